Context: an optimization exercise on an open-source flow, tuned for a short achievable clock period. The choices shown serve that exercise and are no tape-out recipe. At most, simulation tests tie the RTL to the original design; equivalence was not proved. Order is by start time. A run may have started before the one above it ended, and the first run may already hold edits. Not every run is shown, and edits may drop behaviour that the tests do not exercise. For runs 1 to 4, only the layout was checked, not whether the RTL still works. Power figures rest on the tool's default switching activity, not on a simulated workload.

### design/flow/config.mk
export PLATFORM = sky130hd
export DESIGN_NAME = spiking_neural_network
export DESIGN_NICKNAME = spiking_neural_network
export VERILOG_FILES = /design/flow/design.v
export SDC_FILE = /design/flow/constraint.sdc
export NUM_CORES = 4
export LEC_CHECK = 0
export CAP_MARGIN = 20
export CORE_MARGIN = 2
export CORE_UTILIZATION = 40
export PLACE_DENSITY = 0.6
export SLEW_MARGIN = 20
### design/flow/constraint.sdc
create_clock -name core_clock -period 10.0 [get_ports {clk}]
set_input_delay 2.0000 -clock core_clock [delete_from_list [all_inputs] [get_ports {clk}]]
set_output_delay 2.0000 -clock core_clock [all_outputs]
set_load 0.01 [all_outputs]
### design/flow/design.v
module lif_neuron #(
    parameter int WIDTH = 16   
) (
    input  logic clk,          
    input  logic rst,          
    input  logic signed [WIDTH-1:0] I_in,   
    input  logic load_params,   
    input  logic [WIDTH-1:0] new_V_threshold,  
    input  logic [WIDTH-1:0] new_leak_factor,  
    input  logic [WIDTH-1:0] new_refr_period,  
    input  logic signed [WIDTH-1:0] new_V_max,  
    input  logic signed [WIDTH-1:0] new_V_min,  
    output logic spike          
);
    logic signed [WIDTH-1:0] V_threshold;
    logic signed [WIDTH-1:0] leak_factor;
    logic signed [WIDTH-1:0] V_max, V_min;
    logic [$clog2(WIDTH):0] refr_period;  
    logic [$clog2(WIDTH):0] refr_count;   
    logic signed [WIDTH-1:0] V_mem;   
    logic signed [WIDTH:0] V_new;     
    localparam signed [WIDTH-1:0] MAX_LIMIT =  (2**(WIDTH-1)) - 1;
    localparam signed [WIDTH-1:0] MIN_LIMIT = -(2**(WIDTH-1));
    always_ff @(posedge clk or posedge rst) begin
        if (rst) begin
            V_mem <= 0;
            spike <= 0;
            refr_count <= 0;
            V_threshold <= 30000;
            leak_factor <= 100;
            refr_period <= 10;
            V_max <= MAX_LIMIT;
            V_min <= MIN_LIMIT;
        end else if (load_params) begin
            logic signed [WIDTH-1:0] temp_V_max, temp_V_min;
            temp_V_max = (new_V_max > MAX_LIMIT) ? MAX_LIMIT : new_V_max;
            temp_V_min = (new_V_min < MIN_LIMIT) ? MIN_LIMIT : new_V_min;
            if (temp_V_max < temp_V_min) begin
                V_max <= temp_V_min + 1;  
                V_min <= temp_V_min;
            end else begin
                V_max <= temp_V_max;
                V_min <= temp_V_min;
            end
            V_threshold <= new_V_threshold;
            leak_factor <= new_leak_factor;
            refr_period <= new_refr_period;
        end else begin
            if (refr_count > 0) begin
                refr_count <= refr_count - 1;
                spike <= 0;
            end else begin
                V_new = V_mem + I_in - leak_factor;
                if (V_new > V_max) begin
                    V_mem <= V_max;
                end else if (V_new < V_min) begin
                    V_mem <= V_min;
                end else begin
                    V_mem <= V_new[WIDTH-1:0];  
                end
                if (V_mem >= V_threshold) begin
                    spike <= 1;
                    V_mem <= 0;  
                    refr_count <= refr_period - 1;  
                end else begin
                    spike <= 0;
                end
            end
        end
    end
endmodule
module spiking_neural_network #(
    parameter int WIDTH = 16,       
    parameter int N_INPUT = 4,      
    parameter int N_OUTPUT = 3      
) (
    input  logic clk, rst,      
    input  logic [N_INPUT*WIDTH-1:0] I_in,  
    input  logic load_params,   
    input  logic [WIDTH-1:0] new_V_threshold, new_leak_factor, new_refr_period,
    input  logic signed [WIDTH-1:0] new_V_max, new_V_min,
    input  logic [N_INPUT*N_OUTPUT*WIDTH-1:0] synapses,  
    output logic [N_OUTPUT-1:0] spike_L2   
);
    logic [N_INPUT-1:0] spike_L1;   
    logic signed [WIDTH+4:0] I_syn [N_OUTPUT];  
    logic signed [WIDTH-1:0] synapse_matrix [N_INPUT][N_OUTPUT];
    always_ff @(posedge clk) begin
        if (load_params) begin
            for (int i = 0; i < N_INPUT; i++) begin
                for (int j = 0; j < N_OUTPUT; j++) begin
                    synapse_matrix[i][j] <= synapses[(i*N_OUTPUT+j)*WIDTH +: WIDTH];
                end
            end
        end
    end
    genvar i;
    generate
        for (i = 0; i < N_INPUT; i++) begin : L1_NEURONS
            lif_neuron #(.WIDTH(WIDTH)) neuron_L1 (
                .clk(clk),
                .rst(rst),
                .I_in(I_in[i*WIDTH +: WIDTH]),
                .load_params(load_params),
                .new_V_threshold(new_V_threshold),
                .new_leak_factor(new_leak_factor),
                .new_refr_period(new_refr_period),
                .new_V_max(new_V_max),
                .new_V_min(new_V_min),
                .spike(spike_L1[i])
            );
        end
    endgenerate
    integer j, k;
    always_ff @(posedge clk or posedge rst) begin
        if (rst) begin
            for (j = 0; j < N_OUTPUT; j = j + 1) begin
                I_syn[j] <= 0;
            end
        end else begin
            for (j = 0; j < N_OUTPUT; j = j + 1) begin
                I_syn[j] <= 0;  
                for (k = 0; k < N_INPUT; k = k + 1) begin
                    if (spike_L1[k]) begin
                        I_syn[j] <= I_syn[j] + signed'(synapse_matrix[k][j]);
                    end
                end
            end
        end
    end
    genvar o;
    generate
        for (o = 0; o < N_OUTPUT; o++) begin : L2_NEURONS
            lif_neuron #(.WIDTH(WIDTH)) neuron_L2 (
                .clk(clk),
                .rst(rst),
                .I_in(I_syn[o][WIDTH-1:0]),  
                .load_params(load_params),
                .new_V_threshold(new_V_threshold),
                .new_leak_factor(new_leak_factor),
                .new_refr_period(new_refr_period),
                .new_V_max(new_V_max),
                .new_V_min(new_V_min),
                .spike(spike_L2[o])
            );
        end
    endgenerate
endmodule
### design/flow/run.sh
#!/bin/bash
# synth_recipe.tcl (not shown) runs the flow's synth.tcl, then flattens the netlist and writes it again
# the make line also repeats each setting of config.mk as NAME=value (left out here)
make -C /OpenROAD-flow-scripts/flow DESIGN_CONFIG=/design/flow/config.mk WORK_HOME=/design/flow/orfs CLKGATE_MAP_FILE= SYNTH_SCRIPT=/design/flow/synth_recipe.tcl finish
==> results of run 1 <==
-- kinds of logic (layout without fill, tap and decap cells) --
logic type                 after synthesis  count (layout)  synth area share [%]
adders and majority gates              790             790                 24.77
AOI/OAI and AO/OA                     1356            1356                 20.65
DFF                                    463             463                 28.82
and+or+nand+nor                        964             964                 10.95
buffers and inverters                  724            1114                 6.302
xor gates and xnor gates               277             277                 5.557
muxes                                  119             119                 2.955
other                                    0               2                     0
-- flip-flops by register name, indices dropped and copies added (netlist names), 15 cells and up --
| name | count |
|---|---|
| L2_NEURONS.neuron_L2.refr_count | 15 |
| L2_NEURONS.neuron_L2.V_threshold | 16 |
| L1_NEURONS.neuron_L1.refr_count | 20 |
| L1_NEURONS.neuron_L1.V_min | 16 |
| L2_NEURONS.neuron_L2.leak_factor | 16 |
| L1_NEURONS.neuron_L1.V_max | 16 |
| I_syn | 48 |
| synapse_matrix | 192 |
| L1_NEURONS.neuron_L1.V_mem | 64 |
| L2_NEURONS.neuron_L2.V_mem | 48 |
-- worst min-delay path, stage by stage (launching register included) --
cell and delay [ps]:
dfrtp_1 340, nand2_1 50, nand2_1 50
-- cell usage in the layout, fill, tap and decap left out, types with 58 or more instances in the layout --
cell type and n:
nand2_1 228, clkbuf_16 60, ha_1 666, nor2_1 247, inv_1 600, dfrtp_1 240
clkdlybuf4s50_1 329, xor2_1 89, nand3_1 73, nand4_1 65, nor2b_1 80, xnor2_1 188
fa_1 124, o22ai_1 62, buf_4 68, o21ai_0 264, edfxtp_1 192, mux2_2 65
nand2b_1 58, a21o_1 166, nor3_1 65, a21oi_1 346
-- per-layer routing --
metal,global-route usage (%),share of wire [%]
met2,41.57,42
met1,37.70,44
met3,5.615,9.2
met4,10.54,4.3
met5,0,0.0065
-- final cells by class --
| type | count | area share [%] |
|---|---|---|
| Inverter | 604 | 4.455 |
| Multi-Input combinational cell | 3506 | 55.52 |
| Tap cell | 1414 | 3.465 |
| Timing Repair Buffer | 399 | 7.500 |
| Clock buffer | 73 | 3.153 |
| Clock inverter | 38 | 1.247 |
| Antenna cell | 2 | 0.009801 |
| Sequential cell | 463 | 24.65 |
-- per-stage QoR --
stage / area, µm² / hold WS (ps) / utilization, % / setup slack, ps / cells
after floorplan: 43660 / 443.1 / - / 579.3 / 4693
after global placement: 48790 / 464.7 / 44.95 / 2082 / 6385
after detailed placement: 48800 / 465.8 / 44.96 / 2089 / 6386
after CTS: 51050 / 480.4 / 47.03 / 2731 / 6497
after global routing: 51060 / 509.9 / 47.04 / 2361 / 6497
final: 51060 / 473.9 / 47.04 / 2555 / 6499
-- final timing paths --
kind | endpoint | slack (ps) | depth (start not counted)
min in group asynchronous | L1_NEURONS[1].neuron_L1.V_mem[1] | 1940 | 2
max | L1_NEURONS[3].neuron_L1.V_mem[13] | 2550 | 22
min | L2_NEURONS[0].neuron_L2.spike | 470 | 2
max reg2reg | L1_NEURONS[3].neuron_L1.V_mem[13] | 3410 | 20
max in group asynchronous | L2_NEURONS[1].neuron_L2.refr_count[0] | 6120 | 4
min reg2reg | L2_NEURONS[0].neuron_L2.spike | 470 | 2
==> metrics.yaml, run 1 <==
slowest_delay_ps: 920
grt_max_degree: 121
via_per_inst: 5.797
synthTopCellsByArea: "ha_1, dfrtp_1, edfxtp_1, fa_1, inv_1"
grt_pass1_vias: 36720
wl_per_cell_um: 23.79
numCtsBuffers: 59
timing.final.crit_share_pct: 74.45
cts_hold_buf: 0
crit_start: "I_in[49]"
cp.required_ps: 10590
fp.dieH_um: 334.4
crit_path_start_kind: "input port"
clock_path_buffers: 3
critPathCaptureType: "flop"
status: "no timing/DRC/antenna violations"
io_buffer_count: 330
ff_latch_area_um2: 12590
track_usage_pct: 27.22
drv_slew: 0
fill_cells: 10170
synth_top_cell_area_share_pct: 19.09
dpl.hpwl_um: 115500
crit_fanout: 14
layout-drive-gt1-share_pct: 6.453
fin_worst_skew_ps: 35.05
setup_viol: 0
setup_tns_ps: 0
die_x_um: 334.4
place.gp.congestion: 0.9330
clock-sinks: 463
cts_tree: "built"
rsz0062_at_grt: "no"
ioPinCount: 342
ys_ff_latch: 463
post-route-min-period_ps: 7445
post_cts_resize_count: 0
finalHoldViolations: 0
clockRootBuffer: "clkbuf_16"
cpMostUsedCell: "a21oi_1"
dieArea_um2: 111800
rows: 121
netlist_area_um2: 43660
gr-total-overflow: 0
synthMostInstantiatedCell: "ha_1"
syn_inst: 4693
synth_cell_types: 95
synthTopCellsByCount: "ha_1, inv_1, a21oi_1"
path_class: "input port to flop"
ys_warn_count: 6
maxCapViolations: 0
post_cts_buffers: 0
ys_seq_area_share_pct: 28.82
max_slew_margin_pct: 20.77
drt_iter0_drc: 3564
nets: 6162
first_pass_iters: 8
grt_pass1_wl_um: 227600
r2r_start: "L2_NEURONS[1].neuron_L2.leak_factor[1]"
via_count: 37670
path_clk_slew_ps: 50
avgSynthCellArea_um2: 9.303
slowest_stage: "nor2_1"
arrival_ps: 8030
ant_nets: 0
drc: 0
routed_wl_um: 154600
synth_ff_type: "dfrtp_1"
clk_latency_ps: 680
worst-path-buf-inv: 3
tightest_slew_ps: 1184
htree_num_levels: 2
fmax_mhz: 134.3
initial_utilization_pct: 40.22
critPathTopFamily: "compound AO/OA/AOI/OAI gates"
multi_input_area_um2: 28350
hold_path_class: "flop to flop"
area_growth_pct: 16.96
crit_chain: "clkdlybuf4s50_1 -> inv_1 -> fa_1 -> inv_1 -> ha_1 -> a21o_1 -> a21oi_1 -> nor2b_1 -> o31a_1 -> o22a_1 -> a211o_1 -> a21oi_1 -> xnor2_1 -> ha_1 -> nand3_1 -> or4_1 -> o21ai_0 -> a21oi_1 -> o22ai_1 -> nand2_1 -> nor2_1 -> a221o_1"
async_flop_share_pct: 58.53
synth_edf_count: 192
coreArea_um2: 108600
antenna_found_initial: 3
yosysTopAreaCell: "ha_1"
min-delay-start: "L2_NEURONS[0].neuron_L2.spike"
Power of run 1 is not shown: the default activity estimate is doubtful for this run.
==> run 2: changes to the inputs <==
==> design/flow/design.v (replaced) <==
module lif_neuron (
    input  logic clk,
    input  logic rst,
    input  logic signed [15:0] I_in,
    input  logic hold,                  
    input  logic signed [15:0] V_threshold,
    input  logic signed [15:0] leak_factor,
    input  logic signed [15:0] V_max,
    input  logic signed [15:0] V_min,
    input  logic [4:0] refr_reload,     
    output logic spike
);
    logic signed [15:0] V_mem;
    logic [4:0] refr_count;
    logic signed [16:0] A;        
    logic signed [17:0] K_max;    
    logic signed [17:0] K_min;    
    logic signed [17:0] K_wpos;   
    logic signed [17:0] K_wneg;   
    assign A      = 17'(V_mem) - 17'(leak_factor);
    assign K_max  = 18'(V_max) - 18'(A);
    assign K_min  = 18'(V_min) - 18'(A);
    assign K_wpos = 18'sd65536 - 18'(A);
    assign K_wneg = -18'sd65536 - 18'(A);
    logic signed [17:0] I_x;
    assign I_x = 18'(I_in);
    logic w_pos, w_neg, gt0, lt0, gt, lt;
    assign w_pos = I_x >= K_wpos;    
    assign w_neg = I_x <  K_wneg;    
    assign gt0   = I_x >  K_max;     
    assign lt0   = I_x <  K_min;     
    assign gt    = w_neg | (gt0 & ~w_pos);    
    assign lt    = w_pos | (lt0 & ~w_neg);    
    logic [15:0] S_lo;
    assign S_lo = A[15:0] + I_in;
    logic signed [15:0] V_sat;
    assign V_sat = gt ? V_max : (lt ? V_min : S_lo);
    always_ff @(posedge clk or posedge rst) begin
        if (rst) begin
            V_mem      <= '0;
            spike      <= 1'b0;
            refr_count <= '0;
        end else if (!hold) begin
            if (refr_count != 5'd0) begin
                refr_count <= refr_count - 5'd1;
                spike      <= 1'b0;
            end else if (V_mem >= V_threshold) begin
                spike      <= 1'b1;
                V_mem      <= '0;
                refr_count <= refr_reload;
            end else begin
                spike      <= 1'b0;
                V_mem      <= V_sat;
            end
        end
    end
endmodule
module spiking_neural_network #(
    parameter int WIDTH = 16,       
    parameter int N_INPUT = 4,      
    parameter int N_OUTPUT = 3      
) (
    input  logic clk, rst,
    input  logic [N_INPUT*WIDTH-1:0] I_in,  
    input  logic load_params,   
    input  logic [WIDTH-1:0] new_V_threshold, new_leak_factor, new_refr_period,
    input  logic signed [WIDTH-1:0] new_V_max, new_V_min,
    input  logic [N_INPUT*N_OUTPUT*WIDTH-1:0] synapses,  
    output logic [N_OUTPUT-1:0] spike_L2   
);
    logic signed [15:0] V_threshold, leak_factor, V_max, V_min;
    logic [4:0] refr_reload;    
    always_ff @(posedge clk or posedge rst) begin
        if (rst) begin
            V_threshold <= 16'sd30000;
            leak_factor <= 16'sd100;
            V_max       <= 16'sh7fff;
            V_min       <= 16'sh8000;
            refr_reload <= 5'd9;
        end else if (load_params) begin
            V_threshold <= new_V_threshold;
            leak_factor <= new_leak_factor;
            V_max       <= (new_V_max < new_V_min) ? new_V_min + 16'sd1 : new_V_max;
            V_min       <= new_V_min;
            refr_reload <= new_refr_period[4:0] - 5'd1;
        end
    end
    logic [N_INPUT*N_OUTPUT*WIDTH-1:0] weights;
    always_ff @(posedge clk) begin
        if (load_params) weights <= synapses;
    end
    logic [N_INPUT-1:0] spike_L1;
    logic [WIDTH-1:0] I_syn [N_OUTPUT];
    genvar i;
    generate
        for (i = 0; i < N_INPUT; i++) begin : L1_NEURONS
            lif_neuron neuron_L1 (
                .clk(clk), .rst(rst),
                .I_in(I_in[i*WIDTH +: WIDTH]),
                .hold(load_params),
                .V_threshold(V_threshold), .leak_factor(leak_factor),
                .V_max(V_max), .V_min(V_min), .refr_reload(refr_reload),
                .spike(spike_L1[i])
            );
        end
    endgenerate
    genvar o;
    generate
        for (o = 0; o < N_OUTPUT; o++) begin : SYN
            logic [WIDTH-1:0] w_sel;
            always_comb begin
                if (spike_L1[3])      w_sel = weights[(3*N_OUTPUT+o)*WIDTH +: WIDTH];
                else if (spike_L1[2]) w_sel = weights[(2*N_OUTPUT+o)*WIDTH +: WIDTH];
                else if (spike_L1[1]) w_sel = weights[(1*N_OUTPUT+o)*WIDTH +: WIDTH];
                else                  w_sel = weights[(0*N_OUTPUT+o)*WIDTH +: WIDTH];
            end
            always_ff @(posedge clk or posedge rst) begin
                if (rst)              I_syn[o] <= '0;
                else if (|spike_L1)   I_syn[o] <= I_syn[o] + w_sel;
                else                  I_syn[o] <= '0;
            end
        end
    endgenerate
    generate
        for (o = 0; o < N_OUTPUT; o++) begin : L2_NEURONS
            lif_neuron neuron_L2 (
                .clk(clk), .rst(rst),
                .I_in(I_syn[o]),
                .hold(load_params),
                .V_threshold(V_threshold), .leak_factor(leak_factor),
                .V_max(V_max), .V_min(V_min), .refr_reload(refr_reload),
                .spike(spike_L2[o])
            );
        end
    endgenerate
endmodule
==> run 2 against run 1 <==
Global-route usage is 0.90 points lower. Register-to-register slack lost 1500 ps. Clock-buffer cell count fell by 9. Cell area up 21%. Routed wire length grew 21%. First-iteration DRC count grew 6.8%. Critical path type is now flop to flop. Synthesized area grew 24%. Via count is 29% higher. Still clean. Cell count is 29% higher. Non-clock buffer count grew 23. Fmax fell by 7.6%. Setup slack lost 610 ps.
==> metrics.yaml, run 2 <==
slowest_stage: "o31ai_4"
setup_tns_ps: 0  # unchanged
cpMostUsedCell: "a21o_1"
die_x_um: 371.8  # +11%
clock-sinks: 463  # unchanged
layout-drive-gt1-share_pct: 5.317  # -1.1 points
path_clk_slew_ps: 60  # about the same
holdWs_ps: 480.0  # +6.156 ps
largestRegisters: "weights (192), L1_NEURONS.neuron_L1.V_mem (64)"
avgSynthCellArea_um2: 8.703  # -6.4%
antenna_found_initial: 8  # +5
synthTopCellsByCount: "ha_1, nor2_1, a21oi_1"
synth_cell_types: 103  # +8.4%
synth_edf_count: 192  # unchanged
ioPinCount: 342  # unchanged
max_slew_margin_pct: 22.18  # +1.4 points
arrival_ps: 8600  # +570 ps
cts_tree: "built"
wl_per_cell_um: 22.26  # -6.5%
synth_top_cell_area_share_pct: 22.63  # +3.5 points
numCtsBuffers: 52  # -12%
final_cells: 8374  # +29%
cts_hold_buf: 0  # unchanged
path_class: "flop to flop"
netlist_area_um2: 54120  # +24%
ys_warn_count: 4  # -2
dieArea_um2: 138300  # +24%
grt_pass1_wl_um: 276700  # +22%
synthMostInstantiatedCell: "ha_1"
slowest_delay_ps: 900  # -20 ps
post_cts_resize_count: 0  # unchanged
r2r_setup_slack_ps: 1940  # -1470 ps
dpl.cell_count: 8270  # +30%
rows: 134  # +11%
maxCapViolations: 0  # unchanged
crit_fanout: 18  # +4
largest_reg_flops: 192  # unchanged
via_count: 48600  # +29%
status: "no timing/DRC/antenna violations"
critPathTopFamily: "compound AO/OA/AOI/OAI gates"
hold_path_class: "flop to flop"
grt_max_degree: 114  # -5.8%
first_pass_iters: 5  # -3
nets: 7906  # +28%
worst-path-buf-inv: 3  # unchanged
synthTopCellsByArea: "ha_1, dfrtp_1, edfxtp_1, xnor2_1, a21oi_1"
fmax_mhz: 124.1  # -7.6%
critPathCaptureType: "flop"
timing.final.crit_share_pct: 80.57  # +6.1 points
ant_nets: 0  # unchanged
drv_slew: 0  # unchanged
drt_iter0_drc: 3806  # +6.8%
via_per_inst: 5.804  # +0.12%
place.gp.congestion: 0.9519  # +2.0%
clk_latency_ps: 670  # about the same
area_growth_pct: 14.29
yosysTopAreaCell: "ha_1"
drc: 0  # unchanged
htree_num_levels: 2  # unchanged
syn_inst: 6219  # +33%
gr-total-overflow: 0  # unchanged
top_register: "weights"
async_flop_share_pct: 58.53  # unchanged
grt_pass1_vias: 46270  # +26%
rsz0062_at_grt: "no"
coreArea_um2: 134000  # +23%
tightest_slew_ps: 1160  # -23.94 ps
routed_wl_um: 186400  # +21%
synth_ff_type: "dfrtp_1"
initial_utilization_pct: 40.40  # +0.18 points
clockRootBuffer: "clkbuf_16"
track_usage_pct: 26.32  # -0.90 points
clock_path_buffers: 3  # unchanged
post_cts_buffers: 0  # unchanged
finalHoldViolations: 0  # unchanged
setup_viol: 0  # unchanged
ys_seq_area_share_pct: 23.25  # -5.6 points
utilization_pct: 46.18  # -0.87 points
io_buffer_count: 330  # unchanged
fp.dieH_um: 371.8  # +11%
final_common_cell: "ha_1"
fin_worst_skew_ps: 58.32  # +23.27 ps
layout_common_cells: "ha_1, nor2_1, a21oi_1"
post-route-min-period_ps: 8057  # +611.7 ps
crit_path_start_kind: "flop"
cp.required_ps: 10540  # -50 ps
ys_ff_latch: 463  # unchanged
dpl.hpwl_um: 142400  # +23%
==> run 2: stage by stage <==
step / instance area, µm² / setup slack [ps]
global placement: 59870 / 2146
detailed placement: 59900 / 2061
CTS: 61820 / 2033
floorplan: 54120 / 579.3
finish: 61860 / 1943
global route: 61850 / 1369
==> run 2: cell type report <==
| class | instances | area, µm² |
|---|---|---|
| well taps | 1768 | 2212 |
| clock buffers | 64 | 1416 |
| diodes | 5 | 12.51 |
| repair buffers | 422 | 4006 |
| inverters | 368 | 1391 |
| flip-flops and latches | 463 | 12590 |
| multi-input cells | 5250 | 39730 |
| clock inverters | 34 | 504.2 |
| fillers | 12870 | 72100 |
==> run 2: cell families after synthesis <==
kind of cell | Yosys count | synth area share [%]
multiplexers | 236 | 4.469
flip-flops | 463 | 23.25
adder cells (fa/ha/maj) | 1052 | 24.56
AND/OR/NAND/NOR | 1672 | 14.74
AO/OA/AOI/OAI | 1754 | 20.64
buffers and inverters | 506 | 3.567
XOR/XNOR | 536 | 8.775
==> run 2: final timing paths <==
check,to,depth (start not counted),from
max reg2reg,L1_NEURONS[2].neuron_L1.V_mem[2],28,leak_factor[1]
max in group asynchronous,leak_factor[11],3,rst
max,L1_NEURONS[2].neuron_L1.V_mem[2],28,leak_factor[1]
min in group asynchronous,L2_NEURONS[0].neuron_L2.V_mem[3],2,rst
min,L1_NEURONS[3].neuron_L1.V_mem[0],2,L1_NEURONS[3].neuron_L1.V_mem[0]
min reg2reg,L1_NEURONS[3].neuron_L1.V_mem[0],2,L1_NEURONS[3].neuron_L1.V_mem[0]
==> run 2: worst register-to-register path: cells and delay by family (launching register included) <==
kind	cells	cell delay, ps
buffers and inverters	3	1050
DFF	1	320
AOI/OAI and AO/OA	15	3710
xor gates and xnor gates	2	400
and+or+nand+nor	1	380
muxes	3	730
adders and majority gates	4	1370
==> run 2: per-layer routing <==
| metal | track usage (%) | vias up | routed length [µm] |
|---|---|---|---|
| li1 | - | 23570 | - |
| met1 | 36.13 | 22940 | 82420 |
| met2 | 40.06 | 1755 | 78060 |
| met3 | 4.858 | 334 | 16660 |
| met4 | 11.83 | 8 | 9204 |
| met5 | 0 | - | 47 |
Power of run 2 is not shown: the default activity estimate is doubtful for this run.
==> run 3: changes to the inputs <==
--- a/design/flow/config.mk
+++ b/design/flow/config.mk
@@ -11,2 +11,3 @@
 export PLACE_DENSITY = 0.6
+export SETUP_SLACK_MARGIN = 5
 export SLEW_MARGIN = 20
==> run 3 against run 2 <==
Still clean. Flip-flop and latch count unchanged. Setup slack better by 1500 ps. Critical path depth up 4. Clock skew down 10 ps. Synthesized area unchanged. Sequential share of layout area down 2.1 points. Fmax up 23%. Clock-buffer cell count up 11. Via count up 4.7%. Critical endpoint is now L1_NEURONS[0].neuron_L1.V_mem[14].
==> metrics.yaml, run 3 <==
status: "no timing/DRC/antenna violations"
rows: 134  # unchanged
holdWs_ps: 477.9  # -2.185 ps
arrival_ps: 7100  # -1500 ps
hold_path_class: "flop to flop"
ys_warn_count: 4  # unchanged
place.gp.congestion: 0.9458  # -0.64%
yosysTopAreaCell: "ha_1"
clk_latency_ps: 670  # about the same
cts_tree: "built"
clock-sinks: 463  # unchanged
timing.final.crit_share_pct: 65.68  # -15 points
routed_wl_um: 198300  # +6.4%
track_usage_pct: 27.43  # +1.1 points
drv_slew: 0  # unchanged
synthMostInstantiatedCell: "ha_1"
max_slew_margin_pct: 23.83  # +1.7 points
post-route-min-period_ps: 6568  # -1488 ps
largestRegisters: "weights (192), L1_NEURONS.neuron_L1.V_mem (64)"
synthTopCellsByCount: "ha_1, nor2_1, a21oi_1"
synth_edf_count: 192  # unchanged
slowest_delay_ps: 480  # -420 ps
drc: 0  # unchanged
wl_met1_um: 85460  # +3.7%
clock_path_buffers: 3  # unchanged
hold_depth: 1  # -1
setup_viol: 0  # unchanged
path_clk_slew_ps: 60  # about the same
crit_path_start_kind: "flop"
area_growth_pct: 27.25
layout_common_cells: "ha_1, nand2_1, nor2_1"
largest_reg_flops: 192  # unchanged
r2r_cells: 32  # +14%
coreArea_um2: 134000  # unchanged
min-delay-start: "L2_NEURONS[2].neuron_L2.spike"
nets: 8204  # +3.8%
dieArea_um2: 138300  # unchanged
synth_ff_type: "dfrtp_1"
io_buffer_count: 330  # unchanged
grt_max_degree: 149  # +31%
rsz0062_at_grt: "yes"
die_x_um: 371.8  # unchanged
via_per_inst: 5.866  # +1.1%
grt_pass1_vias: 48330  # +4.5%
tightest_slew_ps: 1143  # -17.65 ps
slowest_stage: "dfrtp_4"
routed.top_layer: "met5"
avgSynthCellArea_um2: 8.703  # unchanged
clockRootBuffer: "clkbuf_16"
first_pass_iters: 6  # +1
fp.dieH_um: 371.8  # unchanged
antenna_found_initial: 7  # -1
ioPinCount: 342  # unchanged
final_common_cell: "ha_1"
numCtsBuffers: 55  # +5.8%
whs_endpoint: "L2_NEURONS[2].neuron_L2.spike"
setup_tns_ps: 0  # unchanged
path_class: "flop to flop"
synth_top_cell_area_share_pct: 22.63  # unchanged
wl_per_cell_um: 22.86  # +2.7%
layout-drive-gt1-share_pct: 18.36  # +13 points
syn_inst: 6219  # unchanged
via_count: 50870  # +4.7%
finalHoldViolations: 0  # unchanged
drt_iter0_drc: 3853  # +1.2%
top_register: "weights"
critPathCaptureType: "flop"
r2r_setup_slack_ps: 3430  # +1490 ps
htree_num_levels: 2  # unchanged
maxCapViolations: 0  # unchanged
grt_pass1_wl_um: 288800  # +4.3%
r2r_start: "leak_factor[0]"
netlist_area_um2: 54120  # unchanged
ys_ff_latch: 463  # unchanged
cpMostUsedCell: "buf_12"
wl_met3_um: 17690  # +6.2%
cp.required_ps: 10530  # about the same
fmax_mhz: 152.2  # +23%
synth_cell_types: 103  # unchanged
crit_fanout: 6  # -12
async_flop_share_pct: 58.53  # unchanged
ys_seq_area_share_pct: 23.25  # unchanged
rr_endpoint: "L1_NEURONS[0].neuron_L1.V_mem[14]"
ant_nets: 0  # unchanged
fin_worst_skew_ps: 47.84  # -10.48 ps
gr-total-overflow: 0  # unchanged
initial_utilization_pct: 40.40  # unchanged
synthTopCellsByArea: "ha_1, dfrtp_1, edfxtp_1, xnor2_1, a21oi_1"
dpl.hpwl_um: 140400  # -1.4%
wl_met2_um: 84010  # +7.6%
## run 3: cell counts after synthesis
Identical to the previous run, type by type.
## run 3: metrics by stage
stage | instances | instance area, µm² | setup WS [ps] | util [%]
final | 8673 | 68870 | 3432 | 51.41
after detailed placement | 8257 | 60430 | 2383 | 45.11
after global placement | 8256 | 60420 | 2352 | 45.10
after CTS | 8584 | 66630 | 3591 | 49.74
after floorplan | 6219 | 54920 | 3969 | -
after global routing | 8670 | 68870 | 3284 | 51.41
## run 3: layout make-up
type / count / area, µm²
Inverter: 368 / 1415
Fill cell: 12180 / 65090
Sequential cell: 463 / 12590
Tap cell: 1768 / 2212
Multi-Input combinational cell: 5260 / 43970
Timing Repair Buffer: 707 / 6930
Clock buffer: 75 / 1533
Antenna cell: 3 / 7.507
Clock inverter: 29 / 211.5
## run 3: critical path, delay by kind of cell (launching register included)
kind	cells	cell delay (ps)
AND/OR/NAND/NOR	7	1200
XOR/XNOR	1	150
multiplexers	1	280
buffers and inverters	8	1050
AO/OA/AOI/OAI	12	2410
flip-flops	1	480
adder cells (fa/ha/maj)	3	840
## run 3: cell families after synthesis
logic type	share of synthesized area, %
AO/OA/AOI/OAI	20.64
flip-flops	23.25
multiplexers	4.469
AND/OR/NAND/NOR	14.74
adder cells (fa/ha/maj)	24.56
XOR/XNOR	8.775
buffers and inverters	3.567
## run 3: how the worst max path moves through the flow
stage	end	slack [ps]	startpoint	cells after the start
after floorplan	L1_NEURONS[2].neuron_L1.V_mem[12]	3970	leak_factor[1]	28
after global placement	L2_NEURONS[2].neuron_L2.V_mem[2]	2350	leak_factor[1]	28
after detailed placement	L2_NEURONS[0].neuron_L2.V_mem[14]	2380	leak_factor[1]	25
after CTS	L1_NEURONS[0].neuron_L1.V_mem[13]	3590	leak_factor[0]	29
after global routing	L2_NEURONS[2].neuron_L2.V_mem[2]	3280	leak_factor[0]	32
final	L1_NEURONS[0].neuron_L1.V_mem[14]	3430	leak_factor[0]	32
## run 3: what timing repair did
action	CTS	global route
pin swaps	228	289
resized for setup	494	336
setup endpoints to repair	112	113
gates cloned	22	3
buffers inserted	201	83
hold buffers	0	0
## run 3: per-layer routing
| layer | vias up | GRT usage, % |
|---|---|---|
| met4 | 8 | 13.10 |
| met2 | 1977 | 41.99 |
| li1 | 24180 | - |
| met5 | - | 0 |
| met3 | 455 | 5.334 |
| met1 | 24250 | 36.98 |
Power of run 3 is not shown: the default activity estimate is doubtful for this run.
==> run 4: changes to the inputs <==
==> design/flow/design.v (replaced) <==
module pfx_gp (
    input  logic g_hi, p_hi, g_lo, p_lo,
    output logic g, p
);
    assign g = g_hi | (p_hi & g_lo);
    assign p = p_hi & p_lo;
endmodule
module pfx_g (
    input  logic g_hi, p_hi, g_lo,
    output logic g
);
    assign g = g_hi | (p_hi & g_lo);
endmodule
module ks_add #(
    parameter int W = 16
) (
    input  logic [W-1:0] a,
    input  logic [W-1:0] b,
    input  logic         cin,
    output logic [W-1:0] s
);
    localparam int L = $clog2(W);
    logic [W-1:0] p0, g0;
    logic [W-1:0] g [0:L];
    logic [W-1:0] p [0:L];
    assign p0 = a ^ b;
    assign g0 = a & b;
    pfx_g u_cin (.g_hi(g0[0]), .p_hi(p0[0]), .g_lo(cin), .g(g[0][0]));
    assign p[0][0] = p0[0];
    assign g[0][W-1:1] = g0[W-1:1];
    assign p[0][W-1:1] = p0[W-1:1];
    genvar l, i;
    generate
        for (l = 1; l <= L; l++) begin : lvl
            for (i = 0; i < W; i++) begin : bit_
                if (i >= (1 << (l - 1))) begin : node
                    pfx_gp u (.g_hi(g[l-1][i]), .p_hi(p[l-1][i]),
                              .g_lo(g[l-1][i - (1 << (l - 1))]), .p_lo(p[l-1][i - (1 << (l - 1))]),
                              .g(g[l][i]), .p(p[l][i]));
                end else begin : pass
                    assign g[l][i] = g[l-1][i];
                    assign p[l][i] = p[l-1][i];
                end
            end
        end
    endgenerate
    assign s = p0 ^ {g[L][W-2:0], cin};
endmodule
module csa #(
    parameter int W = 16
) (
    input  logic [W-1:0] a,
    input  logic [W-1:0] b,
    input  logic [W-1:0] c,
    output logic [W-1:0] s,
    output logic [W-1:0] c_out
);
    assign s     = a ^ b ^ c;
    assign c_out = (a & b) | (a & c) | (b & c);
endmodule
module lif_neuron (
    input  logic clk,
    input  logic rst,
    input  logic [15:0] I_in,
    input  logic hold,
    input  logic [15:0] V_threshold,
    input  logic [17:0] n_leak,
    input  logic [17:0] c_x,
    input  logic [17:0] c_y,
    input  logic [15:0] V_max,
    input  logic [15:0] V_min,
    input  logic [4:0]  refr_reload,    
    output logic spike,
    output logic spike_next
);
    logic [15:0] V_mem;
    logic [4:0] refr_count;
    logic [17:0] v_x, i_x;
    assign v_x = {{2{V_mem[15]}}, V_mem};
    assign i_x = {{2{I_in[15]}}, I_in};
    logic [17:0] S, X, Y;
    logic [17:0] ss, sc, xs, xc, ys, yc;
    csa    #(18) u_cs (.a(v_x), .b(i_x), .c(n_leak), .s(ss), .c_out(sc));
    ks_add #(18) u_s  (.a(ss), .b({sc[16:0], 1'b0}), .cin(1'b1), .s(S));
    csa    #(18) u_cx (.a(v_x), .b(i_x), .c(c_x), .s(xs), .c_out(xc));
    ks_add #(18) u_x  (.a(xs), .b({xc[16:0], 1'b0}), .cin(1'b0), .s(X));
    csa    #(18) u_cy (.a(v_x), .b(i_x), .c(c_y), .s(ys), .c_out(yc));
    ks_add #(18) u_y  (.a(ys), .b({yc[16:0], 1'b0}), .cin(1'b0), .s(Y));
    logic wrapped, gt, lt;
    assign wrapped = S[17] ^ S[16];
    assign gt = ~(X[17] ^ wrapped);    
    assign lt = Y[17] ^ wrapped;       
    logic [15:0] V_sat;
    assign V_sat = gt ? V_max : (lt ? V_min : S[15:0]);
    logic [16:0] d_thr;
    ks_add #(17) u_thr (.a({V_mem[15], V_mem}), .b(~{V_threshold[15], V_threshold}),
                        .cin(1'b1), .s(d_thr));
    logic refr_zero, fire;
    assign refr_zero = (refr_count == 5'd0);
    assign fire = refr_zero & ~d_thr[16];
    assign spike_next = hold ? spike : fire;
    always_ff @(posedge clk or posedge rst) begin
        if (rst) begin
            V_mem      <= '0;
            spike      <= 1'b0;
            refr_count <= '0;
        end else begin
            spike <= spike_next;
            if (!hold) begin
                if (!refr_zero) begin
                    refr_count <= refr_count - 5'd1;
                end else if (fire) begin
                    V_mem      <= '0;
                    refr_count <= refr_reload;
                end else begin
                    V_mem      <= V_sat;
                end
            end
        end
    end
endmodule
module spiking_neural_network #(
    parameter int WIDTH = 16,       
    parameter int N_INPUT = 4,      
    parameter int N_OUTPUT = 3      
) (
    input  logic clk, rst,
    input  logic [N_INPUT*WIDTH-1:0] I_in,  
    input  logic load_params,   
    input  logic [WIDTH-1:0] new_V_threshold, new_leak_factor, new_refr_period,
    input  logic signed [WIDTH-1:0] new_V_max, new_V_min,
    input  logic [N_INPUT*N_OUTPUT*WIDTH-1:0] synapses,  
    output logic [N_OUTPUT-1:0] spike_L2   
);
    logic [15:0] V_threshold, V_max, V_min;
    logic [17:0] n_leak, c_x, c_y;
    logic [4:0]  refr_reload;    
    logic [17:0] nl_x, nmax_x, nmin_x;
    assign nl_x   = ~{{2{new_leak_factor[15]}}, new_leak_factor};
    assign nmax_x = ~{{2{new_V_max[15]}}, new_V_max};
    assign nmin_x = ~{{2{new_V_min[15]}}, new_V_min};
    logic [16:0] d_lim;
    ks_add #(17) u_lim (.a({new_V_max[15], new_V_max}), .b(~{new_V_min[15], new_V_min}),
                        .cin(1'b1), .s(d_lim));
    logic adj;
    assign adj = d_lim[16];
    logic [15:0] min_p1;
    ks_add #(16) u_inc (.a(new_V_min), .b(16'd0), .cin(1'b1), .s(min_p1));
    logic [17:0] cx_a, cx_b, cx_w, cy_n, cys, cyc;
    ks_add #(18) u_cxa (.a(nl_x), .b(nmax_x), .cin(1'b1), .s(cx_a));
    ks_add #(18) u_cxb (.a(nl_x), .b(nmin_x), .cin(1'b0), .s(cx_b));
    assign cx_w = {nl_x[17:15] + 3'd1, nl_x[14:0]};
    logic min_top;
    assign min_top = (new_V_min == 16'h7fff);
    csa    #(18) u_cyc (.a(nl_x), .b(nmin_x), .c(18'd2), .s(cys), .c_out(cyc));
    ks_add #(18) u_cy  (.a(cys), .b({cyc[16:0], 1'b0}), .cin(1'b0), .s(cy_n));
    localparam logic [17:0] CX_RST = -18'sd100 - 18'sd32767 - 18'sd1;
    localparam logic [17:0] CY_RST = -18'sd100 + 18'sd32768;
    always_ff @(posedge clk or posedge rst) begin
        if (rst) begin
            V_threshold <= 16'd30000;
            n_leak      <= ~18'd100;
            V_max       <= 16'h7fff;
            V_min       <= 16'h8000;
            c_x         <= CX_RST;
            c_y         <= CY_RST;
            refr_reload <= 5'd9;
        end else if (load_params) begin
            V_threshold <= new_V_threshold;
            n_leak      <= nl_x;
            V_max       <= adj ? min_p1 : new_V_max;
            V_min       <= new_V_min;
            c_x         <= adj ? (min_top ? cx_w : cx_b) : cx_a;
            c_y         <= cy_n;
            refr_reload <= new_refr_period[4:0] - 5'd1;
        end
    end
    logic [15:0] d_V_threshold, d_V_max, d_V_min;
    logic [17:0] d_n_leak, d_c_x, d_c_y;
    logic [4:0]  d_refr_reload;
    always_ff @(posedge clk or posedge rst) begin
        if (rst) begin
            d_V_threshold <= 16'd30000;
            d_n_leak      <= ~18'd100;
            d_V_max       <= 16'h7fff;
            d_V_min       <= 16'h8000;
            d_c_x         <= CX_RST;
            d_c_y         <= CY_RST;
            d_refr_reload <= 5'd9;
        end else begin
            d_V_threshold <= V_threshold;
            d_n_leak      <= n_leak;
            d_V_max       <= V_max;
            d_V_min       <= V_min;
            d_c_x         <= c_x;
            d_c_y         <= c_y;
            d_refr_reload <= refr_reload;
        end
    end
    logic [N_INPUT*WIDTH-1:0] I_in_d;
    always_ff @(posedge clk) I_in_d <= I_in;
    logic load_d;
    always_ff @(posedge clk or posedge rst) begin
        if (rst) load_d <= 1'b1;
        else     load_d <= load_params;
    end
    logic [N_INPUT*N_OUTPUT*WIDTH-1:0] weights;
    always_ff @(posedge clk) begin
        if (load_params) weights <= synapses;
    end
    logic [N_INPUT-1:0] spike_L1;    
    logic [N_INPUT-1:0] spike_L1_late;
    logic [WIDTH-1:0] I_syn [N_OUTPUT];
    genvar i;
    generate
        for (i = 0; i < N_INPUT; i++) begin : L1_NEURONS
            lif_neuron neuron_L1 (
                .clk(clk), .rst(rst),
                .I_in(I_in_d[i*WIDTH +: WIDTH]),
                .hold(load_d),
                .V_threshold(d_V_threshold), .n_leak(d_n_leak), .c_x(d_c_x), .c_y(d_c_y),
                .V_max(d_V_max), .V_min(d_V_min), .refr_reload(d_refr_reload),
                .spike(spike_L1_late[i]),
                .spike_next(spike_L1[i])
            );
        end
    endgenerate
    genvar o, k;
    generate
        for (o = 0; o < N_OUTPUT; o++) begin : SYN
            logic [WIDTH-1:0] sum [N_INPUT];
            for (k = 0; k < N_INPUT; k++) begin : ADD
                ks_add #(WIDTH) u_syn (.a(I_syn[o]), .b(weights[(k*N_OUTPUT+o)*WIDTH +: WIDTH]),
                                       .cin(1'b0), .s(sum[k]));
            end
            always_ff @(posedge clk or posedge rst) begin
                if (rst)              I_syn[o] <= '0;
                else if (spike_L1[3]) I_syn[o] <= sum[3];
                else if (spike_L1[2]) I_syn[o] <= sum[2];
                else if (spike_L1[1]) I_syn[o] <= sum[1];
                else if (spike_L1[0]) I_syn[o] <= sum[0];
                else                  I_syn[o] <= '0;
            end
        end
    endgenerate
    logic [N_OUTPUT-1:0] spike_L2_next;
    generate
        for (o = 0; o < N_OUTPUT; o++) begin : L2_NEURONS
            lif_neuron neuron_L2 (
                .clk(clk), .rst(rst),
                .I_in(I_syn[o]),
                .hold(load_params),
                .V_threshold(V_threshold), .n_leak(n_leak), .c_x(c_x), .c_y(c_y),
                .V_max(V_max), .V_min(V_min), .refr_reload(refr_reload),
                .spike(spike_L2[o]),
                .spike_next(spike_L2_next[o])
            );
        end
    endgenerate
endmodule
--- a/design/flow/config.mk
+++ b/design/flow/config.mk
@@ -13 +13,2 @@
 export SLEW_MARGIN = 20
+export SYNTH_HIERARCHICAL = 1
==> run 4 against run 3 <==
First-iteration DRC count rose by 16%. Critical endpoint is now I_syn[2][1]. Still clean. Worst hold slack got worse by 9.6 ps. Critical path type unchanged. Largest cell class unchanged. Fmax up 38%. Routed wire length rose by 30%. Synthesized cell count rose by 11%. Register-to-register slack improved by 1800 ps.
==> metrics.yaml, run 4 <==
post-route-min-period_ps: 4769  # -1800 ps
largest_reg_flops: 192  # unchanged
ioPinCount: 342  # unchanged
routed_wl_um: 257000  # +30%
critPathCaptureType: "flop"
clock-sinks: 669  # +44%
ant_nets: 0  # unchanged
gr-total-overflow: 0  # unchanged
drc: 0  # unchanged
rows: 153  # +14%
fill_cells: 16390  # +35%
initial_utilization_pct: 40.32  # -0.084 points
dieArea_um2: 178800  # +29%
netlist_area_um2: 70160  # +30%
via_count: 55670  # +9.4%
htree_num_levels: 3  # +1
track_usage_pct: 28.21  # +0.79 points
timing.final.crit_share_pct: 47.69  # -18 points
cts_hold_buf: 0  # unchanged
antenna_found_initial: 12  # +5
clockRootBuffer: "clkbuf_16"
whs_endpoint: "d_V_threshold[12]"
ff_latch_area_um2: 17540  # +39%
setup_viol: 0  # unchanged
setup_tns_ps: 0  # unchanged
nets: 8815  # +7.4%
grt_pass1_vias: 56010  # +16%
grt_pass1_wl_um: 370600  # +28%
place.gp.congestion: 0.9505  # +0.50%
hold_depth: 0  # -1
layout-drive-gt1-share_pct: 6.663  # -12 points
hold_path_class: "flop to flop"
drt_iter0_drc: 4466  # +16%
clk_latency_ps: 750  # +80 ps
cts_tree: "built"
clock_path_buffers: 3  # unchanged
area_growth_pct: 13.28
status: "no timing/DRC/antenna violations"
r2r_cells: 15  # -53%
maxCapViolations: 0  # unchanged
multi_input_area_um2: 51430  # +17%
min-delay-start: "V_threshold[12]"
final_common_cell: "a21o_1"
tightest_slew_ps: 1127  # -15.44 ps
cp.required_ps: 10580  # +50 ps
fp.dieH_um: 422.8  # +14%
path_class: "flop to flop"
fin_worst_skew_ps: 52.38  # +4.538 ps
syn_inst: 6933  # +11%
via_per_inst: 5.709  # -2.7%
rsz0062_at_grt: "no"
drv_slew: 0  # unchanged
io_buffer_count: 330  # unchanged
finalHoldViolations: 0  # unchanged
dpl.hpwl_um: 201500  # +44%
top_register: "weights"
largestRegisters: "weights (192), I_in_d (64), L1_NEURONS.neuron_L1.V_mem (64)"
crit_fanout: 51  # +45
r2r_setup_slack_ps: 5230  # +1800 ps
rr_endpoint: "I_syn[2][1]"
die_x_um: 422.8  # +14%
r2r_start: "L1_NEURONS[1].neuron_L1.V_mem[0]"
numCtsBuffers: 86  # +56%
grt_max_degree: 108  # -28%
coreArea_um2: 174000  # +30%
first_pass_iters: 8  # +2
wl_per_cell_um: 26.36  # +15%
ys_warn_count: 28  # +24
layout_common_cells: "a21o_1, and2_1, ha_1"
max_slew_margin_pct: 24.86  # +1.0 points
arrival_ps: 5340  # -1760 ps
path_clk_slew_ps: 60  # about the same
avgSynthCellArea_um2: 10.12  # +16%
crit_path_start_kind: "flop"
fmax_mhz: 209.7  # +38%
run 4: layout make-up:
| type | instances | share of cell area, % |
|---|---|---|
| multi-input combinational | 5962 | 64.72 |
| sequential | 669 | 22.07 |
| timing repair buffer | 393 | 4.788 |
| tap | 2325 | 3.660 |
| clock buffer | 115 | 2.985 |
| inverter | 229 | 1.086 |
| clock inverter | 46 | 0.6549 |
| antenna | 13 | 0.04093 |
run 4: layer usage:
layer	up-vias	global-route usage, %	routed length (µm)
met5	-	0	47
li1	25730	-	-
met2	1874	44.83	116700
met3	499	4.271	15590
met1	27560	36.30	107200
met4	6	16.89	17480
run 4: worst max path at each step:
stage	from	endpoint	slack (ps)
floorplan	rst	I_syn[0][0]	4690
global placement	new_V_min[0]	c_x[15]	4310
CTS	L1_NEURONS[1].neuron_L1.V_mem[0]	I_syn[0][8]	5010
global route	I_syn[1][15]	L2_NEURONS[1].neuron_L2.V_mem[1]	5040
finish	L1_NEURONS[1].neuron_L1.V_mem[0]	I_syn[2][1]	5230
detailed placement	new_V_min[0]	c_x[15]	4250
run 4: what timing repair did:
item	4_1_cts	5_1_grt
cloned	0	1
pin swaps	0	1
endpoints found under the setup margin	40	49
gates resized for setup	3	3
setup buffers	0	2
run 4: through the flow:
stage | util (%) | instance area [µm²] | hold slack [ps] | setup slack, ps | instances
after global routing | 45.65 | 79440 | 464.6 | 5041 | 9739
after floorplan | - | 70570 | 369.0 | 4688 | 7041
final | 45.67 | 79470 | 468.2 | 5231 | 9752
after global placement | 43.97 | 76510 | 464.4 | 4312 | 9575
after CTS | 45.63 | 79410 | 470.5 | 5010 | 9736
after detailed placement | 43.97 | 76510 | 464.0 | 4253 | 9575
run 4: critical path: stages (launching register included):
cell and delay (ps):
dfrtp_1 640, ha_1 320, a21o_1 180, a21o_1 170
a21o_1 190, a21o_1 280, a21o_1 230, xor3_2 430
inv_1 300, nand2_1 170, o21ai_4 160, buf_6 400
nor2b_4 70, buf_4 230, a221oi_1 590, o31ai_1 120
Power of run 4 is left out: the tool's default activity adds up to more than one toggle a clock period on the data nets, which glitch-free logic cannot reach.
==> run 5: changes to the inputs <==
--- a/design/flow/design.v
+++ b/design/flow/design.v
@@ -1,13 +1,55 @@
-module pfx_gp (
+module pfx_n (
     input  logic g_hi, p_hi, g_lo, p_lo,
+    output logic ng, np
+);
+    assign ng = ~(g_hi | (p_hi & g_lo));
+    assign np = ~(p_hi & p_lo);
+endmodule
+module pfx_p (
+    input  logic ng_hi, np_hi, ng_lo, np_lo,
     output logic g, p
 );
-    assign g = g_hi | (p_hi & g_lo);
-    assign p = p_hi & p_lo;
-endmodule
-module pfx_g (
-    input  logic g_hi, p_hi, g_lo,
-    output logic g
-);
-    assign g = g_hi | (p_hi & g_lo);
+    assign g = ~(ng_hi & (np_hi | ng_lo));
+    assign p = ~(np_hi | np_lo);
+endmodule
+module ks_carry #(
+    parameter int W = 16
+) (
+    input  logic [W-1:0] a,
+    input  logic [W-1:0] b,
+    input  logic         cin,
+    output logic [W-1:0] p0,
+    output logic [W:0]   c
+);
+    localparam int L = $clog2(W);
+    logic [W-1:0] g [0:L];
+    logic [W-1:0] p [0:L];
+    assign p0 = a ^ b;
+    always_comb begin
+        g[0] = a & b;
+        g[0][0] = (a[0] & b[0]) | (p0[0] & cin);
+    end
+    assign p[0] = p0;
+    genvar l, i;
+    generate
+        for (l = 1; l <= L; l++) begin : lvl
+            for (i = 0; i < W; i++) begin : bit_
+                if (i >= (1 << (l - 1))) begin : node
+                    if (l % 2 == 1) begin : n
+                        pfx_n u (.g_hi(g[l-1][i]), .p_hi(p[l-1][i]),
+                                 .g_lo(g[l-1][i - (1 << (l - 1))]), .p_lo(p[l-1][i - (1 << (l - 1))]),
+                                 .ng(g[l][i]), .np(p[l][i]));
+                    end else begin : p_
+                        pfx_p u (.ng_hi(g[l-1][i]), .np_hi(p[l-1][i]),
+                                 .ng_lo(g[l-1][i - (1 << (l - 1))]), .np_lo(p[l-1][i - (1 << (l - 1))]),
+                                 .g(g[l][i]), .p(p[l][i]));
+                    end
+                end else begin : pass
+                    assign g[l][i] = ~g[l-1][i];
+                    assign p[l][i] = ~p[l-1][i];
+                end
+            end
+        end
+    endgenerate
+    assign c = (L % 2 == 1) ? {~g[L], cin} : {g[L], cin};
 endmodule
@@ -21,28 +63,29 @@
 );
-    localparam int L = $clog2(W);
-    logic [W-1:0] p0, g0;
-    logic [W-1:0] g [0:L];
-    logic [W-1:0] p [0:L];
-    assign p0 = a ^ b;
-    assign g0 = a & b;
-    pfx_g u_cin (.g_hi(g0[0]), .p_hi(p0[0]), .g_lo(cin), .g(g[0][0]));
-    assign p[0][0] = p0[0];
-    assign g[0][W-1:1] = g0[W-1:1];
-    assign p[0][W-1:1] = p0[W-1:1];
-    genvar l, i;
-    generate
-        for (l = 1; l <= L; l++) begin : lvl
-            for (i = 0; i < W; i++) begin : bit_
-                if (i >= (1 << (l - 1))) begin : node
-                    pfx_gp u (.g_hi(g[l-1][i]), .p_hi(p[l-1][i]),
-                              .g_lo(g[l-1][i - (1 << (l - 1))]), .p_lo(p[l-1][i - (1 << (l - 1))]),
-                              .g(g[l][i]), .p(p[l][i]));
-                end else begin : pass
-                    assign g[l][i] = g[l-1][i];
-                    assign p[l][i] = p[l-1][i];
-                end
-            end
-        end
-    endgenerate
-    assign s = p0 ^ {g[L][W-2:0], cin};
+    logic [W-1:0] p0;
+    logic [W:0] c;
+    ks_carry #(W) u_c (.a(a), .b(b), .cin(cin), .p0(p0), .c(c));
+    assign s = p0 ^ c[W-1:0];
+endmodule
+module mux_bit (
+    input  logic sel,
+    input  logic d1,
+    input  logic d0,
+    output logic y
+);
+    assign y = sel ? d1 : d0;
+endmodule
+module muxi_bit (
+    input  logic sel,
+    input  logic d1,
+    input  logic d0,
+    output logic y_n
+);
+    assign y_n = ~(sel ? d1 : d0);
+endmodule
+module xor_bit (
+    input  logic late,
+    input  logic early,
+    output logic y
+);
+    assign y = late ^ early;
 endmodule
@@ -60,3 +103,5 @@
 endmodule
-module lif_neuron (
+module lif_neuron #(
+    parameter bit NEXT_OUT = 1    
+) (
     input  logic clk,
@@ -80,16 +125,25 @@
     assign i_x = {{2{I_in[15]}}, I_in};
-    logic [17:0] S, X, Y;
     logic [17:0] ss, sc, xs, xc, ys, yc;
-    csa    #(18) u_cs (.a(v_x), .b(i_x), .c(n_leak), .s(ss), .c_out(sc));
-    ks_add #(18) u_s  (.a(ss), .b({sc[16:0], 1'b0}), .cin(1'b1), .s(S));
-    csa    #(18) u_cx (.a(v_x), .b(i_x), .c(c_x), .s(xs), .c_out(xc));
-    ks_add #(18) u_x  (.a(xs), .b({xc[16:0], 1'b0}), .cin(1'b0), .s(X));
-    csa    #(18) u_cy (.a(v_x), .b(i_x), .c(c_y), .s(ys), .c_out(yc));
-    ks_add #(18) u_y  (.a(ys), .b({yc[16:0], 1'b0}), .cin(1'b0), .s(Y));
-    logic wrapped, gt, lt;
-    assign wrapped = S[17] ^ S[16];
-    assign gt = ~(X[17] ^ wrapped);    
-    assign lt = Y[17] ^ wrapped;       
-    logic [15:0] V_sat;
-    assign V_sat = gt ? V_max : (lt ? V_min : S[15:0]);
+    logic [17:0] s_b, x_b, y_b;
+    csa #(18) u_cs (.a(v_x), .b(i_x), .c(n_leak), .s(ss), .c_out(sc));
+    csa #(18) u_cx (.a(v_x), .b(i_x), .c(c_x), .s(xs), .c_out(xc));
+    csa #(18) u_cy (.a(v_x), .b(i_x), .c(c_y), .s(ys), .c_out(yc));
+    assign s_b = {sc[16:0], 1'b0};
+    assign x_b = {xc[16:0], 1'b0};
+    assign y_b = {yc[16:0], 1'b0};
+    logic [17:0] ps, px, py;
+    logic [18:0] cs, cx, cy;
+    ks_carry #(18) u_s (.a(ss), .b(s_b), .cin(1'b1), .p0(ps), .c(cs));
+    ks_carry #(18) u_x (.a(xs), .b(x_b), .cin(1'b0), .p0(px), .c(cx));
+    ks_carry #(18) u_y (.a(ys), .b(y_b), .cin(1'b0), .p0(py), .c(cy));
+    logic gen16, kill16, w0, w1;
+    assign gen16  = ss[16] & s_b[16];
+    assign kill16 = ~(ss[16] | s_b[16]);
+    assign w0 = ps[16] ^ ps[17] ^ gen16;     
+    assign w1 = ps[16] ^ ps[17] ^ kill16;    
+    logic gt_w, lt_w, gt, lt;
+    mux_bit u_gtw (.sel(cs[16]), .d1(~(px[17] ^ w1)), .d0(~(px[17] ^ w0)), .y(gt_w));
+    mux_bit u_ltw (.sel(cs[16]), .d1(py[17] ^ w1), .d0(py[17] ^ w0), .y(lt_w));
+    xor_bit u_gt (.late(cx[17]), .early(gt_w), .y(gt));
+    xor_bit u_lt (.late(cy[17]), .early(lt_w), .y(lt));
     logic [16:0] d_thr;
@@ -100,19 +154,38 @@
     assign fire = refr_zero & ~d_thr[16];
-    assign spike_next = hold ? spike : fire;
+    logic [15:0] a0, b0, c0, a_n, b_v, c_v, r_n, v_next, s_lo;
+    assign s_lo = ps[15:0] ^ cs[15:0];
+    assign a0 = ~refr_zero ? V_mem : (fire ? 16'd0 : V_max);
+    assign b0 = ~refr_zero ? V_mem : (fire ? 16'd0 : V_min);
+    assign c0 = ~refr_zero ? V_mem : (fire ? 16'd0 : s_lo);
+    genvar i;
+    generate
+        for (i = 0; i < 16; i++) begin : SEL
+            muxi_bit u_ha (.sel(hold), .d1(V_mem[i]), .d0(a0[i]), .y_n(a_n[i]));
+            mux_bit  u_hb (.sel(hold), .d1(V_mem[i]), .d0(b0[i]), .y(b_v[i]));
+            mux_bit  u_hc (.sel(hold), .d1(V_mem[i]), .d0(c0[i]), .y(c_v[i]));
+            muxi_bit u_lt (.sel(lt), .d1(b_v[i]), .d0(c_v[i]), .y_n(r_n[i]));
+            muxi_bit u_gt (.sel(gt), .d1(a_n[i]), .d0(r_n[i]), .y_n(v_next[i]));
+        end
+    endgenerate
+    generate
+        if (NEXT_OUT) begin : g_next
+            assign spike_next = hold ? spike : fire;
+        end else begin : g_no_next
+            assign spike_next = 1'b0;
+        end
+    endgenerate
+    always_ff @(posedge clk or posedge rst) begin
+        if (rst) V_mem <= '0;
+        else     V_mem <= v_next;
+    end
     always_ff @(posedge clk or posedge rst) begin
         if (rst) begin
-            V_mem      <= '0;
             spike      <= 1'b0;
             refr_count <= '0;
-        end else begin
-            spike <= spike_next;
-            if (!hold) begin
-                if (!refr_zero) begin
-                    refr_count <= refr_count - 5'd1;
-                end else if (fire) begin
-                    V_mem      <= '0;
-                    refr_count <= refr_reload;
-                end else begin
-                    V_mem      <= V_sat;
-                end
+        end else if (!hold) begin
+            spike <= fire;
+            if (!refr_zero) begin
+                refr_count <= refr_count - 5'd1;
+            end else if (fire) begin
+                refr_count <= refr_reload;
             end
@@ -216,3 +289,3 @@
         for (i = 0; i < N_INPUT; i++) begin : L1_NEURONS
-            lif_neuron neuron_L1 (
+            lif_neuron #(.NEXT_OUT(1)) neuron_L1 (
                 .clk(clk), .rst(rst),
@@ -248,3 +321,3 @@
         for (o = 0; o < N_OUTPUT; o++) begin : L2_NEURONS
-            lif_neuron neuron_L2 (
+            lif_neuron #(.NEXT_OUT(0)) neuron_L2 (
                 .clk(clk), .rst(rst),
==> design/flow/flow/run.sh (new file) <==
#!/bin/bash
# The standard layout, with the timing repair aiming below the clock
# period (setup margin) so that it keeps improving paths that already meet
# the period. The clock, constraints and every other step are unchanged.
set -euo pipefail
bash standard.sh SETUP_SLACK_MARGIN=7.5 finish > standard_flow.log 2>&1
==> design/flow/standard.sh (new file) <==
#!/bin/bash
# synth_recipe.tcl (not shown) runs the flow's synth.tcl, then flattens the netlist and writes it again
# the make line also repeats each setting of config.mk as NAME=value (left out here)
make -C /OpenROAD-flow-scripts/flow DESIGN_CONFIG=/design/flow/config.mk WORK_HOME=/design/flow/orfs CLKGATE_MAP_FILE= SYNTH_SCRIPT=/design/flow/synth_recipe.tcl "${@:-finish}"
--- a/design/flow/config.mk
+++ b/design/flow/config.mk
@@ -11,3 +11,2 @@
 export PLACE_DENSITY = 0.6
-export SETUP_SLACK_MARGIN = 5
 export SLEW_MARGIN = 20
removed: design/flow/run.sh
==> run 5 against run 4 <==
Cell count up 7.4%. First-iteration DRC count down 10%. Fmax up 34%. Cell area up 20%. Synthesized area up 6.3%. Routed wire length up 8.2%. Via count up 5.0%. Die area up 6.3%. Clock-buffer cell count down 6. Register-to-register slack better by 1200 ps. Critical path depth down 3. Non-clock buffer count up 477. Still clean.
==> metrics.yaml, run 5 <==
status: "no timing/DRC/antenna violations"
finalHoldViolations: 0  # unchanged
rsz0062_at_grt: "yes"
grt_pass1_vias: 59390  # +6.0%
place.gp.congestion: 0.9555  # +0.53%
post-route-min-period_ps: 3556  # -1213 ps
layout-drive-gt1-share_pct: 43.20  # +37 points
holdWs_ps: 463.5  # -4.712 ps
dpl.hpwl_um: 194000  # -3.7%
crit_chain: "buf_8 -> clkinvlp_4 -> fa_1 -> ha_4 -> a21oi_2 -> o21ai_2 -> a21oi_2 -> o21ai_2 -> a21oi_2 -> inv_1 -> xor2_1 -> mux2_4"
arrival_ps: 4180  # -1160 ps
fin_worst_skew_ps: 94.13  # +41.76 ps
layout_common_cells: "a21oi_2, nand2_1, ha_1"
drt_iter0_drc: 4012  # -10%
fmax_mhz: 281.2  # +34%
netlist_area_um2: 74600  # +6.3%
largestRegisters: "weights (192), I_in_d (64), L1_NEURONS.neuron_L1.V_mem (64)"
drc: 0  # unchanged
clock_path_buffers: 3  # unchanged
ioPinCount: 342  # unchanged
slowest_delay_ps: 630  # about the same
timing.final.crit_share_pct: 35.56  # -12 points
routed_wl_um: 278000  # +8.2%
nets: 9435  # +7.0%
gr-total-overflow: 0  # unchanged
ant_nets: 0  # unchanged
drv_slew: 0  # unchanged
antenna_found_initial: 20  # +8
grt_max_degree: 106  # -1.9%
wl_per_cell_um: 26.54  # +0.70%
slowest_stage: "fa_1"
multi_input_area_um2: 59820  # +16%
tightest_slew_ps: 1293  # +166.2 ps
fill_cells: 16400  # +0.079%
syn_inst: 7174  # +3.5%
via_count: 58430  # +5.0%
largest_reg_flops: 192  # unchanged
critPathTopFamily: "adder cells"
met3_usage_pct: 4.137  # -0.13 points
maxCapViolations: 0  # unchanged
ys_warn_count: 345  # +1100%
cts_tree: "built"
cpMostUsedCell: "a21oi_2"
fp.dieH_um: 435.9  # +3.1%
setup_viol: 0  # unchanged
initial_utilization_pct: 40.23  # -0.087 points
post-route-worst-setup-slack_ps: 6444  # +1213 ps
coreArea_um2: 185400  # +6.6%
setup_tns_ps: 0  # unchanged
io_buffer_count: 330  # unchanged
crit_fanout: 4  # -92%
top_usage_layer: "met2"
rows: 158  # +3.3%
dieArea_um2: 190000  # +6.3%
worst-path-buf-inv: 3  # unchanged
first_pass_iters: 5  # -3
met2_usage_pct: 46.38  # +1.5 points
cp.required_ps: 10620  # +40 ps
numCtsBuffers: 87  # +1.2%
grt_pass1_wl_um: 396700  # +7.0%
max_slew_margin_pct: 13.56  # -11 points
ff_latch_area_um2: 17880  # +1.9%
critPathCaptureType: "flop"
avgSynthCellArea_um2: 10.40  # +2.8%
via_per_inst: 5.579  # -2.3%
clock-sinks: 669  # unchanged
top_register: "weights"
crit_path_start_kind: "input port"
htree_num_levels: 3  # unchanged
pre_cts_ws_ps: 4567  # +313.2 ps
final_common_cell: "a21oi_2"
path_clk_slew_ps: 60  # about the same
clockRootBuffer: "clkbuf_16"
track_usage_pct: 28.43  # +0.22 points
path_class: "input port to flop"
use_met1_pct: 36.37  # +0.070 points
area_growth_pct: 27.77
clk_latency_ps: 790  # +40 ps
die_x_um: 435.9  # +3.1%
hold_path_class: "flop to flop"
-- run 5: layer usage --
metal  vias up  part of all wire (%)
li1      26840                     -
met5         -                 0.041
met1     29210                    41
met4        16                   6.3
met2      1789                    47
met3       575                   5.6
-- run 5: worst paths after layout --
kind | startpoint | to | slack (ps) | depth (start not counted)
min reg2reg | refr_reload[3] | d_refr_reload[3] | 460 | 0
max in group asynchronous | rst | c_y[13] | 7660 | 4
min in group asynchronous | rst | L1_NEURONS[2].neuron_L1.spike | 1310 | 2
min | refr_reload[3] | d_refr_reload[3] | 460 | 0
max | new_leak_factor[15] | c_y[17] | 6440 | 12
max reg2reg | n_leak[0] | L2_NEURONS[0].neuron_L2.V_mem[12] | 6480 | 14
-- run 5: area by class of cell --
type,instances,share of cell area (%)
multi-input combinational,5895,62.76
sequential,669,18.76
timing repair buffer,870,10.31
tap,2480,3.255
clock buffer,109,2.466
inverter,393,1.785
clock inverter,54,0.6603
antenna,4,0.01050
-- run 5: worst reg2reg max path, stage by stage (launching register included) --
cell and delay (ps):
dfstp_4 700, buf_6 130, buf_12 100, fa_1 420
ha_4 240, a21o_1 200, a21oi_4 200, o21ai_4 80
a21oi_2 190, o21ai_2 110, mux2_4 340, xor2_4 270
clkbuf_16 210, mux2i_1 190, mux2i_1 80
-- run 5: metrics by stage --
step,util [%],area [µm²],std cells
after floorplan,-,77990,7305
after global placement,44.04,81660,9769
after detailed placement,44.04,81660,9769
after CTS,50.09,92880,10340
after global routing,51.40,95310,10470
final,51.40,95320,10470
-- run 5: what timing repair did --
item	4_1_cts	5_1_grt
gates resized for setup	1004	283
pin swaps	290	207
cloned	61	10
hold buffers	0	0
setup buffers	351	116
endpoints found under the setup margin	682	438
Power of run 5 is not shown: the default activity estimate is doubtful for this run.
==> run 6: changes to the inputs <==
--- a/design/flow/design.v
+++ b/design/flow/design.v
@@ -84,2 +84,9 @@
 endmodule
+module xnor_bit (
+    input  logic late,
+    input  logic early,
+    output logic y
+);
+    assign y = ~(late ^ early);
+endmodule
 module xor_bit (
@@ -143,7 +150,13 @@
     assign w1 = ps[16] ^ ps[17] ^ kill16;    
-    logic gt_w, lt_w, gt, lt;
-    mux_bit u_gtw (.sel(cs[16]), .d1(~(px[17] ^ w1)), .d0(~(px[17] ^ w0)), .y(gt_w));
-    mux_bit u_ltw (.sel(cs[16]), .d1(py[17] ^ w1), .d0(py[17] ^ w0), .y(lt_w));
-    xor_bit u_gt (.late(cx[17]), .early(gt_w), .y(gt));
-    xor_bit u_lt (.late(cy[17]), .early(lt_w), .y(lt));
+    logic gt_wn, lt_wn;
+    logic [1:0] gt, lt;
+    muxi_bit u_gtw (.sel(cs[16]), .d1(px[17] ^ w1), .d0(px[17] ^ w0), .y_n(gt_wn));
+    muxi_bit u_ltw (.sel(cs[16]), .d1(py[17] ^ w1), .d0(py[17] ^ w0), .y_n(lt_wn));
+    genvar h;
+    generate
+        for (h = 0; h < 2; h++) begin : GL
+            xor_bit  u_gt (.late(cx[17]), .early(gt_wn), .y(gt[h]));
+            xnor_bit u_lt (.late(cy[17]), .early(lt_wn), .y(lt[h]));
+        end
+    endgenerate
     logic [16:0] d_thr;
@@ -165,4 +178,4 @@
             mux_bit  u_hc (.sel(hold), .d1(V_mem[i]), .d0(c0[i]), .y(c_v[i]));
-            muxi_bit u_lt (.sel(lt), .d1(b_v[i]), .d0(c_v[i]), .y_n(r_n[i]));
-            muxi_bit u_gt (.sel(gt), .d1(a_n[i]), .d0(r_n[i]), .y_n(v_next[i]));
+            muxi_bit u_lt (.sel(lt[i / 8]), .d1(b_v[i]), .d0(c_v[i]), .y_n(r_n[i]));
+            muxi_bit u_gt (.sel(gt[i / 8]), .d1(a_n[i]), .d0(r_n[i]), .y_n(v_next[i]));
         end
@@ -227,3 +240,4 @@
     assign min_top = (new_V_min == 16'h7fff);
-    csa    #(18) u_cyc (.a(nl_x), .b(nmin_x), .c(18'd2), .s(cys), .c_out(cyc));
+    assign cys = nl_x ^ nmin_x ^ 18'd2;
+    assign cyc = (nl_x & nmin_x) | ((nl_x | nmin_x) & 18'd2);
     ks_add #(18) u_cy  (.a(cys), .b({cyc[16:0], 1'b0}), .cin(1'b0), .s(cy_n));
==> run 6 against run 5 <==
Clock skew is 53 ps lower. Cell count is 0.56% lower. Register-to-register slack better by 130 ps. Fmax is 3.1% higher. Flip-flop and latch count stayed put. Largest cell class unchanged.
==> metrics.yaml, run 6 <==
min-delay-start: "refr_reload[3]"
final_common_cell: "a21oi_2"
arrival_ps: 4060  # -120 ps
dpl.hpwl_um: 195900  # +0.98%
timing.final.crit_share_pct: 34.51  # -1.1 points
fmax_mhz: 289.8  # +3.1%
routed_wl_um: 269500  # -3.1%
grt_max_degree: 83  # -22%
largestRegisters: "weights (192), I_in_d (64), L1_NEURONS.neuron_L1.V_mem (64)"
ys_warn_count: 345  # unchanged
max_slew_margin_pct: 34.18  # +21 points
grt_pass1_vias: 59220  # -0.30%
drv_slew: 0  # unchanged
nets: 9374  # -0.65%
gr-total-overflow: 0  # unchanged
grt_pass1_wl_um: 386600  # -2.5%
first_pass_iters: 5  # unchanged
slowest_delay_ps: 340  # -290 ps
largest_reg_flops: 192  # unchanged
htree_num_levels: 3  # unchanged
clk_latency_ps: 760  # -30 ps
cts_hold_buf: 0  # unchanged
worst-path-buf-inv: 5  # +2
path_clk_slew_ps: 60  # about the same
clock-sinks: 669  # unchanged
slowest_stage: "ha_4"
hold_path_class: "flop to flop"
setup_viol: 0  # unchanged
status: "no timing/DRC/antenna violations"
crit_path_start_kind: "input port"
cts_tree: "built"
path_class: "input port to flop"
layout_common_cells: "a21oi_2, nand2_1, ha_1"
antenna_found_initial: 14  # -30%
rsz0062_at_grt: "yes"
crit_fanout: 4  # unchanged
ioPinCount: 342  # unchanged
numCtsBuffers: 86  # -1.1%
wl_per_cell_um: 25.87  # -2.5%
via_count: 58020  # -0.71%
ant_nets: 0  # unchanged
utilization_pct: 51.54  # +0.13 points
tightest_slew_ps: 973.6  # -319.7 ps
cp.required_ps: 10610  # about the same
crit_start: "new_V_min[4]"
rows: 158  # unchanged
drt_iter0_drc: 3756  # -6.4%
setup_tns_ps: 0  # unchanged
area_growth_pct: 28.22
io_buffer_count: 330  # unchanged
maxCapViolations: 0  # unchanged
r2r_start: "n_leak[0]"
dieArea_um2: 189400  # -0.31%
clock_path_buffers: 3  # unchanged
place.gp.congestion: 0.9168  # -4.1%
fin_worst_skew_ps: 40.99  # -53.14 ps
critPathCaptureType: "flop"
finalHoldViolations: 0  # unchanged
crit_chain: "buf_12 -> clkinvlp_4 -> ha_4 -> ha_4 -> a21oi_4 -> buf_4 -> buf_6 -> buf_6 -> o21ai_4 -> a21oi_4 -> o21ai_2 -> xor2_1 -> mux2_4"
coreArea_um2: 185000  # -0.21%
r2r_setup_slack_ps: 6610  # +130 ps
die_x_um: 435.2  # -0.15%
critPathTopFamily: "buffers and inverters"
top_register: "weights"
drc: 0  # unchanged
clockRootBuffer: "clkbuf_16"
avgSynthCellArea_um2: 10.37  # -0.24%
netlist_area_um2: 74370  # -0.31%
fp.dieH_um: 435.2  # -0.15%
post-route-min-period_ps: 3451  # -105.4 ps
syn_inst: 7169  # -0.070%
track_usage_pct: 27.53  # -0.90 points
initial_utilization_pct: 40.19  # about the same
via_per_inst: 5.571  # -0.15%
layout-drive-gt1-share_pct: 43.16  # -0.044 points
run 6: worst paths after layout:
path                                                          to  cells after the start
worst min-delay path                            d_refr_reload[3]                      0
worst max register to register  L2_NEURONS[2].neuron_L2.V_mem[1]                     13
worst max-delay path                                     c_y[15]                     13
max in group asynchronous                                 c_y[2]                      4
worst min register to register                  d_refr_reload[3]                      0
min in group asynchronous          L1_NEURONS[3].neuron_L1.spike                      2
run 6: metrics by stage:
step / instances / setup WS [ps] / instance area [µm²] / hold WS (ps)
2_1_floorplan: 7282 / 4688 / 77570 / 373.1
3_3_place_gp: 9769 / 4579 / 81510 / 419.9
3_5_place_dp: 9772 / 4569 / 81580 / 420.9
4_1_cts: 10290 / 6629 / 92930 / 429.2
5_1_grt: 10410 / 6532 / 95350 / 427.5
6_report: 10420 / 6549 / 95360 / 428.7
run 6: area by class of cell:
| class | instances | area, µm² |
|---|---|---|
| Tap cell | 2480 | 3103 |
| Inverter | 374 | 1539 |
| Sequential cell | 669 | 17870 |
| Multi-Input combinational cell | 5883 | 59940 |
| Clock buffer | 103 | 2266 |
| Timing Repair Buffer | 843 | 9769 |
| Fill cell | 16420 | 89680 |
| Antenna cell | 4 | 10.01 |
| Clock inverter | 59 | 869.6 |
run 6: repair_timing:
action / CTS / global route
setup endpoints to repair: 745 / 404
gates cloned: 35 / 16
pin swaps: 289 / 180
gates resized for setup: 967 / 278
buffers inserted: 324 / 102
run 6: routing by layer:
metal	vias up	wire length, µm	track usage [%]
li1	26700	-	-
met1	29110	112000	35.01
met2	1658	126500	45.54
met3	535	14480	3.827
met4	12	16370	14.12
met5	-	87	0
Power of run 6 is not shown: the default activity estimate is doubtful for this run.
==> run 7: changes to the inputs <==
--- a/design/flow/design.v
+++ b/design/flow/design.v
@@ -26,6 +26,13 @@
     logic [W-1:0] p [0:L];
-    assign p0 = a ^ b;
+    logic [W-1:0] g0;
+    genvar j;
+    generate
+        for (j = 0; j < W; j++) begin : PG
+            xor_bit u_p (.late(a[j]), .early(b[j]), .y(p0[j]));
+            and_bit u_g (.a(a[j]), .b(b[j]), .y(g0[j]));
+        end
+    endgenerate
     always_comb begin
-        g[0] = a & b;
-        g[0][0] = (a[0] & b[0]) | (p0[0] & cin);
+        g[0] = g0;
+        g[0][0] = g0[0] | (p0[0] & cin);
     end
@@ -107,7 +114,30 @@
 );
-    assign s     = a ^ b ^ c;
-    assign c_out = (a & b) | (a & c) | (b & c);
+    logic [W-1:0] ab;
+    genvar j;
+    generate
+        for (j = 0; j < W; j++) begin : B
+            xor_bit u_ab (.late(a[j]), .early(b[j]), .y(ab[j]));
+            xor_bit u_s  (.late(ab[j]), .early(c[j]), .y(s[j]));
+            maj_bit u_c  (.a(a[j]), .b(b[j]), .c(c[j]), .y(c_out[j]));
+        end
+    endgenerate
+endmodule
+module maj_bit (
+    input  logic a,
+    input  logic b,
+    input  logic c,
+    output logic y
+);
+    assign y = (a & b) | (c & (a | b));
+endmodule
+module and_bit (
+    input  logic a,
+    input  logic b,
+    output logic y
+);
+    assign y = a & b;
 endmodule
 module lif_neuron #(
-    parameter bit NEXT_OUT = 1    
+    parameter bit NEXT_OUT = 1,
+    parameter bit TRUE_OUT = 0
 ) (
@@ -124,4 +154,9 @@
     input  logic [4:0]  refr_reload,    
+    input  logic        load_now,
+    input  logic [15:0] thr_now,
+    input  logic [17:0] c_t,
+    input  logic        max_at_thr,     
+    input  logic        min_at_thr,     
     output logic spike,
-    output logic spike_next
+    output logic [2:0] spike_next      
 );
@@ -161,8 +196,10 @@
     endgenerate
-    logic [16:0] d_thr;
-    ks_add #(17) u_thr (.a({V_mem[15], V_mem}), .b(~{V_threshold[15], V_threshold}),
-                        .cin(1'b1), .s(d_thr));
-    logic refr_zero, fire;
+    logic [15:0] p_thr;
+    logic [16:0] c_thr;
+    ks_carry #(16) u_thr (.a({~V_mem[15], V_mem[14:0]}), .b({V_threshold[15], ~V_threshold[14:0]}),
+                          .cin(1'b1), .p0(p_thr), .c(c_thr));
+    logic refr_zero, fire, keep;
     assign refr_zero = (refr_count == 5'd0);
-    assign fire = refr_zero & ~d_thr[16];
+    assign fire = refr_zero & c_thr[16];
+    assign keep = hold | ~refr_zero;
     logic [15:0] a0, b0, c0, a_n, b_v, c_v, r_n, v_next, s_lo;
@@ -182,26 +219,60 @@
     endgenerate
+    logic [4:0] refr_next;
+    assign refr_next = hold ? refr_count
+                     : (~refr_zero ? refr_count - 5'd1 : (fire ? refr_reload : 5'd0));
+    always_ff @(posedge clk or posedge rst) begin
+        if (rst) begin
+            V_mem      <= '0;
+            refr_count <= '0;
+        end else begin
+            V_mem      <= v_next;
+            refr_count <= refr_next;
+        end
+    end
+    genvar n;
     generate
         if (NEXT_OUT) begin : g_next
-            assign spike_next = hold ? spike : fire;
+            logic spike_late;
+            always_ff @(posedge clk or posedge rst) begin
+                if (rst)        spike_late <= 1'b0;
+                else if (!hold) spike_late <= fire;
+            end
+            for (n = 0; n < 3; n++) begin : CP
+                mux_bit u_next (.sel(hold), .d1(spike_late), .d0(fire), .y(spike_next[n]));
+            end
         end else begin : g_no_next
-            assign spike_next = 1'b0;
+            assign spike_next = '0;
         end
-    endgenerate
-    always_ff @(posedge clk or posedge rst) begin
-        if (rst) V_mem <= '0;
-        else     V_mem <= v_next;
-    end
-    always_ff @(posedge clk or posedge rst) begin
-        if (rst) begin
-            spike      <= 1'b0;
-            refr_count <= '0;
-        end else if (!hold) begin
-            spike <= fire;
-            if (!refr_zero) begin
-                refr_count <= refr_count - 5'd1;
-            end else if (fire) begin
-                refr_count <= refr_reload;
+        if (TRUE_OUT) begin : g_true
+            logic [17:0] ts, tc, pt;
+            logic [18:0] ct;
+            csa      #(18) u_ct (.a(v_x), .b(i_x), .c(c_t), .s(ts), .c_out(tc));
+            ks_carry #(18) u_t  (.a(ts), .b({tc[16:0], 1'b0}), .cin(1'b0), .p0(pt), .c(ct));
+            logic [15:0] p_u;
+            logic [16:0] c_u;
+            ks_carry #(16) u_u (.a({~V_mem[15], V_mem[14:0]}), .b({thr_now[15], ~thr_now[14:0]}),
+                                .cin(1'b1), .p0(p_u), .c(c_u));
+            logic zero_at_thr;
+            assign zero_at_thr = thr_now[15] | (thr_now == 16'd0);
+            logic rz_next, e_kf, kf, sel_s, e_c;
+            assign rz_next = (refr_next == 5'd0);
+            assign kf      = keep | fire;
+            assign e_kf    = rz_next & (keep ? c_u[16] : zero_at_thr);
+            assign sel_s   = ~load_now & ~kf;
+            assign e_c     = load_now ? spike : e_kf;
+            logic a_t, b_t, c_t1, a_tn, r_tn, d_t;
+            assign a_t = load_now ? spike : (kf ? e_kf : max_at_thr);
+            assign b_t = load_now ? spike : (kf ? e_kf : min_at_thr);
+            mux_bit  u_tc (.sel(sel_s), .d1(~(pt[17] ^ ct[17])), .d0(e_c), .y(c_t1));
+            assign a_tn = ~a_t;
+            muxi_bit u_tl (.sel(lt[1]), .d1(b_t), .d0(c_t1), .y_n(r_tn));
+            muxi_bit u_tg (.sel(gt[1]), .d1(a_tn), .d0(r_tn), .y_n(d_t));
+            always_ff @(posedge clk or posedge rst) begin
+                if (rst) spike <= 1'b0;
+                else     spike <= d_t;
             end
+        end else begin : g_no_true
+            assign spike = 1'b0;
         end
-    end
+    endgenerate
 endmodule
@@ -220,68 +291,117 @@
 );
-    logic [15:0] V_threshold, V_max, V_min;
-    logic [17:0] n_leak, c_x, c_y;
-    logic [4:0]  refr_reload;    
-    logic [17:0] nl_x, nmax_x, nmin_x;
-    assign nl_x   = ~{{2{new_leak_factor[15]}}, new_leak_factor};
-    assign nmax_x = ~{{2{new_V_max[15]}}, new_V_max};
-    assign nmin_x = ~{{2{new_V_min[15]}}, new_V_min};
-    logic [16:0] d_lim;
-    ks_add #(17) u_lim (.a({new_V_max[15], new_V_max}), .b(~{new_V_min[15], new_V_min}),
-                        .cin(1'b1), .s(d_lim));
+    localparam logic [15:0] THR_R  = 16'd30000;
+    localparam logic [15:0] LEAK_R = 16'd100;
+    localparam logic [15:0] VMAX_R = 16'h7fff;
+    localparam logic [15:0] VMIN_R = 16'h8000;
+    localparam logic [4:0]  RP_R   = 5'd10;
+    logic [15:0] thr_e, leak_e, vmax_e, vmin_e;
+    logic [4:0]  rp_e;
+    always_ff @(posedge clk or posedge rst) begin
+        if (rst) begin
+            thr_e  <= '0;
+            leak_e <= '0;
+            vmax_e <= '0;
+            vmin_e <= '0;
+            rp_e   <= '0;
+        end else if (load_params) begin
+            thr_e  <= new_V_threshold ^ THR_R;
+            leak_e <= new_leak_factor ^ LEAK_R;
+            vmax_e <= new_V_max ^ VMAX_R;
+            vmin_e <= new_V_min ^ VMIN_R;
+            rp_e   <= new_refr_period[4:0] ^ RP_R;
+        end
+    end
+    logic [15:0] thr, leak, vmax_in, vmin;
+    logic [4:0]  rp;
+    assign thr     = thr_e ^ THR_R;
+    assign leak    = leak_e ^ LEAK_R;
+    assign vmax_in = vmax_e ^ VMAX_R;
+    assign vmin    = vmin_e ^ VMIN_R;
+    assign rp      = rp_e ^ RP_R;
+    logic [17:0] nl_x, nmax_x, nmin_x, nthr_x;
+    assign nl_x   = ~{{2{leak[15]}}, leak};
+    assign nmax_x = ~{{2{vmax_in[15]}}, vmax_in};
+    assign nmin_x = ~{{2{vmin[15]}}, vmin};
+    assign nthr_x = ~{{2{thr[15]}}, thr};
+    logic [15:0] p_lim;
+    logic [16:0] c_lim;
+    ks_carry #(16) u_lim (.a({~vmax_in[15], vmax_in[14:0]}), .b({vmin[15], ~vmin[14:0]}),
+                          .cin(1'b1), .p0(p_lim), .c(c_lim));
     logic adj;
-    assign adj = d_lim[16];
-    logic [15:0] min_p1;
-    ks_add #(16) u_inc (.a(new_V_min), .b(16'd0), .cin(1'b1), .s(min_p1));
-    logic [17:0] cx_a, cx_b, cx_w, cy_n, cys, cyc;
+    assign adj = ~c_lim[16];
+    logic [15:0] min_p1, vmax;
+    ks_add #(16) u_inc (.a(vmin), .b(16'd0), .cin(1'b1), .s(min_p1));
+    assign vmax = adj ? min_p1 : vmax_in;
+    logic [17:0] cx_a, cx_b, cx_bw, cx;
     ks_add #(18) u_cxa (.a(nl_x), .b(nmax_x), .cin(1'b1), .s(cx_a));
     ks_add #(18) u_cxb (.a(nl_x), .b(nmin_x), .cin(1'b0), .s(cx_b));
-    assign cx_w = {nl_x[17:15] + 3'd1, nl_x[14:0]};
     logic min_top;
-    assign min_top = (new_V_min == 16'h7fff);
+    assign min_top = (vmin == 16'h7fff);
+    assign cx_bw = {cx_b[17:16] + {1'b0, min_top}, cx_b[15:0]};
+    assign cx    = adj ? cx_bw : cx_a;
+    logic [17:0] cy, cys, cyc, ct, cts, ctc;
     assign cys = nl_x ^ nmin_x ^ 18'd2;
     assign cyc = (nl_x & nmin_x) | ((nl_x | nmin_x) & 18'd2);
-    ks_add #(18) u_cy  (.a(cys), .b({cyc[16:0], 1'b0}), .cin(1'b0), .s(cy_n));
-    localparam logic [17:0] CX_RST = -18'sd100 - 18'sd32767 - 18'sd1;
-    localparam logic [17:0] CY_RST = -18'sd100 + 18'sd32768;
-    always_ff @(posedge clk or posedge rst) begin
-        if (rst) begin
-            V_threshold <= 16'd30000;
-            n_leak      <= ~18'd100;
-            V_max       <= 16'h7fff;
-            V_min       <= 16'h8000;
-            c_x         <= CX_RST;
-            c_y         <= CY_RST;
-            refr_reload <= 5'd9;
-        end else if (load_params) begin
-            V_threshold <= new_V_threshold;
-            n_leak      <= nl_x;
-            V_max       <= adj ? min_p1 : new_V_max;
-            V_min       <= new_V_min;
-            c_x         <= adj ? (min_top ? cx_w : cx_b) : cx_a;
-            c_y         <= cy_n;
-            refr_reload <= new_refr_period[4:0] - 5'd1;
-        end
-    end
-    logic [15:0] d_V_threshold, d_V_max, d_V_min;
-    logic [17:0] d_n_leak, d_c_x, d_c_y;
-    logic [4:0]  d_refr_reload;
+    ks_add #(18) u_cy (.a(cys), .b({cyc[16:0], 1'b0}), .cin(1'b0), .s(cy));
+    assign cts = nl_x ^ nthr_x ^ 18'd2;
+    assign ctc = (nl_x & nthr_x) | ((nl_x | nthr_x) & 18'd2);
+    ks_add #(18) u_ct (.a(cts), .b({ctc[16:0], 1'b0}), .cin(1'b0), .s(ct));
+    logic [15:0] p_mx, p_mn;
+    logic [16:0] c_mx, c_mn;
+    ks_carry #(16) u_mx (.a({~vmax[15], vmax[14:0]}), .b({thr[15], ~thr[14:0]}),
+                         .cin(1'b1), .p0(p_mx), .c(c_mx));
+    ks_carry #(16) u_mn (.a({~vmin[15], vmin[14:0]}), .b({thr[15], ~thr[14:0]}),
+                         .cin(1'b1), .p0(p_mn), .c(c_mn));
+    logic [4:0] rr;
+    assign rr = rp - 5'd1;
+    localparam logic [15:0] D_THR_R  = 16'd30000;
+    localparam logic [17:0] D_NL_R   = ~18'd100;
+    localparam logic [17:0] D_CX_R   = -18'sd100 - 18'sd32767 - 18'sd1;
+    localparam logic [17:0] D_CY_R   = -18'sd100 + 18'sd32768;
+    localparam logic [17:0] D_CT_R   = -18'sd100 - 18'sd30000;
+    localparam logic [15:0] D_VMAX_R = 16'h7fff;
+    localparam logic [15:0] D_VMIN_R = 16'h8000;
+    localparam logic [4:0]  D_RR_R   = 5'd9;
+    logic [15:0] d_thr_e, d_vmax_e, d_vmin_e;
+    logic [17:0] d_nl_e, d_cx_e, d_cy_e, d_ct_e;
+    logic [4:0]  d_rr_e;
+    logic        d_mx_e, d_mn;
     always_ff @(posedge clk or posedge rst) begin
         if (rst) begin
-            d_V_threshold <= 16'd30000;
-            d_n_leak      <= ~18'd100;
-            d_V_max       <= 16'h7fff;
-            d_V_min       <= 16'h8000;
-            d_c_x         <= CX_RST;
-            d_c_y         <= CY_RST;
-            d_refr_reload <= 5'd9;
+            d_thr_e  <= '0;
+            d_nl_e   <= '0;
+            d_cx_e   <= '0;
+            d_cy_e   <= '0;
+            d_ct_e   <= '0;
+            d_vmax_e <= '0;
+            d_vmin_e <= '0;
+            d_rr_e   <= '0;
+            d_mx_e   <= 1'b0;
+            d_mn     <= 1'b0;
         end else begin
-            d_V_threshold <= V_threshold;
-            d_n_leak      <= n_leak;
-            d_V_max       <= V_max;
-            d_V_min       <= V_min;
-            d_c_x         <= c_x;
-            d_c_y         <= c_y;
-            d_refr_reload <= refr_reload;
+            d_thr_e  <= thr ^ D_THR_R;
+            d_nl_e   <= nl_x ^ D_NL_R;
+            d_cx_e   <= cx ^ D_CX_R;
+            d_cy_e   <= cy ^ D_CY_R;
+            d_ct_e   <= ct ^ D_CT_R;
+            d_vmax_e <= vmax ^ D_VMAX_R;
+            d_vmin_e <= vmin ^ D_VMIN_R;
+            d_rr_e   <= rr ^ D_RR_R;
+            d_mx_e   <= ~c_mx[16];       
+            d_mn     <= c_mn[16];        
         end
     end
+    logic [15:0] d_thr, d_vmax, d_vmin;
+    logic [17:0] d_nl, d_cx, d_cy, d_ct;
+    logic [4:0]  d_rr;
+    logic        d_mx;
+    assign d_thr  = d_thr_e ^ D_THR_R;
+    assign d_nl   = d_nl_e ^ D_NL_R;
+    assign d_cx   = d_cx_e ^ D_CX_R;
+    assign d_cy   = d_cy_e ^ D_CY_R;
+    assign d_ct   = d_ct_e ^ D_CT_R;
+    assign d_vmax = d_vmax_e ^ D_VMAX_R;
+    assign d_vmin = d_vmin_e ^ D_VMIN_R;
+    assign d_rr   = d_rr_e ^ D_RR_R;
+    assign d_mx   = ~d_mx_e;
     logic [N_INPUT*WIDTH-1:0] I_in_d;
@@ -297,5 +417,5 @@
     end
-    logic [N_INPUT-1:0] spike_L1;    
-    logic [N_INPUT-1:0] spike_L1_late;
+    logic [N_INPUT-1:0] spike_L1 [N_OUTPUT];
     logic [WIDTH-1:0] I_syn [N_OUTPUT];
+    logic [WIDTH-1:0] I_syn_d [N_OUTPUT];
     genvar i;
@@ -303,3 +423,5 @@
         for (i = 0; i < N_INPUT; i++) begin : L1_NEURONS
-            lif_neuron #(.NEXT_OUT(1)) neuron_L1 (
+            logic [2:0] nxt;
+            logic unused;
+            lif_neuron #(.NEXT_OUT(1), .TRUE_OUT(0)) neuron_L1 (
                 .clk(clk), .rst(rst),
@@ -307,7 +429,12 @@
                 .hold(load_d),
-                .V_threshold(d_V_threshold), .n_leak(d_n_leak), .c_x(d_c_x), .c_y(d_c_y),
-                .V_max(d_V_max), .V_min(d_V_min), .refr_reload(d_refr_reload),
-                .spike(spike_L1_late[i]),
-                .spike_next(spike_L1[i])
+                .V_threshold(d_thr), .n_leak(d_nl), .c_x(d_cx), .c_y(d_cy),
+                .V_max(d_vmax), .V_min(d_vmin), .refr_reload(d_rr),
+                .load_now(1'b0), .thr_now(16'd0), .c_t(18'd0),
+                .max_at_thr(1'b0), .min_at_thr(1'b0),
+                .spike(unused),
+                .spike_next(nxt)
             );
+            assign spike_L1[0][i] = nxt[0];
+            assign spike_L1[1][i] = nxt[1];
+            assign spike_L1[2][i] = nxt[2];
         end
@@ -322,23 +449,29 @@
             end
+            logic [N_INPUT-1:0] sp, pick;
+            assign sp = spike_L1[o];
+            assign pick[3] = sp[3];
+            assign pick[2] = ~sp[3] & sp[2];
+            assign pick[1] = ~sp[3] & ~sp[2] & sp[1];
+            assign pick[0] = ~sp[3] & ~sp[2] & ~sp[1] & sp[0];
             always_ff @(posedge clk or posedge rst) begin
-                if (rst)              I_syn[o] <= '0;
-                else if (spike_L1[3]) I_syn[o] <= sum[3];
-                else if (spike_L1[2]) I_syn[o] <= sum[2];
-                else if (spike_L1[1]) I_syn[o] <= sum[1];
-                else if (spike_L1[0]) I_syn[o] <= sum[0];
-                else                  I_syn[o] <= '0;
+                if (rst) I_syn[o] <= '0;
+                else     I_syn[o] <= ({WIDTH{pick[3]}} & sum[3]) | ({WIDTH{pick[2]}} & sum[2])
+                                   | ({WIDTH{pick[1]}} & sum[1]) | ({WIDTH{pick[0]}} & sum[0]);
             end
+            always_ff @(posedge clk) I_syn_d[o] <= I_syn[o];
         end
     endgenerate
-    logic [N_OUTPUT-1:0] spike_L2_next;
     generate
         for (o = 0; o < N_OUTPUT; o++) begin : L2_NEURONS
-            lif_neuron #(.NEXT_OUT(0)) neuron_L2 (
+            logic [2:0] unused;
+            lif_neuron #(.NEXT_OUT(0), .TRUE_OUT(1)) neuron_L2 (
                 .clk(clk), .rst(rst),
-                .I_in(I_syn[o]),
-                .hold(load_params),
-                .V_threshold(V_threshold), .n_leak(n_leak), .c_x(c_x), .c_y(c_y),
-                .V_max(V_max), .V_min(V_min), .refr_reload(refr_reload),
+                .I_in(I_syn_d[o]),
+                .hold(load_d),
+                .V_threshold(d_thr), .n_leak(d_nl), .c_x(d_cx), .c_y(d_cy),
+                .V_max(d_vmax), .V_min(d_vmin), .refr_reload(d_rr),
+                .load_now(load_params), .thr_now(thr), .c_t(d_ct),
+                .max_at_thr(d_mx), .min_at_thr(d_mn),
                 .spike(spike_L2[o]),
-                .spike_next(spike_L2_next[o])
+                .spike_next(unused)
             );
==> run 7 against run 6 <==
Cell area is 12% higher. Global-route usage rose by 1.5 points. Clock skew increased by 20 ps. Still clean on timing, DRC and antenna. Die area up 15%. Via count up 26%. Cell count up 29%. Non-clock buffer count up 139. Synthesized area grew 16%.
==> metrics.yaml, run 7 <==
status: "no timing/DRC/antenna violations"
dpl.hpwl_um: 225400  # +15%
grt_pass1_vias: 70630  # +19%
syn_inst: 9593  # +34%
cp.required_ps: 8000  # -2610 ps
rsz0062_at_grt: "yes"
clk_latency_ps: 810  # +50 ps
ioPinCount: 342  # unchanged
r2r_setup_slack_ps: 6680  # +70 ps
via_count: 73390  # +26%
coreArea_um2: 214000  # +16%
crit_fanout: 2  # -2
hold_depth: 0  # unchanged
fmax_mhz: 289.4  # -0.15%
rows: 170  # +7.6%
gr-total-overflow: 0  # unchanged
hold_path_class: "flop to flop"
rr_endpoint: "L2_NEURONS[2].neuron_L2.V_mem[12]"
ys_warn_count: 228  # -34%
layout_common_cells: "xor2_1, a21oi_2, and2_1"
stdcell_area_um2: 107100  # +12%
crit_chain: "buf_6"
path_clk_slew_ps: 60  # about the same
critPathTopFamily: "flip-flops"
area_growth_pct: 24.62
grt_max_degree: 109  # +31%
whs_endpoint: "d_rr_e[0]"
io_buffer_count: 330  # unchanged
avgSynthCellArea_um2: 8.958  # -14%
r2r_start: "d_nl_e[16]"
critPathCaptureType: "primary output"
htree_num_levels: 3  # unchanged
arrival_ps: 1460  # -2600 ps
initial_utilization_pct: 40.16  # about the same
utilization_pct: 50.05  # -1.5 points
layout-drive-gt1-share_pct: 37.63  # -5.5 points
largest_reg_flops: 192  # unchanged
max_slew_margin_pct: 12.48  # -22 points
post-route-min-period_ps: 3456  # +5.060 ps
clockRootBuffer: "clkbuf_16"
drv_slew: 0  # unchanged
ant_nets: 0  # unchanged
wl_per_cell_um: 24.69  # -4.6%
final_common_cell: "xor2_1"
cts_tree: "built"
first_pass_iters: 6  # +1
die_x_um: 467.5  # +7.4%
timing.final.crit_share_pct: 34.56  # +0.051 points
netlist_area_um2: 85940  # +16%
top_register: "weights"
setup_viol: 0  # unchanged
grt_pass1_wl_um: 468800  # +21%
antenna_found_initial: 26  # +12
setup_tns_ps: 0  # unchanged
place.gp.congestion: 0.9487  # +3.5%
r2r_cells: 16  # +3
largestRegisters: "weights (192), I_in_d (64), L1_NEURONS.neuron_L1.V_mem (64)"
path_class: "flop to primary output"
drc: 0  # unchanged
numCtsBuffers: 94  # +9.3%
worst-path-buf-inv: 1  # -4
crit_path_start_kind: "flop"
cts_hold_buf: 0  # unchanged
fp.dieH_um: 467.5  # +7.4%
drt_iter0_drc: 5953  # +58%
via_per_inst: 5.466  # -1.9%
maxCapViolations: 0  # unchanged
track_usage_pct: 29.06  # +1.5 points
slowest_stage: "dfrtp_2"
clock_path_buffers: 3  # unchanged
routed_wl_um: 331500  # +23%
post-route-worst-setup-slack_ps: 6544  # -5.060 ps
fin_worst_skew_ps: 61.48  # +20.49 ps
min-delay-start: "rp_e[0]"
dpl-instance-area_um2: 91980  # +13%
tightest_slew_ps: 1311  # +337.8 ps
nets: 10880  # +16%
dieArea_um2: 218600  # +15%
pre_cts_ws_ps: 5361  # +792.8 ps
slowest_delay_ps: 490  # +150 ps
clock-sinks: 701  # +4.8%
finalHoldViolations: 0  # unchanged
[run 7: layout make-up]
cell class,count,area [µm²]
Tap cell,2838,3551
Fill cell,19890,106900
Clock inverter,60,777.0
Clock buffer,117,2645
Timing Repair Buffer,982,10100
Inverter,559,2576
Antenna cell,11,27.53
Multi-Input combinational cell,8154,68970
Sequential cell,701,18410
Timing Repair inverter,3,28.78
[run 7: through the flow]
step / hold slack, ps / cells
global route: 419.9 / 13420
global placement: 355.4 / 12660
CTS: 372.5 / 13210
floorplan: 353.7 / 9762
detailed placement: 359.0 / 12660
finish: 410.4 / 13430
[run 7: routing by layer]
layer	vias up	routed length [µm]	share of wire (%)	GRT usage, %
met2	2639	143000	43	44.39
met3	718	26470	8.0	6.265
met1	35970	139600	42	37.95
met5	-	107	0.032	0
li1	34040	-	-	-
met4	18	22230	6.7	16.15
[run 7: worst max path at each step]
stage / slack (ps) / start / cells past startpoint / to
final: 6540 / L2_NEURONS[0].neuron_L2.spike / 1 / spike_L2[0]
after global routing: 6520 / L2_NEURONS[0].neuron_L2.spike / 1 / spike_L2[0]
after CTS: 6500 / L2_NEURONS[0].neuron_L2.spike / 1 / spike_L2[0]
after detailed placement: 5360 / L1_NEURONS[0].neuron_L1.V_mem[15] / 12 / I_syn[2][6]
after global placement: 5420 / L1_NEURONS[0].neuron_L1.V_mem[15] / 12 / I_syn[2][8]
after floorplan: 4450 / load_d / 9 / L2_NEURONS[0].neuron_L2.spike
[run 7: what timing repair did]
action | CTS | global route
endpoints found under the setup margin | 806 | 438
resized for setup | 912 | 360
gates cloned | 25 | 7
pin swaps | 134 | 136
buffers inserted | 348 | 195
Power of run 7 is not shown: the default activity estimate is doubtful for this run.
==> run 8: changes to the inputs <==
--- a/design/flow/design.v
+++ b/design/flow/design.v
@@ -145,8 +145,7 @@
     input  logic rst,
-    input  logic [15:0] I_in,
+    input  logic [17:0] j_s,
+    input  logic [17:0] j_x,
+    input  logic [17:0] j_y,
     input  logic hold,
     input  logic [15:0] V_threshold,
-    input  logic [17:0] n_leak,
-    input  logic [17:0] c_x,
-    input  logic [17:0] c_y,
     input  logic [15:0] V_max,
@@ -154,5 +153,5 @@
     input  logic [4:0]  refr_reload,    
+    input  logic [17:0] j_t,
     input  logic        load_now,
     input  logic [15:0] thr_now,
-    input  logic [17:0] c_t,
     input  logic        max_at_thr,     
@@ -164,21 +163,12 @@
     logic [4:0] refr_count;
-    logic [17:0] v_x, i_x;
+    logic [17:0] v_x;
     assign v_x = {{2{V_mem[15]}}, V_mem};
-    assign i_x = {{2{I_in[15]}}, I_in};
-    logic [17:0] ss, sc, xs, xc, ys, yc;
-    logic [17:0] s_b, x_b, y_b;
-    csa #(18) u_cs (.a(v_x), .b(i_x), .c(n_leak), .s(ss), .c_out(sc));
-    csa #(18) u_cx (.a(v_x), .b(i_x), .c(c_x), .s(xs), .c_out(xc));
-    csa #(18) u_cy (.a(v_x), .b(i_x), .c(c_y), .s(ys), .c_out(yc));
-    assign s_b = {sc[16:0], 1'b0};
-    assign x_b = {xc[16:0], 1'b0};
-    assign y_b = {yc[16:0], 1'b0};
     logic [17:0] ps, px, py;
     logic [18:0] cs, cx, cy;
-    ks_carry #(18) u_s (.a(ss), .b(s_b), .cin(1'b1), .p0(ps), .c(cs));
-    ks_carry #(18) u_x (.a(xs), .b(x_b), .cin(1'b0), .p0(px), .c(cx));
-    ks_carry #(18) u_y (.a(ys), .b(y_b), .cin(1'b0), .p0(py), .c(cy));
+    ks_carry #(18) u_s (.a(v_x), .b(j_s), .cin(1'b0), .p0(ps), .c(cs));
+    ks_carry #(18) u_x (.a(v_x), .b(j_x), .cin(1'b0), .p0(px), .c(cx));
+    ks_carry #(18) u_y (.a(v_x), .b(j_y), .cin(1'b0), .p0(py), .c(cy));
     logic gen16, kill16, w0, w1;
-    assign gen16  = ss[16] & s_b[16];
-    assign kill16 = ~(ss[16] | s_b[16]);
+    assign gen16  = v_x[16] & j_s[16];
+    assign kill16 = ~(v_x[16] | j_s[16]);
     assign w0 = ps[16] ^ ps[17] ^ gen16;     
@@ -246,6 +236,5 @@
         if (TRUE_OUT) begin : g_true
-            logic [17:0] ts, tc, pt;
+            logic [17:0] pt;
             logic [18:0] ct;
-            csa      #(18) u_ct (.a(v_x), .b(i_x), .c(c_t), .s(ts), .c_out(tc));
-            ks_carry #(18) u_t  (.a(ts), .b({tc[16:0], 1'b0}), .cin(1'b0), .p0(pt), .c(ct));
+            ks_carry #(18) u_t (.a(v_x), .b(j_t), .cin(1'b0), .p0(pt), .c(ct));
             logic [15:0] p_u;
@@ -269,6 +258,3 @@
             muxi_bit u_tg (.sel(gt[1]), .d1(a_tn), .d0(r_tn), .y_n(d_t));
-            always_ff @(posedge clk or posedge rst) begin
-                if (rst) spike <= 1'b0;
-                else     spike <= d_t;
-            end
+            always_ff @(posedge clk) spike <= d_t;
         end else begin : g_no_true
@@ -296,2 +282,17 @@
     localparam logic [4:0]  RP_R   = 5'd10;
+    logic [1:0] adj;
+    genvar q;
+    generate
+        for (q = 0; q < 2; q++) begin : LIM
+            logic [15:0] p_lim;
+            logic [16:0] c_lim;
+            ks_carry #(16) u_lim (.a({~new_V_max[15], new_V_max[14:0]}),
+                                  .b({new_V_min[15], ~new_V_min[14:0]}),
+                                  .cin(1'b1), .p0(p_lim), .c(c_lim));
+            assign adj[q] = ~c_lim[16];
+        end
+    endgenerate
+    logic [15:0] min_p1, vmax_new;
+    ks_add #(16) u_inc (.a(new_V_min), .b(16'd0), .cin(1'b1), .s(min_p1));
+    assign vmax_new = {adj[1] ? min_p1[15:8] : new_V_max[15:8], adj[0] ? min_p1[7:0] : new_V_max[7:0]};
     logic [15:0] thr_e, leak_e, vmax_e, vmin_e;
@@ -308,3 +309,3 @@
             leak_e <= new_leak_factor ^ LEAK_R;
-            vmax_e <= new_V_max ^ VMAX_R;
+            vmax_e <= vmax_new ^ VMAX_R;
             vmin_e <= new_V_min ^ VMIN_R;
@@ -313,37 +314,18 @@
     end
-    logic [15:0] thr, leak, vmax_in, vmin;
+    logic [15:0] thr, leak, vmax, vmin;
     logic [4:0]  rp;
-    assign thr     = thr_e ^ THR_R;
-    assign leak    = leak_e ^ LEAK_R;
-    assign vmax_in = vmax_e ^ VMAX_R;
-    assign vmin    = vmin_e ^ VMIN_R;
-    assign rp      = rp_e ^ RP_R;
+    assign thr  = thr_e ^ THR_R;
+    assign leak = leak_e ^ LEAK_R;
+    assign vmax = vmax_e ^ VMAX_R;
+    assign vmin = vmin_e ^ VMIN_R;
+    assign rp   = rp_e ^ RP_R;
     logic [17:0] nl_x, nmax_x, nmin_x, nthr_x;
     assign nl_x   = ~{{2{leak[15]}}, leak};
-    assign nmax_x = ~{{2{vmax_in[15]}}, vmax_in};
+    assign nmax_x = ~{{2{vmax[15]}}, vmax};
     assign nmin_x = ~{{2{vmin[15]}}, vmin};
     assign nthr_x = ~{{2{thr[15]}}, thr};
-    logic [15:0] p_lim;
-    logic [16:0] c_lim;
-    ks_carry #(16) u_lim (.a({~vmax_in[15], vmax_in[14:0]}), .b({vmin[15], ~vmin[14:0]}),
-                          .cin(1'b1), .p0(p_lim), .c(c_lim));
-    logic adj;
-    assign adj = ~c_lim[16];
-    logic [15:0] min_p1, vmax;
-    ks_add #(16) u_inc (.a(vmin), .b(16'd0), .cin(1'b1), .s(min_p1));
-    assign vmax = adj ? min_p1 : vmax_in;
-    logic [17:0] cx_a, cx_b, cx_bw, cx;
-    ks_add #(18) u_cxa (.a(nl_x), .b(nmax_x), .cin(1'b1), .s(cx_a));
-    ks_add #(18) u_cxb (.a(nl_x), .b(nmin_x), .cin(1'b0), .s(cx_b));
-    logic min_top;
-    assign min_top = (vmin == 16'h7fff);
-    assign cx_bw = {cx_b[17:16] + {1'b0, min_top}, cx_b[15:0]};
-    assign cx    = adj ? cx_bw : cx_a;
-    logic [17:0] cy, cys, cyc, ct, cts, ctc;
-    assign cys = nl_x ^ nmin_x ^ 18'd2;
-    assign cyc = (nl_x & nmin_x) | ((nl_x | nmin_x) & 18'd2);
-    ks_add #(18) u_cy (.a(cys), .b({cyc[16:0], 1'b0}), .cin(1'b0), .s(cy));
-    assign cts = nl_x ^ nthr_x ^ 18'd2;
-    assign ctc = (nl_x & nthr_x) | ((nl_x | nthr_x) & 18'd2);
-    ks_add #(18) u_ct (.a(cts), .b({ctc[16:0], 1'b0}), .cin(1'b0), .s(ct));
+    localparam logic [15:0] D_THR_R  = 16'd30000;
+    localparam logic [15:0] D_VMAX_R = 16'h7fff;
+    localparam logic [15:0] D_VMIN_R = 16'h8000;
+    localparam logic [4:0]  D_RR_R   = 5'd9;
     logic [15:0] p_mx, p_mn;
@@ -354,14 +336,3 @@
                          .cin(1'b1), .p0(p_mn), .c(c_mn));
-    logic [4:0] rr;
-    assign rr = rp - 5'd1;
-    localparam logic [15:0] D_THR_R  = 16'd30000;
-    localparam logic [17:0] D_NL_R   = ~18'd100;
-    localparam logic [17:0] D_CX_R   = -18'sd100 - 18'sd32767 - 18'sd1;
-    localparam logic [17:0] D_CY_R   = -18'sd100 + 18'sd32768;
-    localparam logic [17:0] D_CT_R   = -18'sd100 - 18'sd30000;
-    localparam logic [15:0] D_VMAX_R = 16'h7fff;
-    localparam logic [15:0] D_VMIN_R = 16'h8000;
-    localparam logic [4:0]  D_RR_R   = 5'd9;
     logic [15:0] d_thr_e, d_vmax_e, d_vmin_e;
-    logic [17:0] d_nl_e, d_cx_e, d_cy_e, d_ct_e;
     logic [4:0]  d_rr_e;
@@ -371,6 +342,2 @@
             d_thr_e  <= '0;
-            d_nl_e   <= '0;
-            d_cx_e   <= '0;
-            d_cy_e   <= '0;
-            d_ct_e   <= '0;
             d_vmax_e <= '0;
@@ -382,9 +349,5 @@
             d_thr_e  <= thr ^ D_THR_R;
-            d_nl_e   <= nl_x ^ D_NL_R;
-            d_cx_e   <= cx ^ D_CX_R;
-            d_cy_e   <= cy ^ D_CY_R;
-            d_ct_e   <= ct ^ D_CT_R;
             d_vmax_e <= vmax ^ D_VMAX_R;
             d_vmin_e <= vmin ^ D_VMIN_R;
-            d_rr_e   <= rr ^ D_RR_R;
+            d_rr_e   <= (rp - 5'd1) ^ D_RR_R;
             d_mx_e   <= ~c_mx[16];       
@@ -394,3 +357,2 @@
     logic [15:0] d_thr, d_vmax, d_vmin;
-    logic [17:0] d_nl, d_cx, d_cy, d_ct;
     logic [4:0]  d_rr;
@@ -398,6 +360,2 @@
     assign d_thr  = d_thr_e ^ D_THR_R;
-    assign d_nl   = d_nl_e ^ D_NL_R;
-    assign d_cx   = d_cx_e ^ D_CX_R;
-    assign d_cy   = d_cy_e ^ D_CY_R;
-    assign d_ct   = d_ct_e ^ D_CT_R;
     assign d_vmax = d_vmax_e ^ D_VMAX_R;
@@ -406,4 +364,2 @@
     assign d_mx   = ~d_mx_e;
-    logic [N_INPUT*WIDTH-1:0] I_in_d;
-    always_ff @(posedge clk) I_in_d <= I_in;
     logic load_d;
@@ -419,3 +375,2 @@
     logic [WIDTH-1:0] I_syn [N_OUTPUT];
-    logic [WIDTH-1:0] I_syn_d [N_OUTPUT];
     genvar i;
@@ -423,2 +378,15 @@
         for (i = 0; i < N_INPUT; i++) begin : L1_NEURONS
+            logic [17:0] i_x, xs, xc, ys, yc, js_n, jx_n, jy_n;
+            logic [17:0] j_s, j_x, j_y;
+            assign i_x = {{2{I_in[i*WIDTH + WIDTH-1]}}, I_in[i*WIDTH +: WIDTH]};
+            ks_add #(18) u_js (.a(i_x), .b(nl_x), .cin(1'b1), .s(js_n));
+            csa    #(18) u_cx (.a(i_x), .b(nl_x), .c(nmax_x), .s(xs), .c_out(xc));
+            ks_add #(18) u_jx (.a(xs), .b({xc[16:0], 1'b0}), .cin(1'b1), .s(jx_n));
+            csa    #(18) u_cy (.a(i_x), .b(nl_x), .c(nmin_x), .s(ys), .c_out(yc));
+            ks_add #(18) u_jy (.a(ys), .b({yc[16:0], 1'b1}), .cin(1'b1), .s(jy_n));
+            always_ff @(posedge clk) begin
+                j_s <= js_n;
+                j_x <= jx_n;
+                j_y <= jy_n;
+            end
             logic [2:0] nxt;
@@ -427,7 +395,6 @@
                 .clk(clk), .rst(rst),
-                .I_in(I_in_d[i*WIDTH +: WIDTH]),
+                .j_s(j_s), .j_x(j_x), .j_y(j_y),
                 .hold(load_d),
-                .V_threshold(d_thr), .n_leak(d_nl), .c_x(d_cx), .c_y(d_cy),
-                .V_max(d_vmax), .V_min(d_vmin), .refr_reload(d_rr),
-                .load_now(1'b0), .thr_now(16'd0), .c_t(18'd0),
+                .V_threshold(d_thr), .V_max(d_vmax), .V_min(d_vmin), .refr_reload(d_rr),
+                .j_t(18'd0), .load_now(1'b0), .thr_now(16'd0),
                 .max_at_thr(1'b0), .min_at_thr(1'b0),
@@ -460,3 +427,2 @@
             end
-            always_ff @(posedge clk) I_syn_d[o] <= I_syn[o];
         end
@@ -465,2 +431,18 @@
         for (o = 0; o < N_OUTPUT; o++) begin : L2_NEURONS
+            logic [17:0] i_x, xs, xc, ys, yc, ts, tc, js_n, jx_n, jy_n, jt_n;
+            logic [17:0] j_s, j_x, j_y, j_t;
+            assign i_x = {{2{I_syn[o][WIDTH-1]}}, I_syn[o]};
+            ks_add #(18) u_js (.a(i_x), .b(nl_x), .cin(1'b1), .s(js_n));
+            csa    #(18) u_cx (.a(i_x), .b(nl_x), .c(nmax_x), .s(xs), .c_out(xc));
+            ks_add #(18) u_jx (.a(xs), .b({xc[16:0], 1'b0}), .cin(1'b1), .s(jx_n));
+            csa    #(18) u_cy (.a(i_x), .b(nl_x), .c(nmin_x), .s(ys), .c_out(yc));
+            ks_add #(18) u_jy (.a(ys), .b({yc[16:0], 1'b1}), .cin(1'b1), .s(jy_n));
+            csa    #(18) u_ct (.a(i_x), .b(nl_x), .c(nthr_x), .s(ts), .c_out(tc));
+            ks_add #(18) u_jt (.a(ts), .b({tc[16:0], 1'b1}), .cin(1'b1), .s(jt_n));
+            always_ff @(posedge clk) begin
+                j_s <= js_n;
+                j_x <= jx_n;
+                j_y <= jy_n;
+                j_t <= jt_n;
+            end
             logic [2:0] unused;
@@ -468,7 +450,6 @@
                 .clk(clk), .rst(rst),
-                .I_in(I_syn_d[o]),
+                .j_s(j_s), .j_x(j_x), .j_y(j_y),
                 .hold(load_d),
-                .V_threshold(d_thr), .n_leak(d_nl), .c_x(d_cx), .c_y(d_cy),
-                .V_max(d_vmax), .V_min(d_vmin), .refr_reload(d_rr),
-                .load_now(load_params), .thr_now(thr), .c_t(d_ct),
+                .V_threshold(d_thr), .V_max(d_vmax), .V_min(d_vmin), .refr_reload(d_rr),
+                .j_t(j_t), .load_now(load_params), .thr_now(thr),
                 .max_at_thr(d_mx), .min_at_thr(d_mn),
--- a/design/flow/config.mk
+++ b/design/flow/config.mk
@@ -9,4 +9,4 @@
 export CORE_MARGIN = 2
-export CORE_UTILIZATION = 40
-export PLACE_DENSITY = 0.6
+export CORE_UTILIZATION = 65
+export PLACE_DENSITY = 0.8
 export SLEW_MARGIN = 20
==> run 8 against run 7 <==
The flow now stops in global routing. Synthesized cell count rose by 33%. Synthesized area rose by 28%.
==> metrics.yaml, run 8 <==
status: "stopped before the end"
failing_step: "global routing"
error: "[ERROR GRT-0232] Routing congestion too high. Check the congestion heatmap in the GUI."
gr-total-overflow: 11000
track_usage_pct: 103.4
clockRootBuffer: "clkbuf_16"
rows: 151  # -11%
die_x_um: 415.9  # -11%
numCtsBuffers: 113  # +20%
avgSynthCellArea_um2: 8.621  # -3.8%
io_buffer_count: 330  # unchanged
crit_endpoint: "spike_L2[2]"
htree_num_levels: 3  # unchanged
clock_path_buffers: 3  # unchanged
initial_utilization_pct: 65.29  # +25 points
ioPinCount: 342  # unchanged
place.gp.congestion: 1.011  # +6.6%
dpl.cell_count: 15080  # +19%
grt_max_degree: 88
worst_path_end_type: "primary output"
dpl.hpwl_um: 273300  # +21%
syn_inst: 12790  # +33%
fp.dieH_um: 415.9  # -11%
netlist_area_um2: 110300  # +28%
ys_warn_count: 226  # -0.88%
## run 8: worst max path at each step
stage	end	start	slack, ps	depth (start not counted)
after floorplan	L2_NEURONS[0].neuron_L2.spike	load_d	4730	8
after detailed placement	I_syn[0][1]	rst	5110	4
after CTS	spike_L2[2]	L2_NEURONS[2].neuron_L2.spike	6630	1
after global placement	I_syn[0][0]	rst	5190	4
## run 8: stage by stage
| stage | setup WS [ps] | instance area, µm² | utilization (%) |
|---|---|---|---|
| floorplan | 4728 | 113000 | - |
| global placement | 5188 | 115500 | 68.39 |
| detailed placement | 5114 | 115600 | 68.43 |
| CTS | 6633 | 143100 | 84.70 |
## run 8: metal layers
metal	GRT overflow	GRT usage, %
met1	1042	96.69
met4	2337	110.0
met3	1064	94.39
met2	6475	117.1
met5	83	85.50
## run 8: timing repair
action / CTS
setup endpoints to repair: 1146
resized for setup: 2922
hold buffers: 0
buffers inserted: 1139
gates cloned: 81
pin swaps: 962
==> run 9: changes to the inputs <==
--- a/design/flow/design.v
+++ b/design/flow/design.v
@@ -159,2 +159,3 @@
     output logic spike,
+    output logic spike_d,              
     output logic [2:0] spike_next      
@@ -259,4 +260,6 @@
             always_ff @(posedge clk) spike <= d_t;
+            assign spike_d = d_t;
         end else begin : g_no_true
             assign spike = 1'b0;
+            assign spike_d = 1'b0;
         end
@@ -400,3 +403,3 @@
                 .max_at_thr(1'b0), .min_at_thr(1'b0),
-                .spike(unused),
+                .spike(unused), .spike_d(),
                 .spike_next(nxt)
@@ -448,2 +451,3 @@
             logic [2:0] unused;
+            logic spike_d;
             lif_neuron #(.NEXT_OUT(0), .TRUE_OUT(1)) neuron_L2 (
@@ -455,5 +459,6 @@
                 .max_at_thr(d_mx), .min_at_thr(d_mn),
-                .spike(spike_L2[o]),
+                .spike(), .spike_d(spike_d),
                 .spike_next(unused)
             );
+            always_ff @(posedge clk) spike_L2[o] <= spike_d;
         end
==> design/flow/flow/run.sh (replaced) <==
#!/bin/bash
# The standard layout, with two changes in how it is made:
#  - the timing repair aims below the clock period (setup margin), so that
#    it keeps improving paths that already meet the period;
#  - after placement, each output port's register is moved next to the
#    port's output buffer (then legalized), as the placer, seeing ample
#    slack at the design's period, leaves it far from the port.
# The clock, constraints and every other step are unchanged.
set -euo pipefail
bash standard.sh SETUP_SLACK_MARGIN=7.5 place > standard_place.log 2>&1
PLACE_ODB=orfs/results/sky130hd/spiking_neural_network/base/3_place.odb \
    openroad -no_init -exit flow/move_out_regs.tcl > move_out_regs.log 2>&1
bash standard.sh SETUP_SLACK_MARGIN=7.5 finish > standard_finish.log 2>&1
==> design/flow/flow/move_out_regs.tcl (new file) <==
# Place each output port's driving register next to that port's output
# buffer, then legalize. Only placement changes.
set odb_file $::env(PLACE_ODB)
read_db $odb_file
set block [ord::get_db_block]
foreach bterm [$block getBTerms] {
  if {[$bterm getIoType] ne "OUTPUT"} { continue }
  set net [$bterm getNet]
  set buf ""
  foreach it [$net getITerms] {
    if {[$it isOutputSignal]} { set buf [$it getInst] }
  }
  if {$buf eq ""} { continue }
  set reg ""
  foreach it [$buf getITerms] {
    if {[$it isInputSignal]} {
      set n2 [$it getNet]
      foreach it2 [$n2 getITerms] {
        if {[$it2 isOutputSignal]} { set reg [$it2 getInst] }
      }
    }
  }
  if {$reg eq ""} { continue }
  set master [[$reg getMaster] getName]
  if {![string match "*df*" $master]} { puts "skip [$bterm getName]: driver $master"; continue }
  set loc [$buf getLocation]
  puts "move [$reg getName] ($master) from [$reg getLocation] to near [$buf getName] at $loc"
  $reg setLocation [lindex $loc 0] [lindex $loc 1]
  $reg setPlacementStatus PLACED
}
detailed_placement
check_placement -verbose
write_db $odb_file
--- a/design/flow/config.mk
+++ b/design/flow/config.mk
@@ -9,4 +9,4 @@
 export CORE_MARGIN = 2
-export CORE_UTILIZATION = 65
-export PLACE_DENSITY = 0.8
+export CORE_UTILIZATION = 40
+export PLACE_DENSITY = 0.6
 export SLEW_MARGIN = 20
==> run 9 against run 8 <==
Now clean on timing, DRC and antenna. Synthesized area about the same. Synthesized cell count is essentially flat.
==> metrics.yaml, run 9 <==
status: "no timing/DRC/antenna violations"
fp.dieH_um: 529.2  # +27%
final_common_cell: "xor2_1"
switching_share_pct: 51.43
clockRootBuffer: "clkbuf_16"
rsz0062_at_grt: "yes"
die_x_um: 529.2  # +27%
r2r_cells: 18
avgSynthCellArea_um2: 8.624  # about the same
maxCapViolations: 0
grt_pass1_vias: 93360
critPathCaptureType: "primary output"
via_count: 100900
powerDensity_nw_per_um2: 324.5
finalHoldViolations: 0
layout-drive-gt1-share_pct: 52.14
drc: 0
critPathTopFamily: "flip-flops"
clock_path_buffers: 3  # unchanged
gr-total-overflow: 0
p_leak_uw: 0.06427
fmax_mhz: 307.2
max_slew_margin_pct: 17.43
via_per_inst: 5.491
antenna_found_initial: 31
rows: 192  # +27%
p_switching_uw: 26190
tightest_slew_ps: 1239
dpl.hpwl_um: 274200  # +0.33%
coreArea_um2: 274100
cp.required_ps: 8000
drt_iter0_drc: 8777
crit_chain: "buf_6"
p_clk_share_pct: 9.4
layout_common_cells: "xor2_1, a21oi_2, and2_1"
nets: 14920
grt_max_degree: 76
ioPinCount: 342  # unchanged
intPower_uw: 24730
setup_tns_ps: 0
initial_utilization_pct: 40.25  # -25 points
peakVddDrop_v: 0.0002742
syn_inst: 12790  # +0.023%
clk_latency_ps: 830
crit_path_start_kind: "flop"
worst-path-buf-inv: 1
cts_tree: "built"
clock-sinks: 954
arrival_ps: 1250
dieArea_um2: 280000
ant_nets: 0
routed_wl_um: 474100
slowest_stage: "dfxtp_2"
cp.depth: 1
drv_slew: 0
path_class: "flop to primary output"
place.gp.congestion: 0.9463  # -6.4%
r2r_start: "d_thr_e[0]"
post-route-min-period_ps: 3255
crit_fanout: 1
fill_cells: 22470
track_usage_pct: 29.87
slowest_delay_ps: 320
ys_warn_count: 226  # unchanged
p_seq_share_pct: 14.7
setup_viol: 0
hold_path_class: "flop to flop"
top_register: "weights"
largest_reg_flops: 192
pre_cts_ws_ps: 5132  # +17.87 ps
setup.worst_path.end: "spike_L2[0]"
fin_worst_skew_ps: 55.11
post-route-worst-setup-slack_ps: 6745
grt_pass1_wl_um: 616800
htree_num_levels: 3  # unchanged
path_clk_slew_ps: 70
io_buffer_count: 330  # unchanged
first_pass_iters: 6
numCtsBuffers: 118  # +4.4%
area_growth_pct: 42.24
crit_start: "spike_L2[0]"
rr_endpoint: "spike_L2[1]"
timing.final.crit_share_pct: 32.55
netlist_area_um2: 110300  # about the same
r2r_setup_slack_ps: 6850
combPwrFrac_pct: 75.9
wl_per_cell_um: 25.80
==> run 9: worst min-delay path by stage <==
stage               cells past startpoint  slack (ps)     from        end
finish                                  0         420  rp_e[0]  d_rr_e[0]
global placement                        0         390  rp_e[0]  d_rr_e[0]
global route                            0         450  rp_e[0]  d_rr_e[0]
floorplan                               0         370  rp_e[0]  d_rr_e[0]
detailed placement                      0         400  rp_e[0]  d_rr_e[0]
CTS                                     0         420  rp_e[0]  d_rr_e[0]
==> run 9: worst register-to-register path, stage by stage (launching register included) <==
cell,delay [ps]
dfrtp_2,390
buf_12,140
buf_12,120
inv_6,30
xor2_2,130
a21o_1,190
a21oi_2,130
o21ai_2,80
a21oi_2,240
o21ai_4,120
buf_6,150
nand2_4,60
mux2i_4,90
a221oi_4,340
nand4b_4,150
o211ai_1,280
mux2i_4,130
mux2i_4,180
buf_12,150
==> run 9: final cells by class <==
type / count / area, µm² / share of cell area [%]
Sequential cell: 954 / 23060 / 14.70
Clock buffer: 160 / 3551 / 2.263
Inverter: 645 / 2910 / 1.855
Tap cell: 3686 / 4612 / 2.939
Timing Repair Buffer: 2030 / 21990 / 14.01
Clock inverter: 63 / 673.1 / 0.4290
Multi-Input combinational cell: 10810 / 100000 / 63.74
Timing Repair inverter: 9 / 76.32 / 0.04864
Antenna cell: 13 / 32.53 / 0.02073
==> run 9: stage by stage <==
stage               hold WS (ps)  cells  util, %  total power [µW]  cell area (µm²)
floorplan                  374.7  13010        -             29310           113000
global placement           393.1  16550    42.85             33970           117500
detailed placement         401.8  16560    42.87             34170           117500
CTS                        420.6  17850    52.44             45700           143700
global route               445.5  18360    57.24             53360           156900
finish                     419.3  18370    57.25             50920           156900
==> run 9: routing by layer <==
metal	wire length (µm)	up-vias	global-route usage (%)
met5	166	-	0
met4	41930	21	17.90
met3	44300	1462	5.528
met2	203500	4566	46.48
met1	184200	49270	38.37
li1	-	45560	-
==> run 9: what timing repair did <==
action                      CTS  global route
setup buffers              1002           482
hold buffers                  0             0
gates cloned                 69            27
setup endpoints to repair  1148           680
gates resized for setup    2965          1512
pin swaps                   900           922
==> run 9: power by group through the flow <==
stage	Combinational [µW]	Sequential (µW)	Clock (µW)
3_3_place_gp	26700	7280	0
2_1_floorplan	22400	6910	0
6_report	38700	7500	4770
3_5_place_dp	26800	7320	0
5_1_grt	40800	7630	4930
4_1_cts	33600	7350	4780
==> run 10: changes to the inputs <==
==> design/flow/flow/run.sh (replaced) <==
#!/bin/bash
# The standard layout, with the timing repair aiming below the clock
# period (setup margin) so that it keeps improving paths that already meet
# the period. The clock, constraints and every other step are unchanged.
set -euo pipefail
bash standard.sh SETUP_SLACK_MARGIN=7.5 finish > standard_flow.log 2>&1
removed: design/flow/flow/move_out_regs.tcl
==> run 10 against run 9 <==
Clock skew is 43 ps higher. Fmax down 4.6%. Register-to-register slack hardly changed. Clock-buffer cell count increased by 9. Cell area increased by 0.18%. Die area is the same. Critical path depth is the same. Setup slack lost 160 ps. Non-clock buffer count increased by 41. Sequential share of layout area hardly changed. Critical path type unchanged. Critical endpoint unchanged. Highest routed layer unchanged.
==> metrics.yaml, run 10 <==
hold_path_class: "flop to flop"
area_growth_pct: 42.50
path_class: "flop to primary output"
dpl.hpwl_um: 274200  # unchanged
timing.final.crit_share_pct: 34.10  # +1.6 points
grt_max_degree: 76  # unchanged
critPathTopFamily: "flip-flops"
arrival_ps: 1410  # +160 ps
place.gp.congestion: 0.9463  # unchanged
fin_worst_skew_ps: 98.29  # +43.18 ps
crit_path_start_kind: "flop"
fill_cells: 22350  # -0.51%
drt_iter0_drc: 9227  # +5.1%
slowest_delay_ps: 410  # +90 ps
layout-drive-gt1-share_pct: 52.13  # about the same
peakVddDrop_v: 0.0003652  # +33%
path_clk_slew_ps: 70  # about the same
htree_num_levels: 3  # unchanged
wl_per_cell_um: 25.83  # +0.11%
numCtsBuffers: 119  # +0.85%
powerDensity_nw_per_um2: 326.5  # +0.61%
ant_nets: 0  # unchanged
grt_pass1_wl_um: 616400  # about the same
cts_hold_buf: 0  # unchanged
grt_pass1_vias: 93210  # -0.16%
clock_path_buffers: 3  # unchanged
antenna_found_initial: 34  # +9.7%
multi_input_area_um2: 100300  # +0.26%
finalHoldViolations: 0  # unchanged
via_per_inst: 5.509  # +0.33%
p_leak_uw: 0.06441  # +0.22%
post-route-worst-setup-slack_ps: 6590  # -155.2 ps
io_buffer_count: 330  # unchanged
ff_latch_area_um2: 23050  # about the same
netlist_area_um2: 110300  # unchanged
rsz0062_at_grt: "yes"
die_x_um: 529.2  # unchanged
post-route-min-period_ps: 3410  # +155.2 ps
gr-total-overflow: 0  # unchanged
rows: 192  # unchanged
first_pass_iters: 6  # unchanged
worst-path-buf-inv: 1  # unchanged
clock-sinks: 954  # unchanged
fmax_mhz: 293.2  # -4.6%
routed_wl_um: 476200  # +0.45%
track_usage_pct: 29.88  # about the same
top_register: "weights"
status: "no timing/DRC/antenna violations"
setup_tns_ps: 0  # unchanged
initial_utilization_pct: 40.25  # unchanged
final_common_cell: "xor2_1"
tightest_slew_ps: 1272  # +33.44 ps
slowest_stage: "dfxtp_4"
cp.required_ps: 8000  # about the same
crit_fanout: 1  # unchanged
drv_slew: 0  # unchanged
setup_viol: 0  # unchanged
clk_latency_ps: 880  # +50 ps
crit_chain: "buf_6"
max_slew_margin_pct: 15.20  # -2.2 points
nets: 14960  # +0.31%
ys_warn_count: 226  # unchanged
ioPinCount: 342  # unchanged
clockRootBuffer: "clkbuf_16"
critPathCaptureType: "primary output"
coreArea_um2: 274100  # unchanged
avgSynthCellArea_um2: 8.624  # unchanged
via_count: 101600  # +0.68%
largest_reg_flops: 192  # unchanged
cts_tree: "built"
fp.dieH_um: 529.2  # unchanged
pre_cts_ws_ps: 5132  # unchanged
layout_common_cells: "xor2_1, a21oi_2, buf_4"
p_total_uw: 51330  # +0.80%
maxCapViolations: 0  # unchanged
drc: 0  # unchanged
syn_inst: 12790  # unchanged
dieArea_um2: 280000  # unchanged
==> run 10: final timing paths <==
path / endpoint / slack [ps] / startpoint / depth (start not counted)
hold reg to reg: d_rr_e[0] / 430 / rp_e[0] / 0
setup / recovery: spike_L2[0] / 6590 / spike_L2[0] / 1
setup reg to reg: I_syn[0][4] / 6850 / d_thr_e[0] / 19
hold / removal: d_rr_e[0] / 430 / rp_e[0] / 0
max in group asynchronous: I_syn[2][9] / 7590 / rst / 4
min in group asynchronous: L2_NEURONS[0].neuron_L2.refr_count[0] / 1540 / rst / 2
==> run 10: cell type report <==
cell class / count / area share [%]
multi-input cells: 10820 / 63.79
flip-flops and latches: 954 / 14.66
repair buffers: 2071 / 14.03
well taps: 3686 / 2.933
clock buffers: 169 / 2.237
inverters: 645 / 1.873
clock inverters: 56 / 0.3820
repair inverters: 9 / 0.04855
diodes: 29 / 0.04616
==> run 10: through the flow <==
step,instance area [µm²],hold WS [ps],cells,util (%)
floorplan,113000,374.7,13010,-
global placement,117500,393.1,16550,42.85
detailed placement,117500,401.8,16560,42.87
CTS,143300,419.8,17870,52.29
global route,157200,445.1,18410,57.33
finish,157200,429.3,18440,57.36
==> run 10: where the power goes <==
| group | internal (µW) | switching [µW] | total, µW | leakage, µW |
|---|---|---|---|---|
| logic | 16800 | 22400 | 39100 | 0.0529 |
| registers | 5500 | 2000 | 7500 | 0.00946 |
| clock network | 2620 | 2070 | 4690 | 0.00201 |
==> run 10: layer usage <==
metal / global-route usage, % / routed length (µm) / vias up
li1: - / - / 45610
met2: 46.19 / 203400 / 4774
met3: 5.333 / 45130 / 1521
met5: 0 / 211 / -
met1: 38.65 / 185100 / 49640
met4: 18.21 / 42370 / 16
==> run 10: timing repair <==
item	4_1_cts	5_1_grt
gates resized for setup	2862	1613
pin swaps	916	1000
endpoints found under the setup margin	1114	667
setup buffers	1023	506
cloned	70	26

[re-timing with driven ports]
How much do the figures lean on ideal ports? The routed layouts below were timed once more, with nothing changed but the port constraints. Step 1: set_driving_cell puts a clkbuf_16 on clk and a buf_2 on each other input, an assumption about the parent block. Step 2, shift: input delay + t, output delay - t, t = (earliest + latest rising clock arrival at the registers) / 2. This alone moves slack from input paths to output paths. a / b / c = ideal ports / drivers / drivers and shift; a / b = the first two.
| run | t (ns) | slack for setup (ns) | worst setup path after step 2 | worst register clock-pin slew, ns | cell pins on the clock port's net |
|---|---|---|---|---|---|
| run 1 | 0.742 | 2.555 / 2.581 / 1.839 | input to register | 0.07 / 0.07 | 1 |
| run 2 | 0.710 | 1.943 / 1.943 / 1.943 | register to register | 0.07 / 0.07 | 1 |
| run 3 | 0.727 | 3.432 / 3.432 / 3.432 | register to register | 0.07 / 0.07 | 1 |
| run 4 | 0.815 | 5.231 / 5.231 / 4.562 | input to register | 0.07 / 0.07 | 1 |
| run 5 | 0.832 | 6.444 / 6.458 / 5.626 | input to register | 0.07 / 0.07 | 1 |
| run 6 | 0.829 | 6.549 / 6.576 / 5.748 | input to register | 0.07 / 0.07 | 1 |
| run 7 | 0.873 | 6.544 / 6.449 / 6.676 | register to register | 0.07 / 0.07 | 1 |
| run 9 | 0.901 | 6.745 / 6.644 / 5.937 | input to register | 0.08 / 0.08 | 1 |
| run 10 | 0.935 | 6.590 / 6.486 / 5.891 | input to register | 0.08 / 0.08 | 1 |
After both steps setup and hold are still met in every run listed. For run 5, which loses most, drivers alone change the setup slack by +0.014 ns; drivers and shift together by -0.818 ns.
